Background: an optimization exercise with open tools, aiming at small area. Do not read the settings as production practice. Where RTL was checked, it was by simulation tests only, not by an equivalence proof against the original. Runs are listed by start time; runs that overlapped did not see each other's results, and the first one shown may already differ from the original design. Not every run is shown, and edits may drop behaviour that the tests do not exercise. No functional check of the RTL was part of runs 1 and 2. Power figures rest on the tool's default switching activity, not on a simulated workload.

==> design.v <==
module chia_xung (
    input main_clk,
    input rst,
    input [6:0]count_set,
    output reg out
);
parameter Clock_frequency  = 27_000_000;
reg [24:0] count;
always @(posedge main_clk)
begin
    if (rst) begin
        count <= 0;
        out <= 1'b0;
    end
    else if(count <= ((((Clock_frequency/2)-1) / count_set)-1)) count <= count + 1'b1;
    else begin
        count <= 0;
        out <= ~out;
    end
end
endmodule
module dieu_khien_nut(
    input main_clk,
    input rst,
    input btn_up, btn_dwn,
    output reg [6:0] count
);
reg btn_up_old, btn_dwn_old;
reg [19:0] debounce_counter_up, debounce_counter_dwn;
reg btn_up_stable, btn_dwn_stable;
reg [6:0] cnt;
parameter DEBOUNCE_LIMIT = 2700;   
always @(posedge main_clk)
begin
    if (rst) begin
        btn_up_old = 0;
        btn_dwn_old = 0;
        btn_up_stable = 0;
        btn_dwn_stable = 0;
        debounce_counter_up <= 0;
        debounce_counter_dwn <= 0;
        count <= 7'd1;
    end else begin
    cnt = count;
    if (btn_up != btn_up_stable) begin
        debounce_counter_up <= debounce_counter_up + 1;
        if (debounce_counter_up >= DEBOUNCE_LIMIT) begin
            btn_up_stable = btn_up;
            debounce_counter_up <= 0;
        end
    end
    if (btn_dwn != btn_dwn_stable) begin
        debounce_counter_dwn <= debounce_counter_dwn + 1;
        if (debounce_counter_dwn >= DEBOUNCE_LIMIT) begin
            btn_dwn_stable = btn_dwn;
            debounce_counter_dwn <= 0;
        end
    end 
    if (cnt < 99 && btn_up_stable) begin
        if (btn_up_old == 0) begin
            cnt = cnt + 1'b1;
            btn_up_old = 1;
        end
    end else if (btn_up_stable == 0) begin
        btn_up_old = 0;
    end
    if (cnt > 1 && btn_dwn_stable) begin
        if (btn_dwn_old == 0) begin
            cnt = cnt - 1'b1;
            btn_dwn_old = 1;
        end
    end else if (btn_dwn_stable == 0) begin
        btn_dwn_old = 0;
    end
    count <= cnt;
    end
end
endmodule
module led_7_doan(
    input wire clk,                
    input wire rst,                
    input wire [6:0] value,        
    output reg [6:0] seg,          
    output reg [1:0] led_select    
);
    reg [3:0] tens;                
    reg [3:0] units;               
    reg toggle;
    always @(posedge clk) begin
        if (rst) begin
            tens   <= 4'd0;
            units  <= 4'd0;
            toggle <= 1'b0;
        end else begin
            tens  <= value / 10;        
            units <= value % 10;        
            toggle <= ~toggle;          
        end
    end
    always @(*) begin
        case (toggle)
            1'b0: begin
                seg = decode(units);   
                led_select[0] = 0;
                led_select[1] = 1;
            end
            1'b1: begin
                seg = decode(tens);    
                led_select[0] = 1;
                led_select[1] = 0;
            end
        endcase
    end
    function [6:0] decode;
        input [3:0] num;
        case (num)
            4'd0: decode = 7'b0111111;
            4'd1: decode = 7'b0000110;
            4'd2: decode = 7'b1011011;
            4'd3: decode = 7'b1001111;
            4'd4: decode = 7'b1100110;
            4'd5: decode = 7'b1101101;
            4'd6: decode = 7'b1111101;
            4'd7: decode = 7'b0000111;
            4'd8: decode = 7'b1111111;
            4'd9: decode = 7'b1101111;
            default: decode = 7'b0000000;
        endcase
    endfunction
endmodule
module top_module(
    input main_clk,
    input rst,
    input btn_up, btn_dwn,
    output [6:0] leds,
    output [1:0] segment,
    output out_pulse
);
wire [6:0] count; 
dieu_khien_nut u0 (main_clk, rst, btn_up, btn_dwn, count);
chia_xung u1 (main_clk, rst, count, out_pulse);
led_7_doan u2 (main_clk, rst, count, leds, segment);
endmodule
==> run.sh <==
#!/bin/bash
# synth_recipe.tcl (not shown) runs the flow's synth.tcl, then flattens the netlist and writes it again
# the make line also repeats each setting of config.mk as NAME=value (left out here)
make -C /OpenROAD-flow-scripts/flow DESIGN_CONFIG=/design/flow/config.mk WORK_HOME=/design/flow/orfs CLKGATE_MAP_FILE= SYNTH_SCRIPT=/design/flow/synth_recipe.tcl finish
==> config.mk <==
export PLATFORM = sky130hd
export DESIGN_NAME = top_module
export DESIGN_NICKNAME = top_module
export VERILOG_FILES = /design/flow/design.v
export SDC_FILE = /design/flow/constraint.sdc
export NUM_CORES = 4
export LEC_CHECK = 0
export CAP_MARGIN = 20
export CORE_MARGIN = 2
export CORE_UTILIZATION = 40
export SLEW_MARGIN = 20
==> constraint.sdc <==
create_clock -name core_clock -period 80.0 [get_ports {main_clk}]
set_input_delay 16.0000 -clock core_clock [delete_from_list [all_inputs] [get_ports {main_clk}]]
set_output_delay 16.0000 -clock core_clock [all_outputs]
set_load 0.01 [all_outputs]
==> impl_metrics.py, run 1 <==
metrics = {
    "sta": {
        "finalSetupViolCount": 0,
        "post-route-period-util_pct": 92.57,
        "hold_slack_ns": 0.4735,
        "relSlewSlack_pct": 28.86,
        "report.final.slew_viol_count": 0,
        "hold_viol_final": 0,
        "clock_skew_ns": 0.01220,
        "finalCriticalPeriod_ns": 74.05,
        "worst_pin_slew_ns": 1.056,
        "max_clock_freq_ghz": 0.01350,
    },
    "die": {
        "start_util_pct": 40.46,
        "ioPinCount": 14,
        "die_h_um": 267.4,
        "die_w_um": 267.4,
        "die_area_um2": 71500,
        "num_rows": 96,
        "core_um2": 68590,
    },
    "detailed_routing": {
        "routedWlPerCell_um": 18.02,
        "vias_per_cell": 6.263,
        "drt_iter0_drc": 2383,
        "first_pass_iters": 5,
        "drt_wl_total_um": 86820,
        "ant_nets": 0,
        "drc": 0,
        "vias": 30173,
    },
    "synth": {
        "syn_inst": 3875,
        "synth_ff_type": "dfxtp_1",
        "synth_area_leaders": "ha_1 (10%), dfxtp_1 (6.6%), nor2_1 (6.1%)",
        "synthAdderAreaFrac_pct": 10.22,
        "postSynthAreaPerCell_um2": 7.162,
        "async_flop_share_pct": 0,
        "synth-seq-area-share_pct": 6.637,
        "synth_area_um2": 27750,
        "synth_xor_area_share_pct": 9.445,
        "ys_types": 154,
        "yosysWarningCount": 3,
        "synth-compound-area-share_pct": 34.33,
        "syn-num-nets": 4104,
        "ys_ff_latch": 92,
        "synth_top_area_share_pct": 10.14,
        "synth_edf_count": 0,
        "synth.area.mux_share_pct": 4.053,
        "synth_top_family_by_area": "compound AO/OA/AOI/OAI gates",
        "synth_top_cell_by_area": "ha_1",
        "synthSimpleGateAreaFrac_pct": 31.29,
    },
    "worst_setup_path": {
        "endpoint": "u1.count[8]",
        "slowest_stage": "nor4_1",
        "start_kind": "flip-flop",
        "rr_worst_depth": 375,
        "ff2ff_setup_slack_ns": 5.95,
        "r2r-start": "u0.count[4]",
        "worstReg2RegEnd": "u1.count[8]",
        "path_common_cell": "ha_1",
        "cp_data_required_time_ns": 80.25,
        "crit_arrival_ns": 74.31,
        "cp-startpoint": "u0.count[4]",
        "end_kind": "flip-flop",
        "crit_fanout": 26,
        "cp_slowest_stage_delay_ns": 0.63,
        "criticalPathCategory": "reg -> reg",
    },
    "layout": {
        "final_core_util_pct": 43.50,
        "synthToLayoutAreaGrowth_pct": 7.502,
        "layout-drive-gt1-share_pct": 11.94,
        "final_cell_area_um2": 29830,
        "nNetsFinal": 4111,
        "num_antenna_cells": 0,
    },
    "place": {
        "dp_hpwl_um": 66800,
        "dpl-instance-area_um2": 28720,
        "portBuffers": 13,
        "gp_congestion": 0.9566,
    },
    "clocking": {
        "cts_hold_buf": 0,
        "clk_pin_slew_ns": 0.08,
        "cts_buffers": 9,
        "clk_latency_ns": 0.36,
        "cts.sink_count": 92,
        "root_buffer": "clkbuf_16",
        "clock_path_buffers": 2,
        "htreeDepth": 3,
        "cts_tree": "done",
    },
    "flow_run": {
        "maxCapViolCount": 0,
    },
    "global_route": {
        "grt.total_usage_pct": 22.84,
        "grt_remaining_overflow": 0,
        "first_global_vias": 27536,
        "antenna_found_initial": 0,
        "grt_pass1_wl_um": 140000,
        "grt_max_degree": 60,
    },
    "min_path": {
        "hold_path_class": "reg -> reg",
    },
    "status": {
        "outcome": "no timing/DRC/antenna violations",
    },
}
-- how the worst min path moves through the flow --
stage,startpoint,to,slack (ns),cells after the start
floorplan,u0.debounce_counter_dwn[19],u0.debounce_counter_dwn[19],0.44,2
global placement,u0.debounce_counter_up[19],u0.debounce_counter_up[19],0.45,2
detailed placement,u0.btn_dwn_old,u0.btn_dwn_old,0.46,1
CTS,u0.btn_up_old,u0.btn_up_old,0.48,1
global route,u0.btn_up_old,u0.btn_up_old,0.51,1
finish,u0.debounce_counter_up[19],u0.debounce_counter_up[19],0.47,2
-- Yosys cell counts (16+ instances only) --
master / count
buf_4: 31
o31a_1: 21
buf_6: 18
or3_1: 52
nand4_1: 77
nor3_1: 124
dfxtp_1: 92
nand2_1: 270
clkbuf_1: 47
nor2_1: 452
inv_1: 92
nand3_1: 115
and2_1: 56
nor4_1: 54
buf_2: 18
o2111ai_1: 16
a31o_2: 20
xor2_1: 105
o21ai_0: 165
or2_2: 39
o211ai_1: 49
ha_1: 225
and3_1: 66
o31ai_1: 42
o21bai_1: 22
a21o_1: 124
a31oi_1: 66
o21ai_1: 21
a211oi_1: 55
a21oi_1: 267
nor2b_1: 43
o22ai_1: 30
a311oi_1: 19
a41oi_1: 16
or4_1: 21
mux2i_1: 45
o21a_1: 89
xnor2_1: 178
mux2_2: 54
nand2b_1: 72
and4_1: 25
-- layer usage --
metal | share of wire, % | up-vias | track usage [%]
li1 | - | 14953 | -
met1 | 49 | 14243 | 32.37
met2 | 45 | 861 | 37.78
met3 | 4.5 | 116 | 1.591
met4 | 1.6 | 0 | 4.646
met5 | 0 | - | 0
-- placed cells by master (no fill, tap or decap), types with 65 or more instances in the layout --
cell	n
nor2_1	449
nand2_1	266
a21oi_1	248
ha_1	225
xnor2_1	178
o21ai_0	160
a21o_1	123
nor3_1	123
nand3_1	113
xor2_1	105
buf_4	96
inv_1	91
dfxtp_1	90
o21a_1	89
nand4_1	77
nand2b_1	72
and3_1	65
a31oi_1	65
-- per-stage QoR --
step	setup WS [ns]	std cells	TNS [ns]
after floorplan	5.053	3875	0
after global placement	0.9452	4754	0
after detailed placement	-1.338	4754	-33.98
after CTS	0.04374	4771	0
after global routing	-0.2311	4818	-5.128
final	5.947	4818	0
-- worst max-delay path: cells and delay by family (launching register included) --
family | cells | cell delay [ns]
and+or+nand+nor | 141 | 24.93
AOI/OAI and AO/OA | 168 | 32.99
xor gates and xnor gates | 1 | 0.17
DFF | 1 | 0.57
buffers and inverters | 29 | 4.04
adders and majority gates | 33 | 10.02
muxes | 3 | 0.99
-- area by class of cell --
| cell class | count | area [µm²] |
|---|---|---|
| fillers | 7161 | 38750 |
| multi-input cells | 3565 | 25260 |
| repair buffers | 109 | 850.8 |
| flip-flops and latches | 92 | 1844 |
| clock buffers | 9 | 225.2 |
| well taps | 931 | 1165 |
| inverters | 105 | 400.4 |
| clock inverters | 7 | 88.84 |
-- timing repair --
action	in CTS	in global routing
cloned	0	5
setup buffers	1	42
resized for setup	12	89
pin swaps	2	14
setup endpoints to repair	26	26
-- cells by family after synthesis --
family,count (synthesis)
fa+ha+maj,227
flops,92
mux,104
xor+xnor,290
simple gates,1622
compound gates,1317
buf+inv,223
Power of run 1 is left out: the tool's default activity adds up to more than one toggle a clock period on the data nets, which glitch-free logic cannot reach.
==> run 2: changes to the inputs <==
==> design.v (replaced) <==
module thr_table(
    input [7:0] n,
    output [23:0] thr
);
    assign thr =
        ({24{n == 8'd1}} & 24'd13499999) |
        ({24{n == 8'd2}} & 24'd6749999) |
        ({24{n == 8'd3}} & 24'd4499999) |
        ({24{n == 8'd4}} & 24'd3374999) |
        ({24{n == 8'd5}} & 24'd2699999) |
        ({24{n == 8'd6}} & 24'd2249999) |
        ({24{n == 8'd7}} & 24'd1928571) |
        ({24{n == 8'd8}} & 24'd1687499) |
        ({24{n == 8'd9}} & 24'd1499999) |
        ({24{n == 8'd16}} & 24'd1349999) |
        ({24{n == 8'd17}} & 24'd1227272) |
        ({24{n == 8'd18}} & 24'd1124999) |
        ({24{n == 8'd19}} & 24'd1038461) |
        ({24{n == 8'd20}} & 24'd964285) |
        ({24{n == 8'd21}} & 24'd899999) |
        ({24{n == 8'd22}} & 24'd843749) |
        ({24{n == 8'd23}} & 24'd794117) |
        ({24{n == 8'd24}} & 24'd749999) |
        ({24{n == 8'd25}} & 24'd710526) |
        ({24{n == 8'd32}} & 24'd674999) |
        ({24{n == 8'd33}} & 24'd642857) |
        ({24{n == 8'd34}} & 24'd613636) |
        ({24{n == 8'd35}} & 24'd586956) |
        ({24{n == 8'd36}} & 24'd562499) |
        ({24{n == 8'd37}} & 24'd539999) |
        ({24{n == 8'd38}} & 24'd519230) |
        ({24{n == 8'd39}} & 24'd499999) |
        ({24{n == 8'd40}} & 24'd482142) |
        ({24{n == 8'd41}} & 24'd465517) |
        ({24{n == 8'd48}} & 24'd449999) |
        ({24{n == 8'd49}} & 24'd435483) |
        ({24{n == 8'd50}} & 24'd421874) |
        ({24{n == 8'd51}} & 24'd409090) |
        ({24{n == 8'd52}} & 24'd397058) |
        ({24{n == 8'd53}} & 24'd385714) |
        ({24{n == 8'd54}} & 24'd374999) |
        ({24{n == 8'd55}} & 24'd364864) |
        ({24{n == 8'd56}} & 24'd355263) |
        ({24{n == 8'd57}} & 24'd346153) |
        ({24{n == 8'd64}} & 24'd337499) |
        ({24{n == 8'd65}} & 24'd329268) |
        ({24{n == 8'd66}} & 24'd321428) |
        ({24{n == 8'd67}} & 24'd313953) |
        ({24{n == 8'd68}} & 24'd306818) |
        ({24{n == 8'd69}} & 24'd299999) |
        ({24{n == 8'd70}} & 24'd293478) |
        ({24{n == 8'd71}} & 24'd287234) |
        ({24{n == 8'd72}} & 24'd281249) |
        ({24{n == 8'd73}} & 24'd275510) |
        ({24{n == 8'd80}} & 24'd269999) |
        ({24{n == 8'd81}} & 24'd264705) |
        ({24{n == 8'd82}} & 24'd259615) |
        ({24{n == 8'd83}} & 24'd254716) |
        ({24{n == 8'd84}} & 24'd249999) |
        ({24{n == 8'd85}} & 24'd245454) |
        ({24{n == 8'd86}} & 24'd241071) |
        ({24{n == 8'd87}} & 24'd236842) |
        ({24{n == 8'd88}} & 24'd232758) |
        ({24{n == 8'd89}} & 24'd228813) |
        ({24{n == 8'd96}} & 24'd224999) |
        ({24{n == 8'd97}} & 24'd221311) |
        ({24{n == 8'd98}} & 24'd217741) |
        ({24{n == 8'd99}} & 24'd214285) |
        ({24{n == 8'd100}} & 24'd210937) |
        ({24{n == 8'd101}} & 24'd207692) |
        ({24{n == 8'd102}} & 24'd204545) |
        ({24{n == 8'd103}} & 24'd201492) |
        ({24{n == 8'd104}} & 24'd198529) |
        ({24{n == 8'd105}} & 24'd195652) |
        ({24{n == 8'd112}} & 24'd192857) |
        ({24{n == 8'd113}} & 24'd190140) |
        ({24{n == 8'd114}} & 24'd187499) |
        ({24{n == 8'd115}} & 24'd184931) |
        ({24{n == 8'd116}} & 24'd182432) |
        ({24{n == 8'd117}} & 24'd179999) |
        ({24{n == 8'd118}} & 24'd177631) |
        ({24{n == 8'd119}} & 24'd175324) |
        ({24{n == 8'd120}} & 24'd173076) |
        ({24{n == 8'd121}} & 24'd170886) |
        ({24{n == 8'd128}} & 24'd168749) |
        ({24{n == 8'd129}} & 24'd166666) |
        ({24{n == 8'd130}} & 24'd164634) |
        ({24{n == 8'd131}} & 24'd162650) |
        ({24{n == 8'd132}} & 24'd160714) |
        ({24{n == 8'd133}} & 24'd158823) |
        ({24{n == 8'd134}} & 24'd156976) |
        ({24{n == 8'd135}} & 24'd155172) |
        ({24{n == 8'd136}} & 24'd153409) |
        ({24{n == 8'd137}} & 24'd151685) |
        ({24{n == 8'd144}} & 24'd149999) |
        ({24{n == 8'd145}} & 24'd148351) |
        ({24{n == 8'd146}} & 24'd146739) |
        ({24{n == 8'd147}} & 24'd145161) |
        ({24{n == 8'd148}} & 24'd143617) |
        ({24{n == 8'd149}} & 24'd142105) |
        ({24{n == 8'd150}} & 24'd140624) |
        ({24{n == 8'd151}} & 24'd139175) |
        ({24{n == 8'd152}} & 24'd137755) |
        ({24{n == 8'd153}} & 24'd136363);
endmodule
module top_module(
    input main_clk,
    input rst,
    input btn_up, btn_dwn,
    output [6:0] leds,
    output [1:0] segment,
    output out_pulse
);
    reg [11:0] up_d;
    reg up_s, up_o;
    wire up_diff = btn_up ^ up_s;
    wire up_lim = ~up_d[0] & ~up_d[1] & ~up_d[3] & up_d[4] & up_d[6] & ~up_d[8] & up_d[9] & up_d[10] & ~up_d[11];
    wire up_flip = up_diff & up_lim;
    wire up_sn = up_s ^ up_flip;
    always @(posedge main_clk) begin
        if (rst | up_flip) up_d <= 12'b000000000001;
        else if (up_diff) up_d <= {up_d[10:0], ~(up_d[10] ^ up_d[11])};
    end
    reg [11:0] dn_d;
    reg dn_s, dn_o;
    wire dn_diff = btn_dwn ^ dn_s;
    wire dn_lim = ~dn_d[0] & ~dn_d[1] & ~dn_d[3] & dn_d[4] & dn_d[6] & ~dn_d[8] & dn_d[9] & dn_d[10] & ~dn_d[11];
    wire dn_flip = dn_diff & dn_lim;
    wire dn_sn = dn_s ^ dn_flip;
    always @(posedge main_clk) begin
        if (rst | dn_flip) dn_d <= 12'b000000000001;
        else if (dn_diff) dn_d <= {dn_d[10:0], ~(dn_d[10] ^ dn_d[11])};
    end
    reg [3:0] pt, pu;
    reg si, sd;
    wire plus = si & ~sd;
    wire minus = sd & ~si;
    wire pu9 = (pu == 4'd9);
    wire pu0 = (pu == 4'd0);
    wire [3:0] nu = plus ? (pu9 ? 4'd0 : pu + 4'd1) : minus ? (pu0 ? 4'd9 : pu - 4'd1) : pu;
    wire [3:0] nt = (plus & pu9) ? pt + 4'd1 : (minus & pu0) ? pt - 4'd1 : pt;
    wire at_max = (nt == 4'd9) & (nu == 4'd9);
    wire at_one = (nt == 4'd0) & (nu == 4'd1);
    wire inc = up_sn & ~up_o & ~at_max;
    wire up_on = up_sn & (up_o | ~at_max);
    wire dn_lock = at_one & ~inc;
    wire dec = dn_sn & ~dn_o & ~dn_lock;
    wire dn_on = dn_sn & (dn_o | ~dn_lock);
    reg toggle;
    always @(posedge main_clk) begin
        if (rst) begin
            up_s <= 1'b0; dn_s <= 1'b0; up_o <= 1'b0; dn_o <= 1'b0;
            pt <= 4'd0; pu <= 4'd0; si <= 1'b1; sd <= 1'b0;
            toggle <= 1'b0;
        end else begin
            up_s <= up_sn; dn_s <= dn_sn; up_o <= up_on; dn_o <= dn_on;
            pt <= nt; pu <= nu; si <= inc; sd <= dec;
            toggle <= ~toggle;
        end
    end
    wire [23:0] thr;
    thr_table u_thr (.n({nt, nu}), .thr(thr));
    reg [23:0] c;
    reg pulse;
    wire [24:0] ge;      
    wire [24:0] cy;      
    wire [23:0] c1;
    assign ge[0] = 1'b1;
    assign cy[0] = 1'b1;
    genvar i;
    generate for (i = 0; i < 24; i = i + 1) begin : g
        assign ge[i+1] = (c[i] & ~thr[i]) | (~(c[i] ^ thr[i]) & ge[i]);
        assign c1[i] = c[i] ^ cy[i];
        assign cy[i+1] = c[i] & cy[i];
    end endgenerate
    wire wrap = ge[24];
    always @(posedge main_clk) begin
        if (rst | wrap) c <= 24'd0;
        else c <= c1;
        if (rst) pulse <= 1'b0;
        else if (wrap) pulse <= ~pulse;
    end
    assign out_pulse = pulse;
    wire [3:0] digit = toggle ? pt : pu;
    reg [6:0] seg;
    always @(*) begin
        case (digit)
            4'd0: seg = 7'b0111111;
            4'd1: seg = 7'b0000110;
            4'd2: seg = 7'b1011011;
            4'd3: seg = 7'b1001111;
            4'd4: seg = 7'b1100110;
            4'd5: seg = 7'b1101101;
            4'd6: seg = 7'b1111101;
            4'd7: seg = 7'b0000111;
            4'd8: seg = 7'b1111111;
            4'd9: seg = 7'b1101111;
            default: seg = 7'b0000000;
        endcase
    end
    assign leds = seg;
    assign segment = {~toggle, toggle};
endmodule
==> flow/run.sh (new file) <==
#!/bin/bash
# Own layout flow: the standard flow (standard.sh) with one change to synthesis:
# the combinational logic is mapped by ABC with an area-oriented script (flow/abc_own.script)
# instead of ORFS's, and Yosys's full/half-adder extraction is skipped so that ABC sees all
# the logic. Registers are mapped by the standard synthesis unchanged.
set -euo pipefail
W=$(pwd)
cp flow/abc_own.script "$W/abc_own.script"
cat > "$W/own_synth.tcl" <<EOT
proc abc {args} {
  set i [lsearch -exact \$args -script]
  if {\$i >= 0} { set args [lreplace \$args [expr {\$i+1}] [expr {\$i+1}] $W/abc_own.script] }
  yosys abc {*}\$args
}
proc extract_fa {args} { }
source $W/synth_recipe.tcl
EOT
sed -E "s#SYNTH_SCRIPT=[^ ]*synth_recipe.tcl'?#SYNTH_SCRIPT=$W/own_synth.tcl#" standard.sh > own_standard.sh
grep -q "own_synth.tcl" own_standard.sh
bash own_standard.sh > "$W/own_flow.log" 2>&1
==> flow/abc_own.script (new file) <==
strash
&get -n
&deepsyn -T 120
&dch -f
&nf -R 1000
&put
topo
==> standard.sh (new file) <==
#!/bin/bash
# synth_recipe.tcl (not shown) runs the flow's synth.tcl, then flattens the netlist and writes it again
# the make line also repeats each setting of config.mk as NAME=value (left out here)
make -C /OpenROAD-flow-scripts/flow DESIGN_CONFIG=/design/flow/config.mk WORK_HOME=/design/flow/orfs CLKGATE_MAP_FILE= SYNTH_SCRIPT=/design/flow/synth_recipe.tcl "${@:-finish}"
--- a/config.mk
+++ b/config.mk
@@ -8,4 +8,6 @@
 export CAP_MARGIN = 20
+export CELL_PAD_IN_SITES_DETAIL_PLACEMENT = 1
+export CELL_PAD_IN_SITES_GLOBAL_PLACEMENT = 1
 export CORE_MARGIN = 2
-export CORE_UTILIZATION = 40
+export CORE_UTILIZATION = 45
 export SLEW_MARGIN = 20
removed: run.sh
==> run 2 against run 1 <==
Hold slack gained 0.016 ns. Final area shrank 82%. Non-clock buffer count shrank 83. Global-route usage grew 23 points. Worst setup slack gained 55 ns. Utilization grew 8.4 points. Critical path depth shrank 368. First-iteration DRC count shrank 48%. Sequential share of layout area grew 18 points. Clock skew grew 0.0062 ns. Critical endpoint is now leds[4].
==> impl_metrics.py, run 2 <==
metrics = {
    "global_route": {
        "gr-usage-met3_pct": 18.24,
        "antenna_found_initial": 0,
        "first_global_vias": 6787,
        "met1_usage_pct": 51.19,
        "grt-busiest-layer": "met2",
        "grt_remaining_overflow": 0,
        "grt_pass1_wl_um": 39270,
        "use_met2_pct": 70.06,
        "grt.total_usage_pct": 45.60,
        "grt_max_degree": 20,
    },
    "sta": {
        "post-route-period-util_pct": 23.63,
        "hold_slack_ns": 0.4895,
        "finalSetupTns_ns": 0,
        "hold_viol_final": 0,
        "worst_pin_slew_ns": 1.115,
        "clock_skew_ns": 0.01844,
        "rsz0062_at_grt": "false",
        "relSlewSlack_pct": 24.86,
        "max_clock_freq_ghz": 0.05290,
        "finalSetupViolCount": 0,
        "report.final.slew_viol_count": 0,
        "finalCriticalPeriod_ns": 18.90,
    },
    "layout": {
        "synthToLayoutAreaGrowth_pct": 12.32,
        "layout-drive-gt1-share_pct": 4.172,
        "nNetsFinal": 719,
        "top_regs": "c (24), dn_d (12), up_d (12)",
        "layout_commonest_cell": "nor2_1",
        "num_antenna_cells": 0,
        "largest_reg_flops": 24,
        "final_cell_area_um2": 5339,
        "nFillCells": 1350,
        "regMostFlops": "c",
        "final_cell_mix": "nor2_1 (104), nand2_1 (93), dfxtp_1 (64)",
    },
    "die": {
        "die_w_um": 106.8,
        "core_um2": 10280,
        "start_util_pct": 46.25,
        "die_area_um2": 11400,
        "die_h_um": 106.8,
        "ioPinCount": 14,
        "num_rows": 37,
    },
    "detailed_routing": {
        "ant_nets": 0,
        "drc": 0,
        "routedWlPerCell_um": 30.56,
        "vias": 6684,
        "first_pass_iters": 7,
        "drt_iter0_drc": 1244,
        "drt_wl_total_um": 26130,
        "vias_per_cell": 7.818,
    },
    "worst_setup_path": {
        "start_kind": "flip-flop",
        "crit_arrival_ns": 2.90,
        "cp_data_required_time_ns": 64.00,
        "ff2ff_setup_slack_ns": 68.64,
        "rr_worst_depth": 42,
        "crit_fanout": 8,
        "end_kind": "output pin",
        "criticalPathCategory": "reg -> out",
    },
    "place": {
        "gp_congestion": 1.146,
        "dp_hpwl_um": 17960,
        "portBuffers": 13,
        "dpl-instance-area_um2": 5149,
    },
    "min_path": {
        "hold_path_class": "reg -> reg",
        "whs_path_depth": 1,
    },
    "synth": {
        "async_flop_share_pct": 0,
        "synthMostInstantiatedCell": "nor2_1",
        "synth_area_um2": 4753,
        "postSynthAreaPerCell_um2": 7.000,
        "ys_ff_latch": 64,
        "yosysWarningCount": 1,
        "synth-seq-area-share_pct": 26.95,
        "synth_top_area_share_pct": 26.95,
        "synth_edf_count": 0,
        "synth_ff_type": "dfxtp_1",
        "ys_top_cells_by_count": "nor2_1 (104), nand2_1 (93), dfxtp_1 (64)",
        "synth_top_cell_by_area": "dfxtp_1",
        "synth_area_leaders": "dfxtp_1 (27%), nor2_1 (8.2%), nand2_1 (7.3%)",
        "ys_types": 53,
        "syn_inst": 679,
        "syn-num-nets": 683,
    },
    "clocking": {
        "cts_buffers": 9,
        "ctsResizeCount": 0,
        "cts_hold_buf": 0,
        "root_buffer": "clkbuf_8",
        "cts_setup_buffers": 0,
        "cts_tree": "done",
        "htreeDepth": 3,
        "clk_latency_ns": 0.36,
        "clock_path_buffers": 2,
        "clk_pin_slew_ns": 0.08,
        "cts.sink_count": 64,
    },
    "pwr": {
        "p_seq_share_pct": 26.4,
        "vdd_drop_max_v": 0.00001072,
        "total_power_w": 0.0001287,
        "p_leak_nw": 2.055,
        "power.internal_w": 0.00006534,
        "power_density_nw_per_um2": 24.11,
        "p_sw_share_pct": 49.24,
        "p_clk_share_pct": 21.7,
        "p_sw_w": 0.00006339,
        "combinationalPowerShare_pct": 51.8,
    },
    "flow_run": {
        "maxCapViolCount": 0,
    },
    "status": {
        "outcome": "no timing/DRC/antenna violations",
    },
}
## run 2: changes by cell type in the layout (fill, tap and decap cells not counted), moves of 91 or more
cell and change:
nor2_1 -345, ha_1 -225, a21oi_1 -197, nand2_1 -173, xnor2_1 -163, a21o_1 -121
o21ai_0 -114, xor2_1 -96, nand3_1 -92, inv_1 -91
## run 2: metrics by stage
| step | std cells | worst slack [ns] | utilization [%] |
|---|---|---|---|
| floorplan | 679 | 62.10 | - |
| global placement | 839 | 61.81 | 50.01 |
| detailed placement | 840 | 61.58 | 50.10 |
| CTS | 855 | 61.19 | 51.90 |
| global route | 855 | 60.91 | 51.95 |
| finish | 855 | 61.10 | 51.95 |
## run 2: final cells by class
type / count / area (µm²) / area share [%]
Multi-Input combinational cell: 609 / 3456 / 64.73
Sequential cell: 64 / 1281 / 24.00
Timing Repair Buffer: 26 / 227.7 / 4.265
Tap cell: 136 / 170.2 / 3.187
Clock buffer: 9 / 123.9 / 2.320
Clock inverter: 6 / 61.31 / 1.148
Inverter: 5 / 18.77 / 0.3515
## run 2: power groups by stage
stage | Sequential, W | Clock [W] | Combinational [W]
floorplan | 0.0000343 | 0 | 0.0000365
global placement | 0.0000345 | 0 | 0.0000597
detailed placement | 0.0000347 | 0 | 0.0000593
CTS | 0.0000339 | 0.0000276 | 0.0000606
global route | 0.0000341 | 0.0000294 | 0.0000679
finish | 0.0000340 | 0.0000280 | 0.0000667
## run 2: worst paths after layout
check,from,endpoint
max,toggle,leds[4]
min,dn_d[2],dn_d[2]
max reg2reg,pu[0],c[8]
min reg2reg,dn_d[2],dn_d[2]
## run 2: kinds of logic after synthesis
group           Yosys count  synth area share, %
mux                       7                1.500
fa+ha+maj                 1               0.2106
flops                    64                26.95
simple gates            353                35.75
compound gates          224                30.61
xor+xnor                 24                4.422
buf+inv                   6               0.5529
## run 2: critical path, cell delays in order, from the launching register on
cell and delay (ns):
dfxtp_1 0.55, mux2i_1 0.50, nand2_1 0.16, a31oi_1 0.32, o21a_1 0.19, o22ai_1 0.13
nor2_1 0.15, clkdlybuf4s50_1 0.55
## run 2: metal layers
metal  part of all wire (%)  routed length (µm)
met4                    9.4                2468
met2                     42               10950
met5                      0                   0
met3                     13                3463
met1                     35                9248
==> run 3: changes to the inputs <==
==> design.v (replaced) <==
module thr_table(
    input [7:0] n,
    output [23:0] thr
);
    wire new_n33, new_n34, new_n35, new_n36, new_n39, new_n40, new_n41, new_n42, new_n43, new_n44, new_n45, new_n46, new_n47, new_n48, new_n49, new_n50, new_n51, new_n52, new_n53, new_n54, new_n55, new_n56, new_n57, new_n58, new_n59, new_n60, new_n61, new_n62, new_n63, new_n64, new_n65, new_n66, new_n67, new_n68, new_n69, new_n70, new_n71, new_n72, new_n73, new_n74, new_n75, new_n76, new_n77, new_n78, new_n79, new_n80, new_n81, new_n82, new_n83, new_n84, new_n85, new_n86, new_n87, new_n88, new_n89, new_n90, new_n91, new_n92, new_n93, new_n94, new_n95, new_n96, new_n97, new_n98, new_n99, new_n100, new_n101, new_n102, new_n103, new_n105, new_n106, new_n107, new_n108, new_n109, new_n110, new_n111, new_n112, new_n113, new_n114, new_n115, new_n116, new_n117, new_n119, new_n120, new_n121, new_n122, new_n123, new_n124, new_n125, new_n126, new_n127, new_n128, new_n129, new_n130, new_n131, new_n132, new_n133, new_n134, new_n135, new_n136, new_n138, new_n139, new_n140, new_n141, new_n142, new_n143, new_n144, new_n145, new_n146, new_n147, new_n149, new_n150, new_n151, new_n152, new_n153, new_n154, new_n155, new_n156, new_n157, new_n158, new_n159, new_n160, new_n161, new_n163, new_n164, new_n165, new_n166, new_n167, new_n168, new_n169, new_n170, new_n171, new_n172, new_n173, new_n174, new_n175, new_n176, new_n177, new_n178, new_n179, new_n180, new_n181, new_n182, new_n183, new_n184, new_n185, new_n186, new_n187, new_n188, new_n189, new_n190, new_n191, new_n192, new_n193, new_n194, new_n195, new_n196, new_n197, new_n198, new_n199, new_n200, new_n201, new_n202, new_n203, new_n204, new_n205, new_n206, new_n207, new_n208, new_n209, new_n210, new_n211, new_n212, new_n213, new_n214, new_n215, new_n216, new_n217, new_n218, new_n219, new_n220, new_n221, new_n222, new_n224, new_n225, new_n226, new_n227, new_n228, new_n229, new_n230, new_n231, new_n232, new_n233, new_n234, new_n235, new_n236, new_n237, new_n238, new_n239, new_n240, new_n241, new_n242, new_n243, new_n244, new_n245, new_n246, new_n247, new_n248, new_n250, new_n251, new_n252, new_n253, new_n254, new_n255, new_n256, new_n257, new_n258, new_n259, new_n260, new_n261, new_n262, new_n263, new_n264, new_n265, new_n266, new_n267, new_n268, new_n269, new_n270, new_n271, new_n272, new_n273, new_n274, new_n275, new_n276, new_n277, new_n279, new_n280, new_n281, new_n282, new_n283, new_n284, new_n285, new_n286, new_n287, new_n288, new_n289, new_n290, new_n291, new_n292, new_n293, new_n294, new_n295, new_n296, new_n297, new_n298, new_n299, new_n300, new_n301, new_n302, new_n303, new_n304, new_n305, new_n306, new_n307, new_n308, new_n309, new_n310, new_n311, new_n312, new_n313, new_n314, new_n316, new_n317, new_n318, new_n319, new_n320, new_n321, new_n322, new_n323, new_n324, new_n325, new_n326, new_n328, new_n329, new_n330, new_n331, new_n332, new_n333, new_n334, new_n335, new_n336, new_n337, new_n338, new_n339, new_n341, new_n342, new_n343, new_n344, new_n345, new_n346, new_n347, new_n348, new_n349, new_n350, new_n351, new_n352, new_n353, new_n354, new_n355, new_n356, new_n358, new_n359, new_n360, new_n361, new_n362, new_n363, new_n364, new_n365, new_n366, new_n367, new_n368, new_n369, new_n370, new_n371, new_n372, new_n373, new_n374, new_n375, new_n376, new_n377, new_n378, new_n379, new_n380, new_n381, new_n382, new_n383, new_n384, new_n385, new_n386, new_n387, new_n388, new_n389, new_n390, new_n391, new_n392, new_n394, new_n395, new_n396, new_n397, new_n398, new_n399, new_n400, new_n401, new_n402, new_n403, new_n405, new_n406, new_n407, new_n408, new_n409, new_n410, new_n411, new_n412, new_n413, new_n414, new_n415, new_n416, new_n417, new_n418, new_n419, new_n420, new_n421, new_n422, new_n423, new_n424, new_n425, new_n426, new_n427, new_n428, new_n429, new_n431, new_n432, new_n433, new_n434, new_n435, new_n436, new_n437, new_n438, new_n439, new_n440, new_n441, new_n442, new_n443, new_n444, new_n445, new_n446, new_n447, new_n448, new_n449, new_n450, new_n451, new_n452, new_n453, new_n454, new_n455, new_n456, new_n458, new_n459, new_n460, new_n461, new_n462, new_n463, new_n464, new_n465, new_n466, new_n467, new_n468, new_n469, new_n470, new_n471, new_n472, new_n473, new_n474, new_n475, new_n476, new_n477, new_n478, new_n479, new_n480, new_n481, new_n482, new_n484, new_n485, new_n486, new_n487, new_n488, new_n489, new_n490, new_n491, new_n492, new_n493, new_n494, new_n495, new_n496, new_n497, new_n498, new_n499, new_n500, new_n501, new_n502, new_n503, new_n504, new_n505, new_n506, new_n507, new_n508, new_n509, new_n511, new_n512, new_n513, new_n514, new_n515, new_n516, new_n517, new_n518, new_n519, new_n520, new_n521, new_n522, new_n523, new_n524, new_n525, new_n526, new_n527, new_n528, new_n529, new_n530, new_n531, new_n532, new_n534, new_n535, new_n536, new_n537, new_n538, new_n539, new_n540, new_n541, new_n542, new_n543, new_n544, new_n545, new_n546, new_n547, new_n548, new_n550, new_n551, new_n552, new_n553, new_n554, new_n555, new_n556, new_n557, new_n558, new_n559, new_n560, new_n561, new_n562, new_n563, new_n564, new_n565, new_n566, new_n567, new_n568, new_n569, new_n570, new_n571, new_n573, new_n574, new_n575, new_n576, new_n577, new_n578, new_n579, new_n580, new_n581, new_n582, new_n583, new_n584, new_n585, new_n586, new_n587, new_n588, new_n589, new_n590;
    assign new_n33 = ~n[3] & ~n[2];
    assign new_n34 = ~n[7] & ~n[6];
    assign new_n35 = ~n[5] & new_n34;
    assign new_n36 = ~n[4] & new_n33;
    assign thr[22] = new_n35 & new_n36;
    assign thr[23] = ~n[1] & thr[22];
    assign new_n39 = n[6] & ~new_n33;
    assign new_n40 = ~n[5] & ~n[1];
    assign new_n41 = new_n33 & ~new_n40;
    assign new_n42 = ~n[5] & n[4];
    assign new_n43 = ~new_n39 & ~new_n41;
    assign new_n44 = new_n42 & ~new_n43;
    assign new_n45 = n[4] & ~n[0];
    assign new_n46 = ~n[6] & ~n[3];
    assign new_n47 = n[2] & n[1];
    assign new_n48 = n[5] & n[4];
    assign new_n49 = ~n[4] & ~n[0];
    assign new_n50 = n[3] & ~new_n49;
    assign new_n51 = n[5] & ~new_n50;
    assign new_n52 = ~n[6] & new_n50;
    assign new_n53 = ~new_n51 & ~new_n52;
    assign new_n54 = ~new_n48 & ~new_n53;
    assign new_n55 = new_n46 & ~new_n47;
    assign new_n56 = new_n54 & ~new_n55;
    assign new_n57 = ~n[6] & ~n[5];
    assign new_n58 = ~n[1] & ~new_n45;
    assign new_n59 = new_n57 & new_n58;
    assign new_n60 = ~new_n56 & ~new_n59;
    assign new_n61 = n[6] & ~n[0];
    assign new_n62 = n[4] & new_n61;
    assign new_n63 = ~n[3] & n[2];
    assign new_n64 = ~new_n45 & new_n57;
    assign new_n65 = ~new_n63 & new_n64;
    assign new_n66 = ~new_n33 & new_n62;
    assign new_n67 = ~new_n65 & ~new_n66;
    assign new_n68 = ~n[3] & ~n[1];
    assign new_n69 = n[4] & new_n33;
    assign new_n70 = ~n[0] & new_n68;
    assign new_n71 = ~new_n69 & ~new_n70;
    assign new_n72 = ~n[4] & n[0];
    assign new_n73 = ~n[6] & n[5];
    assign new_n74 = new_n71 & ~new_n72;
    assign new_n75 = new_n73 & new_n74;
    assign new_n76 = ~new_n60 & new_n67;
    assign new_n77 = ~new_n75 & ~new_n76;
    assign new_n78 = ~new_n44 & new_n77;
    assign new_n79 = ~n[5] & new_n78;
    assign new_n80 = ~n[3] & n[0];
    assign new_n81 = n[1] & n[0];
    assign new_n82 = new_n33 & ~new_n81;
    assign new_n83 = ~new_n61 & ~new_n80;
    assign new_n84 = ~new_n82 & ~new_n83;
    assign new_n85 = ~n[1] & ~n[0];
    assign new_n86 = ~new_n81 & ~new_n85;
    assign new_n87 = new_n33 & new_n86;
    assign new_n88 = n[0] & ~new_n33;
    assign new_n89 = ~new_n87 & ~new_n88;
    assign new_n90 = ~n[6] & n[4];
    assign new_n91 = n[4] & ~new_n63;
    assign new_n92 = n[0] & new_n91;
    assign new_n93 = n[6] & n[5];
    assign new_n94 = ~new_n90 & ~new_n92;
    assign new_n95 = new_n68 & new_n93;
    assign new_n96 = ~new_n94 & ~new_n95;
    assign new_n97 = new_n79 & new_n84;
    assign new_n98 = new_n56 & ~new_n89;
    assign new_n99 = ~new_n97 & ~new_n98;
    assign new_n100 = ~new_n96 & new_n99;
    assign new_n101 = ~n[3] & n[1];
    assign new_n102 = ~new_n63 & ~new_n101;
    assign new_n103 = new_n35 & new_n100;
    assign thr[21] = ~new_n102 & new_n103;
    assign new_n105 = ~n[2] & ~n[1];
    assign new_n106 = ~new_n47 & ~new_n105;
    assign new_n107 = ~n[0] & new_n106;
    assign new_n108 = n[4] & ~n[3];
    assign new_n109 = ~new_n47 & ~new_n107;
    assign new_n110 = new_n108 & ~new_n109;
    assign new_n111 = n[4] & ~new_n39;
    assign new_n112 = ~new_n82 & new_n111;
    assign new_n113 = ~n[3] & new_n86;
    assign new_n114 = ~new_n91 & ~new_n110;
    assign new_n115 = new_n113 & new_n114;
    assign new_n116 = ~new_n112 & ~new_n115;
    assign new_n117 = new_n35 & ~new_n36;
    assign thr[20] = new_n116 & new_n117;
    assign new_n119 = n[3] & new_n73;
    assign new_n120 = new_n100 & ~new_n119;
    assign new_n121 = n[6] & n[0];
    assign new_n122 = ~n[5] & ~new_n121;
    assign new_n123 = n[5] & new_n121;
    assign new_n124 = ~new_n122 & ~new_n123;
    assign new_n125 = ~new_n33 & ~new_n124;
    assign new_n126 = ~new_n42 & ~new_n125;
    assign new_n127 = ~new_n82 & ~new_n126;
    assign new_n128 = n[5] & ~n[0];
    assign new_n129 = ~new_n47 & new_n128;
    assign new_n130 = new_n49 & ~new_n129;
    assign new_n131 = ~new_n102 & new_n130;
    assign new_n132 = n[3] & n[0];
    assign new_n133 = ~n[4] & new_n132;
    assign new_n134 = new_n34 & ~new_n133;
    assign new_n135 = ~new_n120 & ~new_n127;
    assign new_n136 = new_n134 & ~new_n135;
    assign thr[19] = ~new_n131 & new_n136;
    assign new_n138 = ~n[6] & ~new_n72;
    assign new_n139 = ~new_n33 & ~new_n68;
    assign new_n140 = ~n[4] & ~new_n139;
    assign new_n141 = new_n79 & ~new_n138;
    assign new_n142 = new_n73 & ~new_n140;
    assign new_n143 = ~new_n141 & ~new_n142;
    assign new_n144 = n[4] & new_n46;
    assign new_n145 = ~new_n87 & new_n144;
    assign new_n146 = new_n143 & ~new_n145;
    assign new_n147 = ~n[7] & ~new_n146;
    assign thr[18] = thr[22] | new_n147;
    assign new_n149 = new_n79 & thr[21];
    assign new_n150 = n[6] & ~new_n79;
    assign new_n151 = ~n[5] & ~n[2];
    assign new_n152 = n[4] & n[0];
    assign new_n153 = ~n[4] & n[2];
    assign new_n154 = new_n151 & ~new_n152;
    assign new_n155 = n[5] & new_n153;
    assign new_n156 = ~new_n154 & ~new_n155;
    assign new_n157 = ~n[6] & new_n156;
    assign new_n158 = ~new_n71 & new_n157;
    assign new_n159 = ~n[7] & ~new_n158;
    assign new_n160 = ~new_n56 & ~new_n149;
    assign new_n161 = ~new_n150 & new_n160;
    assign thr[17] = ~new_n159 | ~new_n161;
    assign new_n163 = ~n[5] & n[3];
    assign new_n164 = n[6] & ~n[5];
    assign new_n165 = new_n102 & ~new_n164;
    assign new_n166 = ~new_n39 & ~new_n46;
    assign new_n167 = new_n165 & ~new_n166;
    assign new_n168 = n[4] & ~n[1];
    assign new_n169 = ~n[4] & n[1];
    assign new_n170 = ~new_n168 & ~new_n169;
    assign new_n171 = new_n63 & new_n170;
    assign new_n172 = new_n56 & ~new_n68;
    assign new_n173 = ~n[2] & ~n[0];
    assign new_n174 = n[2] & n[0];
    assign new_n175 = ~new_n173 & ~new_n174;
    assign new_n176 = ~n[3] & new_n175;
    assign new_n177 = ~new_n101 & ~new_n176;
    assign new_n178 = ~new_n49 & new_n106;
    assign new_n179 = ~new_n177 & new_n178;
    assign new_n180 = ~new_n126 & ~new_n172;
    assign new_n181 = ~new_n179 & new_n180;
    assign new_n182 = ~n[3] & new_n106;
    assign new_n183 = ~n[4] & ~new_n101;
    assign new_n184 = ~new_n45 & ~new_n110;
    assign new_n185 = ~new_n182 & new_n184;
    assign new_n186 = ~new_n183 & new_n185;
    assign new_n187 = ~n[2] & new_n72;
    assign new_n188 = ~new_n47 & ~new_n187;
    assign new_n189 = ~n[3] & new_n188;
    assign new_n190 = new_n164 & ~new_n186;
    assign new_n191 = ~new_n189 & new_n190;
    assign new_n192 = new_n101 & new_n191;
    assign new_n193 = new_n45 & new_n73;
    assign new_n194 = ~new_n192 & ~new_n193;
    assign new_n195 = ~new_n181 & new_n194;
    assign new_n196 = n[5] & new_n195;
    assign new_n197 = new_n167 & ~new_n196;
    assign new_n198 = new_n143 & ~new_n167;
    assign new_n199 = ~new_n91 & new_n198;
    assign new_n200 = ~new_n171 & ~new_n199;
    assign new_n201 = ~new_n197 & new_n200;
    assign new_n202 = ~n[6] & ~new_n151;
    assign new_n203 = ~new_n163 & new_n202;
    assign new_n204 = new_n201 & new_n203;
    assign new_n205 = ~n[5] & new_n204;
    assign new_n206 = ~n[6] & ~n[2];
    assign new_n207 = ~new_n61 & ~new_n206;
    assign new_n208 = ~n[6] & ~new_n152;
    assign new_n209 = new_n46 & new_n81;
    assign new_n210 = new_n163 & new_n208;
    assign new_n211 = ~new_n95 & ~new_n210;
    assign new_n212 = ~new_n209 & new_n211;
    assign new_n213 = ~n[3] & ~new_n207;
    assign new_n214 = ~n[5] & new_n213;
    assign new_n215 = new_n212 & ~new_n214;
    assign new_n216 = ~n[2] & new_n68;
    assign new_n217 = new_n72 & new_n216;
    assign new_n218 = new_n102 & ~new_n215;
    assign new_n219 = new_n49 & new_n218;
    assign new_n220 = ~new_n217 & ~new_n219;
    assign new_n221 = ~new_n205 & new_n220;
    assign new_n222 = new_n78 & new_n221;
    assign thr[16] = ~n[7] & ~new_n222;
    assign new_n224 = new_n36 & ~new_n81;
    assign new_n225 = new_n67 & ~new_n93;
    assign new_n226 = ~new_n95 & ~new_n209;
    assign new_n227 = n[4] & new_n226;
    assign new_n228 = ~new_n73 & ~new_n227;
    assign new_n229 = ~n[1] & new_n138;
    assign new_n230 = new_n188 & ~new_n229;
    assign new_n231 = ~n[3] & ~new_n228;
    assign new_n232 = ~new_n230 & new_n231;
    assign new_n233 = ~n[3] & ~new_n106;
    assign new_n234 = new_n48 & ~new_n182;
    assign new_n235 = ~new_n48 & ~new_n233;
    assign new_n236 = ~new_n234 & ~new_n235;
    assign new_n237 = ~new_n163 & ~new_n232;
    assign new_n238 = ~n[6] & new_n237;
    assign new_n239 = new_n128 & new_n236;
    assign new_n240 = ~new_n238 & ~new_n239;
    assign new_n241 = new_n164 & new_n182;
    assign new_n242 = ~new_n232 & ~new_n241;
    assign new_n243 = ~n[1] & ~new_n240;
    assign new_n244 = ~new_n242 & ~new_n243;
    assign new_n245 = ~n[7] & ~new_n244;
    assign new_n246 = new_n77 & ~new_n225;
    assign new_n247 = new_n245 & ~new_n246;
    assign new_n248 = n[7] & ~new_n224;
    assign thr[15] = ~new_n247 & ~new_n248;
    assign new_n250 = new_n72 & new_n167;
    assign new_n251 = ~new_n45 & ~new_n72;
    assign new_n252 = new_n68 & new_n143;
    assign new_n253 = ~new_n251 & new_n252;
    assign new_n254 = new_n120 & ~new_n253;
    assign new_n255 = ~new_n62 & ~new_n163;
    assign new_n256 = ~new_n254 & ~new_n255;
    assign new_n257 = new_n49 & ~new_n240;
    assign new_n258 = new_n34 & new_n257;
    assign new_n259 = ~n[7] & ~new_n258;
    assign new_n260 = n[5] & n[2];
    assign new_n261 = ~new_n152 & ~new_n260;
    assign new_n262 = ~n[3] & new_n261;
    assign new_n263 = ~n[5] & ~new_n47;
    assign new_n264 = ~new_n62 & ~new_n263;
    assign new_n265 = new_n41 & ~new_n73;
    assign new_n266 = ~new_n208 & new_n265;
    assign new_n267 = new_n75 & ~new_n101;
    assign new_n268 = new_n262 & new_n264;
    assign new_n269 = ~new_n267 & ~new_n268;
    assign new_n270 = ~new_n266 & new_n269;
    assign new_n271 = ~new_n256 & new_n259;
    assign new_n272 = new_n270 & new_n271;
    assign new_n273 = ~n[1] & new_n69;
    assign new_n274 = n[7] & ~new_n273;
    assign new_n275 = ~n[4] & ~new_n82;
    assign new_n276 = new_n274 & ~new_n275;
    assign new_n277 = ~new_n250 & new_n272;
    assign thr[14] = ~new_n276 & ~new_n277;
    assign new_n279 = new_n152 & ~new_n233;
    assign new_n280 = ~new_n63 & ~new_n78;
    assign new_n281 = new_n279 & ~new_n280;
    assign new_n282 = ~n[5] & ~n[4];
    assign new_n283 = ~new_n46 & ~new_n48;
    assign new_n284 = ~new_n282 & new_n283;
    assign new_n285 = n[6] & ~new_n63;
    assign new_n286 = ~new_n266 & ~new_n284;
    assign new_n287 = ~new_n285 & ~new_n286;
    assign new_n288 = ~new_n91 & new_n113;
    assign new_n289 = ~new_n281 & ~new_n287;
    assign new_n290 = ~new_n274 & new_n289;
    assign new_n291 = ~new_n288 & ~new_n290;
    assign new_n292 = ~new_n127 & ~new_n139;
    assign new_n293 = n[5] & ~n[2];
    assign new_n294 = new_n108 & ~new_n293;
    assign new_n295 = ~new_n86 & new_n294;
    assign new_n296 = n[2] & new_n68;
    assign new_n297 = new_n128 & new_n139;
    assign new_n298 = n[4] & new_n297;
    assign new_n299 = ~n[7] & ~new_n298;
    assign new_n300 = ~new_n128 & new_n296;
    assign new_n301 = ~n[6] & new_n300;
    assign new_n302 = new_n299 & ~new_n301;
    assign new_n303 = new_n46 & new_n86;
    assign new_n304 = ~new_n143 & new_n303;
    assign new_n305 = new_n302 & ~new_n304;
    assign new_n306 = ~new_n215 & ~new_n295;
    assign new_n307 = new_n305 & ~new_n306;
    assign new_n308 = n[2] & ~new_n291;
    assign new_n309 = n[7] & ~new_n308;
    assign new_n310 = new_n182 & new_n291;
    assign new_n311 = new_n309 & ~new_n310;
    assign new_n312 = ~new_n291 & ~new_n292;
    assign new_n313 = new_n121 & new_n312;
    assign new_n314 = ~new_n307 & ~new_n311;
    assign thr[13] = new_n313 | new_n314;
    assign new_n316 = n[6] & ~new_n80;
    assign new_n317 = new_n201 & ~new_n316;
    assign new_n318 = ~new_n128 & ~new_n153;
    assign new_n319 = new_n101 & ~new_n318;
    assign new_n320 = n[6] & ~new_n69;
    assign new_n321 = ~new_n319 & new_n320;
    assign new_n322 = n[0] & ~new_n51;
    assign new_n323 = new_n321 & ~new_n322;
    assign new_n324 = ~new_n281 & new_n323;
    assign new_n325 = ~n[7] & ~new_n324;
    assign new_n326 = ~new_n317 & new_n325;
    assign thr[12] = new_n291 | new_n326;
    assign new_n328 = ~n[0] & ~new_n91;
    assign new_n329 = n[7] & ~new_n132;
    assign new_n330 = new_n204 & new_n262;
    assign new_n331 = new_n86 & ~new_n195;
    assign new_n332 = ~n[3] & new_n331;
    assign new_n333 = ~new_n240 & ~new_n332;
    assign new_n334 = ~new_n195 & new_n240;
    assign new_n335 = ~new_n333 & ~new_n334;
    assign new_n336 = ~new_n330 & new_n335;
    assign new_n337 = ~n[7] & ~new_n336;
    assign new_n338 = ~new_n328 & new_n329;
    assign new_n339 = ~new_n92 & new_n338;
    assign thr[11] = new_n337 | new_n339;
    assign new_n341 = n[4] & new_n163;
    assign new_n342 = new_n49 & new_n68;
    assign new_n343 = new_n46 & ~new_n151;
    assign new_n344 = ~new_n342 & ~new_n343;
    assign new_n345 = ~new_n341 & new_n344;
    assign new_n346 = new_n77 & ~new_n345;
    assign new_n347 = ~n[7] & ~new_n346;
    assign new_n348 = ~n[3] & ~n[0];
    assign new_n349 = ~new_n132 & ~new_n348;
    assign new_n350 = n[4] & ~new_n101;
    assign new_n351 = new_n349 & new_n350;
    assign new_n352 = ~new_n36 & ~new_n351;
    assign new_n353 = ~new_n133 & new_n352;
    assign new_n354 = ~new_n70 & new_n353;
    assign new_n355 = n[7] & ~new_n354;
    assign new_n356 = ~new_n254 & new_n347;
    assign thr[10] = ~new_n355 & ~new_n356;
    assign new_n358 = n[0] & new_n42;
    assign new_n359 = ~new_n93 & ~new_n358;
    assign new_n360 = ~new_n39 & new_n359;
    assign new_n361 = ~new_n284 & ~new_n360;
    assign new_n362 = ~new_n153 & ~new_n206;
    assign new_n363 = ~new_n282 & ~new_n362;
    assign new_n364 = n[5] & ~new_n349;
    assign new_n365 = new_n68 & ~new_n363;
    assign new_n366 = ~new_n364 & ~new_n365;
    assign new_n367 = thr[12] & ~new_n366;
    assign new_n368 = new_n361 & ~new_n367;
    assign new_n369 = ~new_n361 & ~new_n366;
    assign new_n370 = ~new_n179 & ~new_n369;
    assign new_n371 = ~new_n368 & new_n370;
    assign new_n372 = ~new_n119 & ~new_n309;
    assign new_n373 = n[4] & new_n348;
    assign new_n374 = new_n102 & ~new_n348;
    assign new_n375 = ~new_n263 & ~new_n374;
    assign new_n376 = ~n[4] & ~new_n375;
    assign new_n377 = ~n[6] & ~new_n376;
    assign new_n378 = ~new_n110 & new_n377;
    assign new_n379 = new_n63 & new_n72;
    assign new_n380 = ~new_n328 & ~new_n379;
    assign new_n381 = ~n[4] & ~new_n380;
    assign new_n382 = ~new_n39 & ~new_n93;
    assign new_n383 = ~new_n381 & ~new_n382;
    assign new_n384 = ~new_n75 & ~new_n378;
    assign new_n385 = ~new_n383 & new_n384;
    assign new_n386 = ~new_n281 & ~new_n385;
    assign new_n387 = ~n[7] & ~new_n386;
    assign new_n388 = ~new_n372 & ~new_n373;
    assign new_n389 = ~new_n132 & new_n388;
    assign new_n390 = ~new_n387 & ~new_n389;
    assign new_n391 = new_n152 & ~new_n371;
    assign new_n392 = new_n68 & new_n391;
    assign thr[9] = ~new_n390 | new_n392;
    assign new_n394 = ~n[7] & new_n371;
    assign new_n395 = ~new_n90 & ~new_n153;
    assign new_n396 = new_n128 & ~new_n395;
    assign new_n397 = ~new_n75 & new_n396;
    assign new_n398 = ~new_n50 & ~new_n379;
    assign new_n399 = n[7] & new_n398;
    assign new_n400 = ~new_n397 & ~new_n399;
    assign new_n401 = new_n106 & new_n254;
    assign new_n402 = ~new_n77 & new_n401;
    assign new_n403 = ~new_n394 & ~new_n402;
    assign thr[8] = ~new_n400 | ~new_n403;
    assign new_n405 = n[4] & n[1];
    assign new_n406 = n[0] & new_n405;
    assign new_n407 = new_n63 & new_n406;
    assign new_n408 = new_n70 & ~new_n276;
    assign new_n409 = new_n329 & ~new_n408;
    assign new_n410 = ~new_n63 & new_n143;
    assign new_n411 = ~new_n317 & new_n410;
    assign new_n412 = new_n63 & ~new_n143;
    assign new_n413 = ~new_n411 & ~new_n412;
    assign new_n414 = new_n68 & new_n260;
    assign new_n415 = new_n212 & ~new_n296;
    assign new_n416 = new_n254 & ~new_n415;
    assign new_n417 = ~new_n138 & ~new_n236;
    assign new_n418 = ~new_n45 & ~new_n417;
    assign new_n419 = ~n[5] & ~new_n116;
    assign new_n420 = new_n72 & ~new_n419;
    assign new_n421 = ~new_n330 & new_n418;
    assign new_n422 = ~new_n420 & ~new_n421;
    assign new_n423 = ~new_n414 & new_n416;
    assign new_n424 = ~new_n422 & ~new_n423;
    assign new_n425 = new_n45 & ~new_n413;
    assign new_n426 = ~new_n424 & ~new_n425;
    assign new_n427 = ~new_n245 & ~new_n302;
    assign new_n428 = ~new_n426 & ~new_n427;
    assign new_n429 = ~new_n407 & new_n409;
    assign thr[7] = ~new_n428 & ~new_n429;
    assign new_n431 = n[7] & ~new_n139;
    assign new_n432 = ~n[5] & new_n132;
    assign new_n433 = ~n[7] & new_n432;
    assign new_n434 = ~new_n431 & ~new_n433;
    assign new_n435 = n[5] & ~new_n107;
    assign new_n436 = new_n206 & new_n435;
    assign new_n437 = ~new_n49 & ~new_n106;
    assign new_n438 = ~new_n107 & ~new_n437;
    assign new_n439 = ~n[5] & ~new_n438;
    assign new_n440 = ~new_n164 & ~new_n170;
    assign new_n441 = ~n[7] & ~new_n440;
    assign new_n442 = ~n[3] & new_n441;
    assign new_n443 = ~new_n439 & new_n442;
    assign new_n444 = n[3] & ~n[0];
    assign new_n445 = ~new_n259 & ~new_n444;
    assign new_n446 = ~n[4] & ~new_n445;
    assign new_n447 = new_n259 & new_n282;
    assign new_n448 = ~new_n373 & ~new_n447;
    assign new_n449 = ~new_n106 & ~new_n448;
    assign new_n450 = thr[12] & new_n446;
    assign new_n451 = ~new_n449 & ~new_n450;
    assign new_n452 = ~new_n165 & new_n347;
    assign new_n453 = ~new_n451 & ~new_n452;
    assign new_n454 = thr[14] & ~new_n434;
    assign new_n455 = ~new_n436 & new_n443;
    assign new_n456 = ~new_n454 & ~new_n455;
    assign thr[6] = new_n453 | ~new_n456;
    assign new_n458 = n[1] & ~new_n42;
    assign new_n459 = new_n82 & ~new_n164;
    assign new_n460 = new_n458 & new_n459;
    assign new_n461 = ~new_n45 & ~new_n460;
    assign new_n462 = new_n79 & ~new_n461;
    assign new_n463 = ~n[1] & ~new_n93;
    assign new_n464 = new_n176 & ~new_n463;
    assign new_n465 = ~new_n42 & ~new_n164;
    assign new_n466 = n[1] & new_n465;
    assign new_n467 = ~new_n191 & ~new_n464;
    assign new_n468 = ~new_n466 & ~new_n467;
    assign new_n469 = new_n52 & ~new_n282;
    assign new_n470 = ~new_n75 & ~new_n266;
    assign new_n471 = new_n236 & ~new_n470;
    assign new_n472 = ~n[7] & ~new_n471;
    assign new_n473 = ~new_n462 & ~new_n468;
    assign new_n474 = ~new_n469 & new_n473;
    assign new_n475 = new_n472 & new_n474;
    assign new_n476 = new_n63 & ~new_n168;
    assign new_n477 = n[0] & new_n476;
    assign new_n478 = n[7] & ~new_n477;
    assign new_n479 = ~new_n71 & ~new_n175;
    assign new_n480 = new_n478 & ~new_n479;
    assign new_n481 = ~new_n186 & new_n480;
    assign new_n482 = ~new_n330 & new_n475;
    assign thr[5] = ~new_n481 & ~new_n482;
    assign new_n484 = ~new_n183 & ~new_n352;
    assign new_n485 = n[1] & new_n348;
    assign new_n486 = new_n86 & new_n143;
    assign new_n487 = ~new_n67 & new_n350;
    assign new_n488 = ~new_n42 & ~new_n54;
    assign new_n489 = new_n121 & new_n488;
    assign new_n490 = ~new_n182 & new_n489;
    assign new_n491 = ~new_n287 & new_n487;
    assign new_n492 = ~new_n490 & ~new_n491;
    assign new_n493 = ~n[1] & new_n93;
    assign new_n494 = new_n492 & ~new_n493;
    assign new_n495 = new_n49 & new_n63;
    assign new_n496 = ~new_n380 & ~new_n495;
    assign new_n497 = ~n[4] & ~new_n163;
    assign new_n498 = ~new_n486 & new_n494;
    assign new_n499 = new_n496 & new_n498;
    assign new_n500 = new_n497 & new_n499;
    assign new_n501 = new_n69 & ~new_n242;
    assign new_n502 = new_n67 & ~new_n501;
    assign new_n503 = new_n494 & new_n502;
    assign new_n504 = ~new_n496 & ~new_n503;
    assign new_n505 = ~new_n167 & new_n504;
    assign new_n506 = new_n305 & ~new_n505;
    assign new_n507 = ~new_n484 & ~new_n485;
    assign new_n508 = n[7] & new_n507;
    assign new_n509 = ~new_n500 & new_n506;
    assign thr[4] = ~new_n508 & ~new_n509;
    assign new_n511 = ~n[2] & n[0];
    assign new_n512 = ~new_n169 & ~new_n511;
    assign new_n513 = ~new_n293 & ~new_n512;
    assign new_n514 = ~n[3] & ~new_n513;
    assign new_n515 = new_n34 & ~new_n514;
    assign new_n516 = n[4] & ~new_n272;
    assign new_n517 = ~new_n515 & ~new_n516;
    assign new_n518 = ~new_n355 & new_n517;
    assign new_n519 = ~n[4] & n[3];
    assign new_n520 = n[7] & new_n519;
    assign new_n521 = ~new_n518 & ~new_n520;
    assign new_n522 = ~new_n110 & new_n521;
    assign new_n523 = n[5] & new_n85;
    assign new_n524 = ~new_n287 & new_n523;
    assign new_n525 = n[1] & new_n138;
    assign new_n526 = ~n[7] & ~new_n525;
    assign new_n527 = ~new_n131 & new_n514;
    assign new_n528 = ~new_n524 & new_n527;
    assign new_n529 = new_n526 & new_n528;
    assign new_n530 = new_n106 & new_n529;
    assign new_n531 = new_n522 & ~new_n530;
    assign new_n532 = ~new_n522 & new_n529;
    assign thr[3] = new_n531 | new_n532;
    assign new_n534 = new_n128 & new_n182;
    assign new_n535 = ~new_n121 & new_n251;
    assign new_n536 = ~new_n534 & ~new_n535;
    assign new_n537 = ~new_n254 & new_n266;
    assign new_n538 = new_n536 & ~new_n537;
    assign new_n539 = new_n80 & new_n164;
    assign new_n540 = new_n538 & ~new_n539;
    assign new_n541 = ~new_n330 & new_n540;
    assign new_n542 = new_n36 & new_n93;
    assign new_n543 = ~new_n419 & ~new_n542;
    assign new_n544 = new_n105 & new_n189;
    assign new_n545 = ~new_n133 & ~new_n544;
    assign new_n546 = new_n478 & new_n545;
    assign new_n547 = ~new_n541 & new_n543;
    assign new_n548 = new_n259 & new_n547;
    assign thr[2] = ~new_n546 & ~new_n548;
    assign new_n550 = ~n[6] & ~n[0];
    assign new_n551 = n[5] & ~new_n550;
    assign new_n552 = ~new_n485 & new_n551;
    assign new_n553 = ~new_n45 & ~new_n183;
    assign new_n554 = ~new_n552 & ~new_n553;
    assign new_n555 = ~new_n419 & new_n554;
    assign new_n556 = ~new_n256 & new_n555;
    assign new_n557 = n[5] & ~new_n63;
    assign new_n558 = ~new_n108 & new_n557;
    assign new_n559 = new_n63 & new_n164;
    assign new_n560 = ~n[6] & ~new_n294;
    assign new_n561 = ~new_n559 & ~new_n560;
    assign new_n562 = ~new_n558 & ~new_n561;
    assign new_n563 = new_n472 & ~new_n562;
    assign new_n564 = ~new_n91 & ~new_n407;
    assign new_n565 = ~new_n71 & ~new_n107;
    assign new_n566 = ~new_n437 & new_n565;
    assign new_n567 = ~new_n140 & new_n564;
    assign new_n568 = ~new_n566 & ~new_n567;
    assign new_n569 = ~new_n556 & new_n563;
    assign new_n570 = ~new_n281 & new_n569;
    assign new_n571 = n[7] & ~new_n568;
    assign thr[1] = ~new_n570 & ~new_n571;
    assign new_n573 = ~n[4] & ~new_n177;
    assign new_n574 = new_n139 & new_n485;
    assign new_n575 = ~new_n573 & ~new_n574;
    assign new_n576 = n[7] & new_n575;
    assign new_n577 = new_n42 & new_n101;
    assign new_n578 = ~new_n287 & ~new_n577;
    assign new_n579 = new_n240 & ~new_n578;
    assign new_n580 = new_n73 & ~new_n102;
    assign new_n581 = ~new_n153 & new_n580;
    assign new_n582 = ~n[0] & new_n240;
    assign new_n583 = ~new_n579 & ~new_n581;
    assign new_n584 = ~new_n582 & ~new_n583;
    assign new_n585 = ~n[7] & new_n492;
    assign new_n586 = ~new_n584 & new_n585;
    assign new_n587 = new_n34 & new_n49;
    assign new_n588 = ~new_n131 & ~new_n587;
    assign new_n589 = ~new_n143 & ~new_n588;
    assign new_n590 = ~new_n576 & ~new_n586;
    assign thr[0] = ~new_n589 & ~new_n590;
endmodule
module top_module(
    input main_clk,
    input rst,
    input btn_up, btn_dwn,
    output [6:0] leds,
    output [1:0] segment,
    output out_pulse
);
    reg [11:0] up_d;
    reg up_s, up_o;
    wire up_diff = btn_up ^ up_s;
    wire up_lim = ~up_d[0] & ~up_d[1] & ~up_d[3] & up_d[4] & up_d[6] & ~up_d[8] & up_d[9] & up_d[10] & ~up_d[11];
    wire up_flip = up_diff & up_lim;
    wire up_sn = up_s ^ up_flip;
    always @(posedge main_clk) begin
        if (rst | up_flip) up_d <= 12'b000000000001;
        else if (up_diff) up_d <= {up_d[10:0], ~(up_d[10] ^ up_d[11])};
    end
    reg [11:0] dn_d;
    reg dn_s, dn_o;
    wire dn_diff = btn_dwn ^ dn_s;
    wire dn_lim = ~dn_d[0] & ~dn_d[1] & ~dn_d[3] & dn_d[4] & dn_d[6] & ~dn_d[8] & dn_d[9] & dn_d[10] & ~dn_d[11];
    wire dn_flip = dn_diff & dn_lim;
    wire dn_sn = dn_s ^ dn_flip;
    always @(posedge main_clk) begin
        if (rst | dn_flip) dn_d <= 12'b000000000001;
        else if (dn_diff) dn_d <= {dn_d[10:0], ~(dn_d[10] ^ dn_d[11])};
    end
    reg [3:0] pt, pu;
    reg si, sd;
    wire plus = si & ~sd;
    wire minus = sd & ~si;
    wire pu9 = (pu == 4'd9);
    wire pu0 = (pu == 4'd0);
    wire [3:0] nu = plus ? (pu9 ? 4'd0 : pu + 4'd1) : minus ? (pu0 ? 4'd9 : pu - 4'd1) : pu;
    wire [3:0] nt = (plus & pu9) ? pt + 4'd1 : (minus & pu0) ? pt - 4'd1 : pt;
    wire at_max = (nt == 4'd9) & (nu == 4'd9);
    wire at_one = (nt == 4'd0) & (nu == 4'd1);
    wire inc = up_sn & ~up_o & ~at_max;
    wire up_on = up_sn & (up_o | ~at_max);
    wire dn_lock = at_one & ~inc;
    wire dec = dn_sn & ~dn_o & ~dn_lock;
    wire dn_on = dn_sn & (dn_o | ~dn_lock);
    reg toggle;
    always @(posedge main_clk) begin
        if (rst) begin
            up_s <= 1'b0; dn_s <= 1'b0; up_o <= 1'b0; dn_o <= 1'b0;
            pt <= 4'd0; pu <= 4'd0; si <= 1'b1; sd <= 1'b0;
            toggle <= 1'b0;
        end else begin
            up_s <= up_sn; dn_s <= dn_sn; up_o <= up_on; dn_o <= dn_on;
            pt <= nt; pu <= nu; si <= inc; sd <= dec;
            toggle <= ~toggle;
        end
    end
    wire [23:0] thr;
    thr_table u_thr (.n({nt, nu}), .thr(thr));
    reg [23:0] c;
    reg pulse;
    wire [24:0] ge;      
    wire [24:0] cy;      
    wire [23:0] c1;
    assign ge[0] = 1'b1;
    assign cy[0] = 1'b1;
    genvar i;
    generate for (i = 0; i < 24; i = i + 1) begin : g
        assign ge[i+1] = (c[i] & ~thr[i]) | (~(c[i] ^ thr[i]) & ge[i]);
        assign c1[i] = c[i] ^ cy[i];
        assign cy[i+1] = c[i] & cy[i];
    end endgenerate
    wire wrap = ge[24];
    always @(posedge main_clk) begin
        if (rst | wrap) c <= 24'd0;
        else c <= c1;
        if (rst) pulse <= 1'b0;
        else if (wrap) pulse <= ~pulse;
    end
    assign out_pulse = pulse;
    wire [3:0] digit = toggle ? pt : pu;
    reg [6:0] seg;
    always @(*) begin
        case (digit)
            4'd0: seg = 7'b0111111;
            4'd1: seg = 7'b0000110;
            4'd2: seg = 7'b1011011;
            4'd3: seg = 7'b1001111;
            4'd4: seg = 7'b1100110;
            4'd5: seg = 7'b1101101;
            4'd6: seg = 7'b1111101;
            4'd7: seg = 7'b0000111;
            4'd8: seg = 7'b1111111;
            4'd9: seg = 7'b1101111;
            default: seg = 7'b0000000;
        endcase
    end
    assign leds = seg;
    assign segment = {~toggle, toggle};
endmodule
==> flow/run.sh (replaced) <==
#!/bin/bash
# Own layout flow: the standard flow (standard.sh, ORFS) with these changes:
#  - synthesis: the combinational logic is mapped by ABC with an area-oriented script
#    (flow/abc_own.script) instead of ORFS's, and Yosys's full/half-adder extraction is
#    skipped so that ABC sees all the logic; registers are mapped by the standard
#    synthesis unchanged (same cells and names);
#  - port buffers are sky130_fd_sc_hd__buf_1 (every input and output still gets one);
#  - CTS builds its tree from clkbuf_8 only and inserts no dummy loads.
# Each tool's log is in orfs/logs/; make's output is in own_flow.log.
set -euo pipefail
W=$(pwd)
cp flow/abc_own.script "$W/abc_own.script"
cat > "$W/own_synth.tcl" <<EOT
proc abc {args} {
  set i [lsearch -exact \$args -script]
  if {\$i >= 0} { set args [lreplace \$args [expr {\$i+1}] [expr {\$i+1}] $W/abc_own.script] }
  yosys abc {*}\$args
}
proc extract_fa {args} { }
source $W/synth_recipe.tcl
EOT
EXTRA="'BUFFER_PORTS_ARGS=-buffer_cell sky130_fd_sc_hd__buf_1' 'CTS_ARGS=-sink_clustering_enable -repair_clock_nets -dont_use_dummy_load -buf_list sky130_fd_sc_hd__clkbuf_8'"
sed -E "s#SYNTH_SCRIPT=[^ ]*synth_recipe.tcl'?#SYNTH_SCRIPT=$W/own_synth.tcl $EXTRA#" standard.sh > own_standard.sh
grep -q "own_synth.tcl" own_standard.sh
bash own_standard.sh > "$W/own_flow.log" 2>&1
==> flow/abc_own.script (replaced) <==
strash
&get -n
&deepsyn -T 300
&dch -f
&nf -R 1000
&put
topo
--- a/config.mk
+++ b/config.mk
@@ -7,3 +7,3 @@
 export LEC_CHECK = 0
-export CAP_MARGIN = 20
+export CAP_MARGIN = 10
 export CELL_PAD_IN_SITES_DETAIL_PLACEMENT = 1
@@ -12,2 +12,3 @@
 export CORE_UTILIZATION = 45
-export SLEW_MARGIN = 20
+export GPL_TIMING_DRIVEN = 0
+export SLEW_MARGIN = 10
==> run 3 against run 2 <==
Hold slack worse by 0.057 ns. Via count is 21% lower. Sequential power hardly changed. Highest routed layer unchanged. Flip-flop and latch count stayed put. Combinational power hardly changed. Synthesized cell count is 12% lower. Still clean.
==> impl_metrics.py, run 3 <==
metrics = {
    "flow_run": {
        "maxCapViolCount": 0,
    },
    "detailed_routing": {
        "first_pass_iters": 5,
        "drc": 0,
        "ant_nets": 0,
        "routedWlPerCell_um": 25.92,
        "drt_wl_total_um": 19520,
        "vias": 5268,
        "drt_iter0_drc": 745,
        "vias_per_cell": 6.996,
    },
    "synth": {
        "syn_inst": 595,
        "synth_ff_type": "dfxtp_1",
        "yosysWarningCount": 1,
        "synth_edf_count": 0,
        "ys_ff_latch": 64,
        "synth_top_cell_by_area": "dfxtp_1",
        "synthMostInstantiatedCell": "nor2_1",
        "ys_top_cells_by_count": "nor2_1 (105), nand2_1 (75), dfxtp_1 (64)",
        "syn-num-nets": 599,
        "synth_area_um2": 4340,
        "synth_top_area_share_pct": 29.52,
        "ys_types": 53,
        "synth-seq-area-share_pct": 29.52,
        "async_flop_share_pct": 0,
        "postSynthAreaPerCell_um2": 7.295,
        "synth_area_leaders": "dfxtp_1 (30%), nor2_1 (9.1%), nand2_1 (6.5%)",
    },
    "worst_setup_path": {
        "crit_fanout": 16,
        "criticalPathCategory": "reg -> out",
        "cp_num_buf_inv": 1,
        "cp_data_required_time_ns": 64.00,
        "rr_worst_depth": 49,
        "cp_slowest_stage_delay_ns": 0.93,
        "r2r-start": "si",
        "crit_arrival_ns": 2.54,
        "critical_path.top_delay_family": "flip-flops",
        "slowest_stage": "dfxtp_1",
        "worstReg2RegEnd": "c[18]",
        "end_kind": "output pin",
        "start_kind": "flip-flop",
        "ff2ff_setup_slack_ns": 65.07,
        "path_cells": "mux2_1 > nor2_1 > xnor2_1 > o21a_1 > nor2_1 > a21oi_1 > buf_1",
        "path_common_cell": "nor2_1",
        "cp-startpoint": "pt[1]",
    },
    "sta": {
        "clock_skew_ns": 0.02951,
        "rsz0062_at_grt": "false",
        "relSlewSlack_pct": 2.233,
        "setup_ws_ns": 61.46,
        "hold_viol_final": 0,
        "finalSetupTns_ns": 0,
        "report.final.slew_viol_count": 0,
        "finalSetupViolCount": 0,
        "finalCriticalPeriod_ns": 18.54,
        "max_clock_freq_ghz": 0.05393,
        "worst_pin_slew_ns": 1.466,
        "post-route-period-util_pct": 23.18,
    },
    "global_route": {
        "grt_remaining_overflow": 0,
        "antenna_found_initial": 0,
        "grt.total_usage_pct": 37.93,
        "grt_pass1_wl_um": 29440,
        "use_met2_pct": 61.89,
        "grt-busiest-layer": "met2",
        "gr-usage-met3_pct": 9.644,
        "met1_usage_pct": 44.85,
        "first_global_vias": 5370,
        "grt_max_degree": 25,
    },
    "place": {
        "dp_hpwl_um": 14580,
        "portBuffers": 13,
        "gp_congestion": 1.053,
        "place_ws_ns": 61.84,
        "dp.cells": 744,
    },
    "die": {
        "num_rows": 35,
        "die_area_um2": 10450,
        "start_util_pct": 46.75,
        "die_h_um": 102.2,
        "die_w_um": 102.2,
        "ioPinCount": 14,
        "core_um2": 9284,
    },
    "layout": {
        "synthToLayoutAreaGrowth_pct": 11.04,
        "layout-drive-gt1-share_pct": 4.006,
        "regMostFlops": "c",
        "largest_reg_flops": 24,
        "instances_no_fill": 753,
        "top_regs": "c (24), dn_d (12), up_d (12)",
        "register_area_um2": 1281,
        "nFillCells": 1236,
        "multi_input_area_um2": 3095,
        "final_cell_mix": "nor2_1 (105), nand2_1 (75), dfxtp_1 (64)",
        "nNetsFinal": 630,
        "layout_commonest_cell": "nor2_1",
        "num_antenna_cells": 0,
    },
    "clocking": {
        "htreeDepth": 3,
        "root_buffer": "clkbuf_8",
        "cts_setup_buffers": 0,
        "cts_tree": "done",
        "clk_pin_slew_ns": 0.06,
        "clk_latency_ns": 0.36,
        "cts_buffers": 9,
        "cts.sink_count": 64,
        "ctsResizeCount": 0,
        "clock_path_buffers": 2,
        "cts_hold_buf": 0,
    },
    "pwr": {
        "p_sw_w": 0.00006017,
        "power.internal_w": 0.00006151,
        "vdd_drop_max_v": 0.00001142,
        "combinationalPowerShare_pct": 54.9,
        "p_sw_share_pct": 49.45,
        "p_leak_nw": 1.823,
        "total_power_w": 0.0001217,
        "p_clk_share_pct": 17.1,
        "p_seq_share_pct": 28.0,
        "power_density_nw_per_um2": 25.25,
    },
    "min_path": {
        "min-delay-start": "dn_o",
        "whs_path_depth": 1,
        "hold_end": "sd",
        "hold_path_class": "reg -> reg",
    },
    "status": {
        "outcome": "no timing/DRC/antenna violations",
    },
}
[run 3: cell count changes in the layout (fill, tap and decap cells not counted), moves of 9 or more]
cell,previous run,this run
buf_4,13,2
nor4_1,22,5
clkdlybuf4s50_1,13,0
o22ai_1,26,13
buf_1,0,13
nand4_1,14,2
nor3_1,37,28
o21ai_0,46,36
o31ai_1,0,9
nand2_1,93,75
[run 3: cells by family after synthesis]
family	after synthesis	synth area share (%)
DFF	64	29.52
buffers and inverters	4	0.4324
and+or+nand+nor	271	27.76
AOI/OAI and AO/OA	206	31.68
xor gates and xnor gates	36	7.264
adders and majority gates	5	1.153
muxes	9	2.191
[run 3: how the worst max path moves through the flow]
stage                          to  cells past startpoint
final                     leds[1]                      7
after CTS                 leds[1]                      7
after global routing      leds[1]                      7
after detailed placement     c[6]                      3
after global placement    leds[1]                      7
after floorplan           leds[1]                      6
[run 3: final cells by class]
type	instances	area share [%]
multi-input cells	527	64.23
inverters	3	0.2336
flip-flops and latches	64	26.58
well taps	129	3.349
clock buffers	9	2.570
plain buffers	1	0.1558
repair buffers	20	2.882
[run 3: power by group through the flow]
stage / registers [W] / clock network, W / logic, W
floorplan: 0.0000341 / 0 / 0.0000398
global placement: 0.0000345 / 0 / 0.0000608
detailed placement: 0.0000346 / 0 / 0.0000626
CTS: 0.0000340 / 0.0000211 / 0.0000631
global route: 0.0000340 / 0.0000225 / 0.0000694
finish: 0.0000340 / 0.0000208 / 0.0000668
[run 3: stage by stage]
step / hold slack, ns / util [%] / cell area [µm²]
2_1_floorplan: 0.3910 / - / 4340
3_3_place_gp: 0.4244 / 49.02 / 4551
3_5_place_dp: 0.4234 / 50.58 / 4696
4_1_cts: 0.4374 / 51.91 / 4820
5_1_grt: 0.4524 / 51.91 / 4820
6_report: 0.4328 / 51.91 / 4820
[run 3: routing by layer]
layer,part of all wire (%),vias up
li1,-,2305
met1,39,2492
met2,44,368
met3,9.9,103
met4,6.8,0
met5,0,-
[run 3: worst register-to-register path: cells and delay by family, from the launching register on]
kind                     cells  cell delay [ns]
flip-flops                   1             0.40
AO/OA/AOI/OAI               24             6.85
XOR/XNOR                     1             0.80
adder cells (fa/ha/maj)      5             0.94
multiplexers                 1             0.25
AND/OR/NAND/NOR             18             5.53
==> run 4: changes to the inputs <==
--- a/config.mk
+++ b/config.mk
@@ -11,4 +11,5 @@
 export CORE_MARGIN = 2
-export CORE_UTILIZATION = 45
+export CORE_UTILIZATION = 40
 export GPL_TIMING_DRIVEN = 0
+export PLACE_DENSITY = 0.45
 export SLEW_MARGIN = 10
==> run 4 against run 3 <==
Critical path depth stayed put. Still clean on timing, DRC and antenna. Utilization is 6.8 points lower. Register-to-register slack worse by 0.34 ns.
==> impl_metrics.py, run 4 <==
metrics = {
    "detailed_routing": {
        "vias_per_cell": 6.754,
        "first_pass_iters": 5,
        "drc": 0,
        "drt_iter0_drc": 562,
        "routedWlPerCell_um": 24.72,
        "vias": 5160,
        "ant_nets": 0,
        "drt_wl_total_um": 18890,
    },
    "synth": {
        "synth-seq-area-share_pct": 29.52,
        "synth_top_area_share_pct": 29.52,
        "synthMostInstantiatedCell": "nor2_1",
        "synth_top_cell_by_area": "dfxtp_1",
        "ys_ff_latch": 64,
        "synth_top_family_by_area": "compound AO/OA/AOI/OAI gates",
        "yosysWarningCount": 1,
        "synth.area.mux_share_pct": 2.191,
        "synthAdderAreaFrac_pct": 1.153,
        "synthSimpleGateAreaFrac_pct": 27.76,
        "synth_xor_area_share_pct": 7.264,
        "synth_area_leaders": "dfxtp_1 (30%), nor2_1 (9.1%), nand2_1 (6.5%)",
        "synth_ff_type": "dfxtp_1",
        "synth_area_um2": 4340,
        "ys_top_cells_by_count": "nor2_1 (105), nand2_1 (75), dfxtp_1 (64)",
        "postSynthAreaPerCell_um2": 7.295,
        "syn_inst": 595,
        "synth-compound-area-share_pct": 31.68,
        "syn-num-nets": 599,
        "async_flop_share_pct": 0,
        "synth_edf_count": 0,
        "ys_types": 53,
    },
    "sta": {
        "rsz0062_at_grt": "false",
        "clock_skew_ns": 0.02704,
        "hold_viol_final": 0,
        "report.final.slew_viol_count": 0,
        "finalCriticalPeriod_ns": 18.50,
        "relSlewSlack_pct": 14.73,
        "post-route-period-util_pct": 23.13,
        "worst_pin_slew_ns": 1.273,
        "max_clock_freq_ghz": 0.05405,
        "finalSetupTns_ns": 0,
        "finalSetupViolCount": 0,
    },
    "worst_setup_path": {
        "ff2ff_setup_slack_ns": 64.73,
        "crit_arrival_ns": 2.50,
        "crit_fanout": 16,
        "start_kind": "flip-flop",
        "path_cells": "mux2_1 > nor2_1 > xnor2_1 > o21a_1 > nor2_1 > a21oi_1 > buf_1",
        "criticalPathCategory": "reg -> out",
        "cp_slowest_stage_delay_ns": 0.95,
        "end_kind": "output pin",
        "path_common_cell": "nor2_1",
        "slowest_stage": "dfxtp_1",
        "cp_data_required_time_ns": 64.00,
        "cp-startpoint": "pt[1]",
        "r2r-start": "si",
    },
    "clocking": {
        "cts_buffers": 9,
        "clk_pin_slew_ns": 0.07,
        "cts_hold_buf": 0,
        "cts_tree": "done",
        "clock_path_buffers": 2,
        "cts_setup_buffers": 0,
        "cts.sink_count": 64,
        "clk_latency_ns": 0.36,
        "ctsResizeCount": 0,
        "root_buffer": "clkbuf_8",
        "htreeDepth": 3,
    },
    "place": {
        "portBuffers": 13,
        "dp.cells": 755,
        "gp_congestion": 1.054,
        "dpl-instance-area_um2": 4706,
        "dp_hpwl_um": 14210,
    },
    "layout": {
        "final_cell_area_um2": 4830,
        "multi_input_area_um2": 3095,
        "top_regs": "c (24), dn_d (12), up_d (12)",
        "nFillCells": 1374,
        "layout-drive-gt1-share_pct": 4.006,
        "regMostFlops": "c",
        "register_area_um2": 1281,
        "final_cell_mix": "nor2_1 (105), nand2_1 (75), dfxtp_1 (64)",
        "largest_reg_flops": 24,
        "synthToLayoutAreaGrowth_pct": 11.27,
        "num_antenna_cells": 0,
        "instances_no_fill": 764,
        "nNetsFinal": 630,
        "layout_commonest_cell": "nor2_1",
    },
    "global_route": {
        "antenna_found_initial": 0,
        "grt_pass1_wl_um": 28970,
        "grt_max_degree": 25,
        "grt_remaining_overflow": 0,
        "grt.total_usage_pct": 33.02,
        "first_global_vias": 5129,
    },
    "die": {
        "num_rows": 38,
        "die_h_um": 108.2,
        "ioPinCount": 14,
        "start_util_pct": 40.57,
        "die_area_um2": 11700,
        "die_w_um": 108.2,
        "core_um2": 10700,
    },
    "status": {
        "outcome": "no timing/DRC/antenna violations",
    },
    "min_path": {
        "min-delay-start": "dn_o",
        "hold_path_class": "reg -> reg",
    },
    "pwr": {
        "p_leak_nw": 1.821,
        "vdd_drop_max_v": 0.00001297,
        "power_density_nw_per_um2": 25.20,
    },
    "flow_run": {
        "maxCapViolCount": 0,
    },
}
## run 4: cell counts after synthesis
Identical to the previous run, type by type.
## run 4: per-stage QoR
step	utilization [%]	hold slack [ns]	worst slack (ns)	power, W
final	45.15	0.4492	61.50	0.0001217
after global routing	45.15	0.4654	61.42	0.0001272
after CTS	45.15	0.4537	61.56	0.0001191
after detailed placement	43.99	0.4438	61.90	0.00009775
after global placement	42.67	0.4261	62.01	0.00009696
after floorplan	-	0.3910	62.31	0.00007388
## run 4: path summary, 6_finish.rpt
path / endpoint / depth (start not counted)
worst min-delay path: sd / 1
worst max register to register: c[12] / 49
worst min register to register: sd / 1
worst max-delay path: leds[1] / 7
## run 4: area by class of cell
type,count,area share [%]
buffer,1,0.1554
multi-input combinational,527,64.09
clock buffer,9,2.565
inverter,3,0.2332
sequential,64,26.53
timing repair buffer,20,2.798
tap,140,3.627
## run 4: cell families after synthesis
kind of cell,Yosys count
adder cells (fa/ha/maj),5
XOR/XNOR,36
AND/OR/NAND/NOR,271
buffers and inverters,4
multiplexers,9
AO/OA/AOI/OAI,206
flip-flops,64
## run 4: routing by layer
layer,wire length (µm),up-vias,global-route usage [%]
li1,-,2308,-
met1,7775,2493,40.52
met2,8408,277,52.16
met3,1562,82,8.740
met4,1139,0,18.96
met5,0,-,0
## run 4: worst max-delay path: cells and delay by family (launching register included)
family                 cells  cell delay (ns)
buffers and inverters      1             0.17
AND/OR/NAND/NOR            2             0.18
flip-flops                 1             0.95
XOR/XNOR                   1             0.20
multiplexers               1             0.34
AO/OA/AOI/OAI              2             0.32
## run 4: power by group
part / internal, W / leakage, nW / total (W) / switching [W]
sequential: 0.0000326 / 0.518 / 0.0000340 / 0.00000139
clock: 0.00000996 / 0.0647 / 0.0000209 / 0.0000109
combinational: 0.0000189 / 1.24 / 0.0000669 / 0.0000480
total: 0.0000614 / 1.82 / 0.000122 / 0.0000603
==> run 5: changes to the inputs <==
==> flow/abc_own.script (replaced) <==
strash
&get -n
&deepsyn -T 600
&dch -f
&nf -R 1000
&put
topo
--- a/config.mk
+++ b/config.mk
@@ -7,3 +7,3 @@
 export LEC_CHECK = 0
-export CAP_MARGIN = 10
+export CAP_MARGIN = 0
 export CELL_PAD_IN_SITES_DETAIL_PLACEMENT = 1
@@ -11,5 +11,5 @@
 export CORE_MARGIN = 2
-export CORE_UTILIZATION = 40
+export CORE_UTILIZATION = 45
 export GPL_TIMING_DRIVEN = 0
-export PLACE_DENSITY = 0.45
-export SLEW_MARGIN = 10
+export PLACE_DENSITY = 0.5
+export SLEW_MARGIN = 0
==> run 5 against run 4 <==
Now fails the layout checks on max-capacitance violations, max-slew violations. Register-to-register slack better by 0.20 ns. Fmax is 0.45% lower. Via count up 3.6%. Final area decreased by 0.44%. Flip-flop and latch count is the same. Hold slack better by 0.0040 ns. Worst setup slack got worse by 0.084 ns. Combinational power hardly changed. Global-route usage rose by 4.1 points. Clock power is 4% higher. Wire length up 2.4%. Clock skew fell by 0.0051 ns. Highest routed layer unchanged.
==> impl_metrics.py, run 5 <==
metrics = {
    "synth": {
        "synth_top_cell_by_area": "dfxtp_1",
        "synth_area_leaders": "dfxtp_1 (30%), nor2_1 (9.1%), nand2_1 (6.5%)",
        "synth-seq-area-share_pct": 29.52,
        "synth_top_area_share_pct": 29.52,
        "synthMostInstantiatedCell": "nor2_1",
        "synth_area_um2": 4340,
        "synth_edf_count": 0,
        "ys_types": 53,
        "ys_ff_latch": 64,
        "syn-num-nets": 599,
        "synth_ff_type": "dfxtp_1",
        "syn_inst": 595,
        "async_flop_share_pct": 0,
        "ys_top_cells_by_count": "nor2_1 (105), nand2_1 (75), dfxtp_1 (64)",
        "yosysWarningCount": 1,
        "postSynthAreaPerCell_um2": 7.295,
    },
    "clocking": {
        "cts_tree": "done",
        "ctsResizeCount": 0,
        "clk_pin_slew_ns": 0.07,
        "root_buffer": "clkbuf_8",
        "cts_setup_buffers": 0,
        "htreeDepth": 3,
        "cts.sink_count": 64,
        "clk_latency_ns": 0.34,
        "cts_hold_buf": 0,
        "clock_path_buffers": 2,
        "cts_buffers": 9,
    },
    "layout": {
        "multi_input_area_um2": 3103,
        "nNetsFinal": 628,
        "layout_commonest_cell": "nor2_1",
        "top_regs": "c (24), dn_d (12), up_d (12)",
        "register_area_um2": 1281,
        "layout-drive-gt1-share_pct": 3.859,
        "instances_no_fill": 751,
        "final_cell_mix": "nor2_1 (105), nand2_1 (75), dfxtp_1 (64)",
        "synthToLayoutAreaGrowth_pct": 10.78,
        "largest_reg_flops": 24,
        "num_antenna_cells": 0,
        "final_core_util_pct": 51.79,
        "final_cell_area_um2": 4808,
        "nFillCells": 1201,
        "regMostFlops": "c",
    },
    "die": {
        "core_um2": 9284,
        "die_w_um": 102.2,
        "die_h_um": 102.2,
        "ioPinCount": 14,
        "start_util_pct": 46.75,
        "num_rows": 35,
        "die_area_um2": 10450,
    },
    "pwr": {
        "power.internal_w": 0.00006121,
        "p_seq_share_pct": 27.8,
        "vdd_drop_max_v": 0.00001206,
        "total_power_w": 0.0001223,
        "combinationalPowerShare_pct": 54.4,
        "p_clk_share_pct": 17.7,
        "p_leak_nw": 1.812,
        "power_density_nw_per_um2": 25.43,
        "p_sw_w": 0.00006106,
        "p_sw_share_pct": 49.94,
    },
    "global_route": {
        "grt_pass1_wl_um": 29370,
        "grt.total_usage_pct": 37.16,
        "grt_remaining_overflow": 0,
        "first_global_vias": 5289,
        "antenna_found_initial": 0,
        "grt_max_degree": 25,
    },
    "worst_setup_path": {
        "criticalPathCategory": "reg -> out",
        "end_kind": "output pin",
        "cp_data_required_time_ns": 64.00,
        "start_kind": "flip-flop",
        "crit_arrival_ns": 2.59,
        "crit_fanout": 16,
    },
    "detailed_routing": {
        "ant_nets": 0,
        "drt_iter0_drc": 737,
        "first_pass_iters": 6,
        "drc": 0,
        "drt_wl_total_um": 19340,
        "vias_per_cell": 7.121,
        "vias": 5348,
        "routedWlPerCell_um": 25.75,
    },
    "sta": {
        "finalSetupTns_ns": 0,
        "finalSetupViolCount": 0,
        "clock_skew_ns": 0.02192,
        "rsz0062_at_grt": "false",
        "finalCriticalPeriod_ns": 18.59,
        "worst_pin_slew_ns": 1.532,
        "relSlewSlack_pct": -4.793,
        "report.final.slew_viol_count": 4,
        "hold_viol_final": 0,
        "max_clock_freq_ghz": 0.05381,
        "post-route-period-util_pct": 23.23,
    },
    "place": {
        "gp_congestion": 1.053,
        "dp.cells": 742,
        "dp_hpwl_um": 14360,
        "dpl-instance-area_um2": 4669,
        "portBuffers": 13,
    },
    "status": {
        "outcome": "finished with violations",
        "violations": "max-capacitance violations, max-slew violations",
    },
    "flow_run": {
        "maxCapViolCount": 1,
    },
    "min_path": {
        "hold_path_class": "reg -> reg",
    },
}
## run 5: layout make-up
class	instances	share of cell area, %
Clock buffer	9	2.576
Multi-Input combinational cell	527	64.53
Inverter	3	0.2342
Buffer	1	0.1561
Sequential cell	64	26.65
Timing Repair Buffer	18	2.498
Tap cell	129	3.357
## run 5: cell families after synthesis
kind of cell / Yosys count / synth area share (%)
buffers and inverters: 4 / 0.4324
XOR/XNOR: 36 / 7.264
AO/OA/AOI/OAI: 206 / 31.68
AND/OR/NAND/NOR: 271 / 27.76
adder cells (fa/ha/maj): 5 / 1.153
multiplexers: 9 / 2.191
flip-flops: 64 / 29.52
## run 5: final timing paths
check / startpoint / to / slack (ns) / cells after the start
worst max-delay path: pt[1] / leds[1] / 61.41 / 7
worst min-delay path: dn_o / sd / 0.45 / 1
worst max register to register: si / c[6] / 64.93 / 49
worst min register to register: dn_o / sd / 0.45 / 1
## run 5: worst max-delay path: stages (launching register included)
cell and delay [ns]:
dfxtp_1 0.98, mux2_1 0.35, nor2_1 0.11, xnor2_1 0.22, o21a_1 0.20, nor2_1 0.08
a21oi_1 0.15, buf_1 0.17
## run 5: power by group through the flow
stage | logic [W] | clock network, W | registers (W)
4_1_cts | 0.0000622 | 0.0000217 | 0.0000339
3_3_place_gp | 0.0000608 | 0 | 0.0000345
3_5_place_dp | 0.0000618 | 0 | 0.0000346
5_1_grt | 0.0000685 | 0.0000231 | 0.0000341
6_report | 0.0000666 | 0.0000217 | 0.0000340
2_1_floorplan | 0.0000398 | 0 | 0.0000341
## run 5: layer usage
layer  vias to the layer above  global-route usage [%]  share of wire, %
met5                         -                       0                 0
met1                      2529                   45.84                38
met2                       399                   60.78                45
li1                       2308                       -                 -
met3                       112                   7.250                11
met4                         0                   20.82               6.6
## run 5: per-stage QoR
step | setup WS [ns] | hold WS, ns
6_report | 61.41 | 0.4532
4_1_cts | 61.53 | 0.4437
2_1_floorplan | 62.31 | 0.3910
3_3_place_gp | 62.05 | 0.4244
5_1_grt | 61.36 | 0.4587
3_5_place_dp | 61.82 | 0.4406
==> run 6: changes to the inputs <==
--- a/design.v
+++ b/design.v
@@ -643,19 +643,11 @@
     assign out_pulse = pulse;
-    wire [3:0] digit = toggle ? pt : pu;
-    reg [6:0] seg;
-    always @(*) begin
-        case (digit)
-            4'd0: seg = 7'b0111111;
-            4'd1: seg = 7'b0000110;
-            4'd2: seg = 7'b1011011;
-            4'd3: seg = 7'b1001111;
-            4'd4: seg = 7'b1100110;
-            4'd5: seg = 7'b1101101;
-            4'd6: seg = 7'b1111101;
-            4'd7: seg = 7'b0000111;
-            4'd8: seg = 7'b1111111;
-            4'd9: seg = 7'b1101111;
-            default: seg = 7'b0000000;
-        endcase
-    end
+    wire [3:0] d = toggle ? pt : pu;
+    wire [6:0] seg;
+    assign seg[6] = ~((~d[3] & ~d[2] & ~d[1]) | (d[2] & d[1] & d[0]));
+    assign seg[5] = d[3] | (d[2] & ~d[1]) | (d[2] & ~d[0]) | (~d[1] & ~d[0]);
+    assign seg[4] = ~((d[2] & ~d[1]) | d[0]);
+    assign seg[3] = d[3] | (~d[2] & d[1]) | (~d[2] & ~d[0]) | (d[2] & ~d[1] & d[0]) | (d[1] & ~d[0]);
+    assign seg[2] = d[2] | ~d[1] | d[0];
+    assign seg[1] = ~d[2] | (~d[1] & ~d[0]) | (d[1] & d[0]);
+    assign seg[0] = d[3] | (~d[2] & ~d[0]) | (d[2] & d[0]) | d[1];
     assign leds = seg;
==> flow/run.sh (replaced) <==
#!/bin/bash
# Own layout flow: the standard flow (standard.sh, ORFS) with these changes:
#  - synthesis runs four times in parallel, each mapping the combinational logic with ABC's
#    &deepsyn (random seed 1..4, flow/abc_own.script) instead of ORFS's ABC script and
#    without Yosys's full/half-adder extraction; the run with the smallest cell area is
#    kept and the layout continues from it. Registers are mapped by the standard
#    synthesis unchanged (same cells and names);
#  - port buffers are sky130_fd_sc_hd__buf_1 (every input and output still gets one);
#  - CTS builds its tree from clkbuf_8 only and inserts no dummy loads.
# Each tool's log is in orfs/logs/ (and orfs_s<seed>/logs/ for the synthesis runs);
# make's output is in own_flow.log and synth_s<seed>.log.
set -euo pipefail
W=$(pwd)
EXTRA="'BUFFER_PORTS_ARGS=-buffer_cell sky130_fd_sc_hd__buf_1' 'CTS_ARGS=-sink_clustering_enable -repair_clock_nets -dont_use_dummy_load -buf_list sky130_fd_sc_hd__clkbuf_8'"
for s in 1 2 3 4; do
  sed "s/@SEED@/$s/" flow/abc_own.script > "$W/abc_own_s$s.script"
  cat > "$W/own_synth_s$s.tcl" <<EOT
proc abc {args} {
  set i [lsearch -exact \$args -script]
  if {\$i >= 0} { set args [lreplace \$args [expr {\$i+1}] [expr {\$i+1}] $W/abc_own_s$s.script] }
  yosys abc {*}\$args
}
proc extract_fa {args} { }
source $W/synth_recipe.tcl
EOT
  sed -E "s#SYNTH_SCRIPT=[^ ]*synth_recipe.tcl'?#SYNTH_SCRIPT=$W/own_synth_s$s.tcl $EXTRA#; s#WORK_HOME=[^ ]*#WORK_HOME=$W/orfs_s$s#" standard.sh > "own_standard_s$s.sh"
  grep -q "own_synth_s$s.tcl" "own_standard_s$s.sh"
  (bash "own_standard_s$s.sh" synth > "$W/synth_s$s.log" 2>&1 || true) &
done
wait
best=""; bestarea=""
for s in 1 2 3 4; do
  f="$W/orfs_s$s/reports/sky130hd/top_module/base/synth_stat.txt"
  [[ -f "$f" && -f "$W/orfs_s$s/results/sky130hd/top_module/base/1_synth.odb" ]] || continue
  a=$(grep -o "Chip area for module '\\\\top_module': [0-9.]*" "$f" | awk '{print $NF}')
  echo "seed $s: synthesis area $a"
  if [[ -z "$best" ]] || awk "BEGIN{exit !($a < $bestarea)}"; then best=$s; bestarea=$a; fi
done
[[ -n "$best" ]]
echo "using seed $best ($bestarea)"
rm -rf "$W/orfs"
cp -a "$W/orfs_s$best" "$W/orfs"
sed -E "s#SYNTH_SCRIPT=[^ ]*synth_recipe.tcl'?#SYNTH_SCRIPT=$W/own_synth_s$best.tcl $EXTRA#" standard.sh > own_standard.sh
grep -q "own_synth_s$best.tcl" own_standard.sh
bash own_standard.sh > "$W/own_flow.log" 2>&1
==> flow/abc_own.script (replaced) <==
strash
&get -n
&deepsyn -T 450 -S @SEED@
&dch -f
&nf -R 1000
&put
topo
--- a/config.mk
+++ b/config.mk
@@ -7,3 +7,3 @@
 export LEC_CHECK = 0
-export CAP_MARGIN = 0
+export CAP_MARGIN = 10
 export CELL_PAD_IN_SITES_DETAIL_PLACEMENT = 1
@@ -14,2 +14,2 @@
 export PLACE_DENSITY = 0.5
-export SLEW_MARGIN = 0
+export SLEW_MARGIN = 10
==> run 6 against run 5 <==
Now clean on timing, DRC and antenna. Wire length is 0.81% lower. Final area is 0.99% higher. Non-clock buffer count is 3 higher. Total power is 27% lower. Critical endpoint is now leds[3].
==> impl_metrics.py, run 6 <==
metrics = {
    "detailed_routing": {
        "vias": 5353,
        "routedWlPerCell_um": 25.34,
        "first_pass_iters": 5,
        "vias_per_cell": 7.071,
        "drt_iter0_drc": 649,
        "drt_wl_total_um": 19180,
        "drc": 0,
        "ant_nets": 0,
    },
    "layout": {
        "regMostFlops": "c",
        "instances_no_fill": 757,
        "layout_commonest_cell": "nor2_1",
        "nNetsFinal": 634,
        "largest_reg_flops": 24,
        "num_antenna_cells": 0,
        "top_regs": "c (24), dn_d (12), up_d (12)",
        "final_cell_mix": "nor2_1 (108), dfxtp_1 (64), nand2_1 (59)",
        "final_core_util_pct": 52.30,
        "layout-drive-gt1-share_pct": 4.618,
        "synthToLayoutAreaGrowth_pct": 11.97,
    },
    "synth": {
        "synth_top_area_share_pct": 29.54,
        "ys_ff_latch": 64,
        "synth_ff_type": "dfxtp_1",
        "synth_top_cell_by_area": "dfxtp_1",
        "synth_edf_count": 0,
        "yosysWarningCount": 1,
        "synth_area_um2": 4337,
        "ys_types": 53,
        "syn_inst": 598,
        "synthMostInstantiatedCell": "nor2_1",
        "syn-num-nets": 602,
        "synth_area_leaders": "dfxtp_1 (30%), nor2_1 (9.3%), a21oi_1 (6.8%)",
        "synth-seq-area-share_pct": 29.54,
        "ys_top_cells_by_count": "nor2_1 (108), dfxtp_1 (64), a21oi_1 (59), nand2_1 (59), o21ai_0 (50)",
        "async_flop_share_pct": 0,
        "postSynthAreaPerCell_um2": 7.252,
    },
    "worst_setup_path": {
        "criticalPathCategory": "reg -> out",
        "crit_fanout": 7,
        "crit_arrival_ns": 2.22,
        "path_common_cell": "nor2_1",
        "start_kind": "flip-flop",
        "slowest_stage": "dfxtp_1",
        "end_kind": "output pin",
        "cp_slowest_stage_delay_ns": 0.55,
        "path_cells": "mux2i_1 > clkinv_1 > nor2_1 > nor2_1 > a21o_1 > nand3b_1 > a21boi_0 > buf_1",
        "critical_path.top_delay_family": "flip-flops",
        "cp_num_buf_inv": 2,
        "cp_data_required_time_ns": 64.00,
    },
    "sta": {
        "rsz0062_at_grt": "false",
        "worst_pin_slew_ns": 1.338,
        "finalCriticalPeriod_ns": 18.22,
        "clock_skew_ns": 0.03061,
        "setup_ws_ns": 61.78,
        "relSlewSlack_pct": 10.53,
        "report.final.slew_viol_count": 0,
        "hold_viol_final": 0,
        "finalSetupTns_ns": 0,
        "post-route-period-util_pct": 22.78,
        "hold_slack_ns": 0.4149,
        "max_clock_freq_ghz": 0.05488,
        "finalSetupViolCount": 0,
    },
    "clocking": {
        "htreeDepth": 3,
        "clk_latency_ns": 0.34,
        "cts_buffers": 9,
        "cts.sink_count": 64,
        "cts_tree": "done",
        "cts_hold_buf": 0,
        "clock_path_buffers": 2,
        "root_buffer": "clkbuf_8",
        "clk_pin_slew_ns": 0.07,
        "ctsResizeCount": 0,
        "cts_setup_buffers": 0,
    },
    "place": {
        "place_ws_ns": 61.93,
        "portBuffers": 13,
        "dp.cells": 748,
        "gp_congestion": 1.066,
        "dp_hpwl_um": 14360,
    },
    "die": {
        "start_util_pct": 46.71,
        "core_um2": 9284,
        "die_area_um2": 10440,
        "die_h_um": 102.2,
        "ioPinCount": 14,
        "num_rows": 35,
        "die_w_um": 102.2,
    },
    "global_route": {
        "grt_pass1_wl_um": 30260,
        "grt_max_degree": 25,
        "first_global_vias": 5420,
        "antenna_found_initial": 0,
        "grt_remaining_overflow": 0,
        "grt.total_usage_pct": 38.22,
    },
    "flow_run": {
        "maxCapViolCount": 0,
    },
    "min_path": {
        "hold_path_class": "reg -> reg",
    },
    "pwr": {
        "p_leak_nw": 1.763,
        "power_density_nw_per_um2": 18.43,
        "vdd_drop_max_v": 0.00001088,
    },
    "status": {
        "outcome": "no timing/DRC/antenna violations",
    },
}
==> run 6: cell count changes after synthesis, moves of 4 or more <==
cell and change:
o31ai_1 -5, a21oi_1 +8, a311oi_1 +4, a32oi_1 +4, o22ai_1 +5, o221ai_1 -4
nand3_1 -9, clkinv_1 +7, nor2b_1 +4, o21ai_0 +14, nand2_1 -16
==> run 6: final timing paths <==
kind	slack, ns	cells after the start	from	endpoint
max	61.78	8	toggle	leds[3]
min	0.41	1	dn_o	sd
max reg2reg	67.14	45	si	c[5]
min reg2reg	0.41	1	dn_o	sd
==> run 6: area by class of cell <==
| type | instances | area, µm² |
|---|---|---|
| repair buffers | 21 | 150.1 |
| plain buffers | 1 | 7.507 |
| multi-input cells | 523 | 3094 |
| flip-flops and latches | 64 | 1281 |
| fillers | 1195 | 4428 |
| inverters | 10 | 37.54 |
| well taps | 129 | 161.4 |
| clock buffers | 9 | 123.9 |
==> run 6: metal layers <==
layer	wire [µm]	vias to the layer above	global-route usage, %
li1	-	2315	-
met1	7788	2611	50.49
met2	8461	341	59.26
met3	1985	86	7.798
met4	948	0	19.59
met5	0	-	0
==> run 6: kinds of logic after synthesis <==
family	count (synthesis)	synth area share (%)
AO/OA/AOI/OAI	221	32.98
XOR/XNOR	35	7.069
adder cells (fa/ha/maj)	4	0.9233
buffers and inverters	11	1.039
flip-flops	64	29.54
multiplexers	7	1.645
AND/OR/NAND/NOR	256	26.80
==> run 6: power by group <==
part	internal [W]	switching (W)	total [W]	leakage (nW)
clock network	0.00000999	0.0000108	0.0000208	0.0647
registers	0.0000324	0.000000813	0.0000332	0.518
logic	0.0000103	0.0000251	0.0000354	1.18
total	0.0000527	0.0000368	0.0000895	1.76
==> run 6: stage by stage <==
stage	total power (W)	instance area (µm²)
finish	0.00008949	4856
global route	0.00009302	4856
detailed placement	0.00006708	4732
floorplan	0.00005494	4337
CTS	0.00008766	4856
global placement	0.00006601	4547
==> run 7: changes to the inputs <==
--- a/design.v
+++ b/design.v
@@ -597,3 +597,3 @@
     wire minus = sd & ~si;
-    wire pu9 = (pu == 4'd9);
+    wire pu9 = pu[3] & pu[0];
     wire pu0 = (pu == 4'd0);
@@ -601,3 +601,3 @@
     wire [3:0] nt = (plus & pu9) ? pt + 4'd1 : (minus & pu0) ? pt - 4'd1 : pt;
-    wire at_max = (nt == 4'd9) & (nu == 4'd9);
+    wire at_max = nt[3] & nt[0] & nu[3] & nu[0];
     wire at_one = (nt == 4'd0) & (nu == 4'd1);
==> run 7 against run 6 <==
Still clean. Clock skew increased by 0.0036 ns. Flip-flop and latch count unchanged. Sequential power about the same. Sequential share of layout area decreased by 0.12 points. Clock power increased by 6%. Critical path depth decreased by 2. Count of clock-buffer cells in the layout unchanged. Via count increased by 3.3%. Synthesized cell count increased by 2.7%. Critical path type unchanged. Highest routed layer unchanged.
==> impl_metrics.py, run 7 <==
metrics = {
    "global_route": {
        "antenna_found_initial": 0,
        "grt_remaining_overflow": 0,
        "first_global_vias": 5604,
        "grt.total_usage_pct": 40.25,
        "grt_max_degree": 25,
        "grt_pass1_wl_um": 31680,
    },
    "pwr": {
        "p_clk_share_pct": 29.7,
        "power.internal_w": 0.00004779,
        "p_seq_share_pct": 44.0,
        "p_sw_w": 0.00002690,
        "p_sw_share_pct": 36.02,
        "combinationalPowerShare_pct": 26.3,
        "power_density_nw_per_um2": 15.31,
        "p_leak_nw": 1.812,
        "vdd_drop_max_v": 0.00001099,
        "total_power_w": 0.00007469,
    },
    "synth": {
        "async_flop_share_pct": 0,
        "synth_top_family_by_area": "compound AO/OA/AOI/OAI gates",
        "synthMostInstantiatedCell": "nor2_1",
        "synth_edf_count": 0,
        "postSynthAreaPerCell_um2": 7.098,
        "synth-compound-area-share_pct": 32.93,
        "synth_area_leaders": "dfxtp_1 (29%), nor2_1 (11%), nand2_1 (6.7%)",
        "synth_area_um2": 4358,
        "synthSimpleGateAreaFrac_pct": 28.80,
        "syn_inst": 614,
        "synth_ff_type": "dfxtp_1",
        "synth-seq-area-share_pct": 29.40,
        "synth.area.mux_share_pct": 2.153,
        "ys_types": 51,
        "synthAdderAreaFrac_pct": 0.6891,
        "synth_top_cell_by_area": "dfxtp_1",
        "synth_top_area_share_pct": 29.40,
        "ys_ff_latch": 64,
        "ys_top_cells_by_count": "nor2_1 (125), nand2_1 (78), dfxtp_1 (64)",
        "synth_xor_area_share_pct": 5.426,
        "yosysWarningCount": 1,
        "syn-num-nets": 618,
    },
    "clocking": {
        "cts_setup_buffers": 0,
        "cts_tree": "done",
        "clock_path_buffers": 2,
        "clk_pin_slew_ns": 0.09,
        "ctsResizeCount": 0,
        "cts_buffers": 9,
        "cts_hold_buf": 0,
        "cts.sink_count": 64,
        "root_buffer": "clkbuf_8",
        "clk_latency_ns": 0.36,
        "htreeDepth": 3,
    },
    "place": {
        "dp.cells": 764,
        "gp_congestion": 1.056,
        "portBuffers": 13,
        "dp_hpwl_um": 14920,
        "place_ws_ns": 61.84,
    },
    "detailed_routing": {
        "ant_nets": 0,
        "routedWlPerCell_um": 26.32,
        "vias": 5529,
        "drt_iter0_drc": 647,
        "drc": 0,
        "first_pass_iters": 8,
        "vias_per_cell": 7.153,
        "drt_wl_total_um": 20350,
    },
    "sta": {
        "rsz0062_at_grt": "false",
        "finalSetupViolCount": 0,
        "relSlewSlack_pct": 15.03,
        "finalSetupTns_ns": 0,
        "max_clock_freq_ghz": 0.05506,
        "hold_viol_final": 0,
        "setup_ws_ns": 61.84,
        "worst_pin_slew_ns": 1.270,
        "report.final.slew_viol_count": 0,
        "post-route-period-util_pct": 22.70,
        "clock_skew_ns": 0.03417,
        "finalCriticalPeriod_ns": 18.16,
    },
    "worst_setup_path": {
        "start_kind": "flip-flop",
        "end_kind": "output pin",
        "criticalPathCategory": "reg -> out",
        "crit_fanout": 9,
        "cp_data_required_time_ns": 64.00,
        "crit_arrival_ns": 2.16,
    },
    "flow_run": {
        "maxCapViolCount": 0,
    },
    "layout": {
        "num_antenna_cells": 0,
        "final_cell_mix": "nor2_1 (124), nand2_1 (78), dfxtp_1 (64)",
        "top_regs": "c (24), dn_d (12), up_d (12)",
        "instances_no_fill": 773,
        "synthToLayoutAreaGrowth_pct": 11.94,
        "nNetsFinal": 650,
        "largest_reg_flops": 24,
        "layout_commonest_cell": "nor2_1",
        "regMostFlops": "c",
        "layout-drive-gt1-share_pct": 4.658,
    },
    "die": {
        "start_util_pct": 46.72,
        "ioPinCount": 14,
        "die_w_um": 102.4,
        "core_um2": 9328,
        "die_area_um2": 10490,
        "num_rows": 35,
        "die_h_um": 102.4,
    },
    "min_path": {
        "hold_path_class": "reg -> reg",
    },
    "status": {
        "outcome": "no timing/DRC/antenna violations",
    },
}
## run 7: cell types whose count changed in the layout (fill, tap and decap cells not counted), moves of 5 or more
| cell | before | now |
|---|---|---|
| nand3_1 | 8 | 19 |
| clkinv_1 | 10 | 5 |
| nor2_1 | 108 | 124 |
| a221oi_1 | 3 | 9 |
| xnor2_1 | 18 | 13 |
| a21oi_1 | 58 | 50 |
| nor3_1 | 26 | 19 |
| nand2_1 | 59 | 78 |
## run 7: metal layers
| metal | vias to the layer above | share of wire (%) | GRT usage, % | routed length [µm] |
|---|---|---|---|---|
| li1 | 2366 | - | - | - |
| met3 | 132 | 11 | 12.79 | 2333 |
| met5 | - | 0 | 0 | 0 |
| met4 | 0 | 6.0 | 20.41 | 1219 |
| met1 | 2649 | 39 | 50.15 | 7932 |
| met2 | 382 | 44 | 62.65 | 8863 |
## run 7: power groups by stage
stage               clock network, W  logic (W)  registers [W]
global route               0.0000231  0.0000204      0.0000329
CTS                        0.0000221  0.0000183      0.0000329
detailed placement                 0  0.0000181      0.0000336
floorplan                          0  0.0000114      0.0000334
finish                     0.0000221  0.0000197      0.0000329
global placement                   0  0.0000175      0.0000335
## run 7: kinds of logic after synthesis
group,count (synthesis)
and+or+nand+nor,286
AOI/OAI and AO/OA,219
DFF,64
xor gates and xnor gates,27
muxes,9
buffers and inverters,6
adders and majority gates,3
## run 7: worst max-delay path, cell delays in order (launching register included)
cell and delay (ns):
dfxtp_1 0.58, mux2_1 0.39, o21ai_0 0.21, nand2_1 0.09
or2_0 0.23, o21a_1 0.18, buf_1 0.12
## run 7: final timing paths
| kind | startpoint | endpoint | slack (ns) | depth (start not counted) |
|---|---|---|---|---|
| setup reg to reg | pu[0] | c[19] | 66.70 | 47 |
| hold / removal | dn_o | sd | 0.43 | 1 |
| setup / recovery | toggle | leds[3] | 61.84 | 6 |
| hold reg to reg | dn_o | sd | 0.43 | 1 |
## run 7: stage by stage
step	instance area, µm²	hold slack [ns]	utilization, %
floorplan	4358	0.3920	-
CTS	4878	0.4454	52.30
detailed placement	4755	0.4223	50.97
finish	4878	0.4332	52.30
global route	4878	0.4601	52.30
global placement	4568	0.4005	48.97
## run 7: final cells by class
type	count	area, µm²
fillers	1227	4449
clock buffers	9	123.9
repair buffers	21	146.4
well taps	129	161.4
multi-input cells	544	3139
flip-flops and latches	64	1281
inverters	5	18.77
plain buffers	1	7.507
==> run 8: changes to the inputs <==
--- a/flow/run.sh
+++ b/flow/run.sh
@@ -8,3 +8,3 @@
 #  - port buffers are sky130_fd_sc_hd__buf_1 (every input and output still gets one);
-#  - CTS builds its tree from clkbuf_8 only and inserts no dummy loads.
+#  - CTS builds its tree from clkbuf_4 only and inserts no dummy loads.
 # Each tool's log is in orfs/logs/ (and orfs_s<seed>/logs/ for the synthesis runs);
@@ -13,3 +13,3 @@
 W=$(pwd)
-EXTRA="'BUFFER_PORTS_ARGS=-buffer_cell sky130_fd_sc_hd__buf_1' 'CTS_ARGS=-sink_clustering_enable -repair_clock_nets -dont_use_dummy_load -buf_list sky130_fd_sc_hd__clkbuf_8'"
+EXTRA="'BUFFER_PORTS_ARGS=-buffer_cell sky130_fd_sc_hd__buf_1' 'CTS_ARGS=-sink_clustering_enable -repair_clock_nets -dont_use_dummy_load -buf_list sky130_fd_sc_hd__clkbuf_4'"
 for s in 1 2 3 4; do
--- a/config.mk
+++ b/config.mk
@@ -11,5 +11,5 @@
 export CORE_MARGIN = 2
-export CORE_UTILIZATION = 45
+export CORE_UTILIZATION = 40
 export GPL_TIMING_DRIVEN = 0
-export PLACE_DENSITY = 0.5
+export PLACE_DENSITY = 0.45
 export SLEW_MARGIN = 10
==> run 8 against run 7 <==
Global-route usage is 6.4 points lower. Non-clock buffer count is 2 higher. Largest cell class unchanged. Critical path depth stayed put. Final cell count is 1.7% higher. Highest routed layer unchanged. Sequential power hardly changed. Still clean on timing, DRC and antenna. Via count is 3.5% lower. Sequential share of layout area hardly changed.
==> impl_metrics.py, run 8 <==
metrics = {
    "detailed_routing": {
        "drt_iter0_drc": 618,
        "first_pass_iters": 5,
        "drt_wl_total_um": 19280,
        "drc": 0,
        "vias_per_cell": 6.789,
        "routedWlPerCell_um": 24.53,
        "vias": 5336,
        "ant_nets": 0,
    },
    "layout": {
        "final_cell_area_um2": 4870,
        "nNetsFinal": 652,
        "final_cell_mix": "nor2_1 (124), nand2_1 (78), dfxtp_1 (64)",
        "top_regs": "c (24), dn_d (12), up_d (12)",
        "largest_reg_flops": 24,
        "regMostFlops": "c",
        "layout-drive-gt1-share_pct": 4.954,
        "synthToLayoutAreaGrowth_pct": 11.74,
        "num_antenna_cells": 0,
        "layout_commonest_cell": "nor2_1",
    },
    "worst_setup_path": {
        "start_kind": "flip-flop",
        "rr_worst_depth": 48,
        "end_kind": "output pin",
        "ff2ff_setup_slack_ns": 66.72,
        "crit_fanout": 9,
        "r2r-start": "pu[0]",
        "criticalPathCategory": "reg -> out",
        "worstReg2RegEnd": "c[7]",
        "cp_data_required_time_ns": 64.00,
        "crit_arrival_ns": 2.23,
    },
    "synth": {
        "synth_ff_type": "dfxtp_1",
        "ys_top_cells_by_count": "nor2_1 (125), nand2_1 (78), dfxtp_1 (64)",
        "synth_top_cell_by_area": "dfxtp_1",
        "synthMostInstantiatedCell": "nor2_1",
        "synth_top_area_share_pct": 29.40,
        "syn-num-nets": 618,
        "synth_area_um2": 4358,
        "synth-seq-area-share_pct": 29.40,
        "synth_area_leaders": "dfxtp_1 (29%), nor2_1 (11%), nand2_1 (6.7%)",
        "yosysWarningCount": 1,
        "postSynthAreaPerCell_um2": 7.098,
        "ys_types": 51,
        "ys_ff_latch": 64,
        "async_flop_share_pct": 0,
        "syn_inst": 614,
        "synth_edf_count": 0,
    },
    "pwr": {
        "p_leak_nw": 1.804,
        "total_power_w": 0.00006748,
        "power_density_nw_per_um2": 13.86,
        "vdd_drop_max_v": 0.00001223,
    },
    "sta": {
        "report.final.slew_viol_count": 0,
        "post-route-period-util_pct": 22.79,
        "clock_skew_ns": 0.03608,
        "finalCriticalPeriod_ns": 18.23,
        "setup_ws_ns": 61.77,
        "rsz0062_at_grt": "false",
        "worst_pin_slew_ns": 1.243,
        "finalSetupTns_ns": 0,
        "relSlewSlack_pct": 16.26,
        "max_clock_freq_ghz": 0.05486,
        "finalSetupViolCount": 0,
        "hold_viol_final": 0,
    },
    "min_path": {
        "hold_end": "sd",
        "hold_path_class": "reg -> reg",
        "whs_path_depth": 1,
        "min-delay-start": "dn_o",
    },
    "global_route": {
        "grt.total_usage_pct": 33.85,
        "antenna_found_initial": 0,
        "first_global_vias": 5148,
        "grt_remaining_overflow": 0,
        "grt_max_degree": 25,
        "grt_pass1_wl_um": 29480,
    },
    "die": {
        "num_rows": 38,
        "die_w_um": 108.4,
        "ioPinCount": 14,
        "die_area_um2": 11750,
        "core_um2": 10750,
        "die_h_um": 108.4,
        "start_util_pct": 40.56,
    },
    "clocking": {
        "ctsResizeCount": 0,
        "cts_tree": "done",
        "cts_buffers": 9,
        "clk_pin_slew_ns": 0.11,
        "cts_setup_buffers": 0,
        "htreeDepth": 3,
        "root_buffer": "clkbuf_4",
        "cts_hold_buf": 0,
        "clk_latency_ns": 0.44,
        "cts.sink_count": 64,
        "clock_path_buffers": 2,
    },
    "status": {
        "outcome": "no timing/DRC/antenna violations",
    },
    "place": {
        "gp_congestion": 1.096,
        "dp_hpwl_um": 14110,
        "place_ws_ns": 61.93,
        "portBuffers": 13,
        "dpl-instance-area_um2": 4802,
    },
    "flow_run": {
        "maxCapViolCount": 0,
    },
}
## run 8: cell counts after synthesis
No cell type changed its count.
## run 8: metal layers
metal | routed length, µm | track usage, % | vias up
met5 | 0 | 0 | -
met4 | 1088 | 19.51 | 0
met3 | 2005 | 8.861 | 111
met2 | 8058 | 49.24 | 337
met1 | 8127 | 45.05 | 2506
li1 | - | - | 2382
## run 8: cells by family after synthesis
| kind of cell | synth area share, % |
|---|---|
| AOI/OAI and AO/OA | 32.93 |
| DFF | 29.40 |
| and+or+nand+nor | 28.80 |
| adders and majority gates | 0.6891 |
| muxes | 2.153 |
| xor gates and xnor gates | 5.426 |
| buffers and inverters | 0.6030 |
## run 8: final cells by class
class	count	area [µm²]
multi-input cells	544	3139
repair buffers	23	180.2
well taps	140	175.2
inverters	5	18.77
flip-flops and latches	64	1281
fillers	1416	5876
plain buffers	1	7.507
clock buffers	9	67.56
## run 8: worst max-delay path, cell delays in order, from the launching register on
cell     delay, ns
dfxtp_1       0.58
mux2_1        0.39
o21ai_0       0.20
nand2_1       0.10
or2_0         0.22
o21a_1        0.18
buf_1         0.12
## run 8: through the flow
| stage | util (%) | hold WS [ns] | cells |
|---|---|---|---|
| after floorplan | - | 0.3920 | 614 |
| after global placement | 42.64 | 0.4000 | 767 |
| after detailed placement | 44.69 | 0.4064 | 777 |
| after CTS | 45.32 | 0.4228 | 786 |
| after global routing | 45.32 | 0.4491 | 786 |
| final | 45.32 | 0.4274 | 786 |
## run 8: how the worst max path moves through the flow
stage	from	end	slack (ns)	depth (start not counted)
floorplan	toggle	leds[3]	62.44	5
global placement	rst	c[5]	62.06	3
detailed placement	rst	c[3]	61.93	3
CTS	toggle	leds[3]	61.75	6
global route	toggle	leds[3]	61.62	7
finish	toggle	leds[3]	61.77	6
## run 8: power by group
| group | switching (W) | internal [W] | leakage, nW |
|---|---|---|---|
| registers | 0.000000574 | 0.0000323 | 0.518 |
| logic | 0.0000138 | 0.00000547 | 1.24 |
| clock network | 0.0000101 | 0.00000520 | 0.0414 |
==> run 9: changes to the inputs <==
--- a/flow/run.sh
+++ b/flow/run.sh
@@ -2,4 +2,4 @@
 # Own layout flow: the standard flow (standard.sh, ORFS) with these changes:
-#  - synthesis runs four times in parallel, each mapping the combinational logic with ABC's
-#    &deepsyn (random seed 1..4, flow/abc_own.script) instead of ORFS's ABC script and
+#  - synthesis runs sixteen times, four at a time, each mapping the combinational logic with
+#    ABC's &deepsyn (random seed 1..16, flow/abc_own.script) instead of ORFS's ABC script and
 #    without Yosys's full/half-adder extraction; the run with the smallest cell area is
@@ -14,3 +14,5 @@
 EXTRA="'BUFFER_PORTS_ARGS=-buffer_cell sky130_fd_sc_hd__buf_1' 'CTS_ARGS=-sink_clustering_enable -repair_clock_nets -dont_use_dummy_load -buf_list sky130_fd_sc_hd__clkbuf_4'"
-for s in 1 2 3 4; do
+SEEDS=$(seq 1 16)
+n=0
+for s in $SEEDS; do
   sed "s/@SEED@/$s/" flow/abc_own.script > "$W/abc_own_s$s.script"
@@ -28,2 +30,4 @@
   (bash "own_standard_s$s.sh" synth > "$W/synth_s$s.log" 2>&1 || true) &
+  n=$((n + 1))
+  if (( n % 4 == 0 )); then wait; fi
 done
@@ -31,3 +35,3 @@
 best=""; bestarea=""
-for s in 1 2 3 4; do
+for s in $SEEDS; do
   f="$W/orfs_s$s/reports/sky130hd/top_module/base/synth_stat.txt"
==> flow/abc_own.script (replaced) <==
strash
&get -n
&deepsyn -T 60 -S @SEED@
&dch -f
&nf -R 1000
&put
topo
==> run 9 against run 8 <==
Largest cell class unchanged. Die area is 1.3% lower. Fmax hardly changed. Synthesized cell count is 2.0% lower. Utilization is 0.71 points higher. First-iteration DRC count is 12% higher. Count of clock-buffer cells in the layout stayed put. Largest power group unchanged. Clock power hardly changed. Area after synthesis is 1.4% lower. Sequential power hardly changed. Flip-flop and latch count stayed put. Non-clock buffer count is 1 lower. Still clean on timing, DRC and antenna.
==> impl_metrics.py, run 9 <==
metrics = {
    "layout": {
        "regMostFlops": "c",
        "final_core_util_pct": 46.03,
        "multi_input_area_um2": 3080,
        "register_area_um2": 1281,
        "final_cell_mix": "nor2_1 (106), nand2_1 (84), dfxtp_1 (64)",
        "num_antenna_cells": 0,
        "synthToLayoutAreaGrowth_pct": 11.06,
        "nFillCells": 1354,
        "largest_reg_flops": 24,
        "layout_commonest_cell": "nor2_1",
        "layout-drive-gt1-share_pct": 4.581,
        "top_regs": "c (24), dn_d (12), up_d (12)",
        "nNetsFinal": 639,
    },
    "sta": {
        "post-route-period-util_pct": 22.80,
        "rsz0062_at_grt": "false",
        "finalSetupViolCount": 0,
        "worst_pin_slew_ns": 1.116,
        "report.final.slew_viol_count": 0,
        "finalSetupTns_ns": 0,
        "relSlewSlack_pct": 25.29,
        "clock_skew_ns": 0.04483,
        "finalCriticalPeriod_ns": 18.24,
        "hold_viol_final": 0,
        "max_clock_freq_ghz": 0.05482,
    },
    "synth": {
        "synth_top_area_share_pct": 29.81,
        "ys_ff_latch": 64,
        "async_flop_share_pct": 0,
        "postSynthAreaPerCell_um2": 7.139,
        "syn-num-nets": 606,
        "syn_inst": 602,
        "synth_top_cell_by_area": "dfxtp_1",
        "yosysWarningCount": 1,
        "synth_area_um2": 4298,
        "synthMostInstantiatedCell": "nor2_1",
        "synth_area_leaders": "dfxtp_1 (30%), nor2_1 (9.3%), nand2_1 (7.3%)",
        "synth_ff_type": "dfxtp_1",
        "synth_edf_count": 0,
        "ys_top_cells_by_count": "nor2_1 (106), nand2_1 (84), dfxtp_1 (64)",
        "ys_types": 53,
        "synth-seq-area-share_pct": 29.81,
    },
    "die": {
        "ioPinCount": 14,
        "die_w_um": 107.7,
        "core_um2": 10370,
        "die_area_um2": 11590,
        "num_rows": 37,
        "start_util_pct": 41.45,
        "die_h_um": 107.7,
    },
    "place": {
        "portBuffers": 13,
        "dp_hpwl_um": 14880,
        "gp_congestion": 1.051,
    },
    "detailed_routing": {
        "drc": 0,
        "vias": 5424,
        "routedWlPerCell_um": 25.52,
        "vias_per_cell": 7.053,
        "ant_nets": 0,
        "drt_iter0_drc": 692,
        "drt_wl_total_um": 19620,
        "first_pass_iters": 6,
    },
    "worst_setup_path": {
        "crit_fanout": 5,
        "path_cells": "mux2i_1 > o21ai_0 > nand2b_1 > nand3b_1 > and2_0 > buf_1",
        "start_kind": "flip-flop",
        "cp_num_buf_inv": 1,
        "crit_arrival_ns": 2.24,
        "cp_data_required_time_ns": 64.00,
        "end_kind": "output pin",
        "slowest_stage": "dfxtp_1",
        "criticalPathCategory": "reg -> out",
        "critical_path.top_delay_family": "flip-flops",
        "cp_slowest_stage_delay_ns": 0.59,
    },
    "global_route": {
        "grt_max_degree": 25,
        "antenna_found_initial": 0,
        "grt.total_usage_pct": 34.89,
        "first_global_vias": 5353,
        "grt_remaining_overflow": 0,
        "grt_pass1_wl_um": 30750,
    },
    "clocking": {
        "htreeDepth": 3,
        "cts_buffers": 9,
        "clk_pin_slew_ns": 0.12,
        "clock_path_buffers": 2,
        "root_buffer": "clkbuf_4",
        "cts.sink_count": 64,
        "cts_setup_buffers": 0,
        "clk_latency_ns": 0.43,
        "cts_tree": "done",
        "ctsResizeCount": 0,
        "cts_hold_buf": 0,
    },
    "pwr": {
        "power_density_nw_per_um2": 13.83,
        "p_leak_nw": 1.762,
        "vdd_drop_max_v": 0.00001150,
    },
    "status": {
        "outcome": "no timing/DRC/antenna violations",
    },
    "min_path": {
        "hold_path_class": "reg -> reg",
    },
    "flow_run": {
        "maxCapViolCount": 0,
    },
}
## run 9: cell count changes in the layout (fill, tap and decap cells not counted), moves of 4 or more
cell / change
nor2b_1: -4
nor2_1: -18
nor3_1: +9
nand3_1: -6
a21oi_1: +7
nand2_1: +6
## run 9: report_power, final
group          internal (W)  leakage, nW  total [W]  switching (W)
clock network    0.00000522       0.0414  0.0000154      0.0000102
registers         0.0000323        0.518  0.0000328    0.000000537
logic            0.00000478         1.20  0.0000178      0.0000130
total             0.0000423         1.76  0.0000660      0.0000237
## run 9: metrics by stage
stage                     hold slack [ns]  cells   power (W)  setup WS [ns]  cell area [µm²]
after floorplan                    0.3902    602  0.00004371          62.37             4298
after global routing               0.4438    769  0.00006883          61.57             4773
after detailed placement           0.4070    760  0.00005027          62.23             4691
final                              0.4247    769  0.00006600          61.76             4773
after global placement             0.3987    751  0.00005000          62.35             4517
after CTS                          0.4274    769  0.00006573          61.79             4758
## run 9: kinds of logic (layout without fill, tap and decap cells)
group | after synthesis | in the layout | share of synthesized area [%]
AOI/OAI and AO/OA | 225 | 225 | 34.27
and+or+nand+nor | 276 | 276 | 28.53
muxes | 6 | 6 | 1.427
DFF | 64 | 64 | 29.81
xor gates and xnor gates | 26 | 26 | 5.298
buffers and inverters | 4 | 35 | 0.4367
adders and majority gates | 1 | 1 | 0.2329
## run 9: layer usage
layer | share of wire [%] | routed length [µm] | GRT usage, % | vias to the layer above
met1 | 41 | 8082 | 44.81 | 2623
met4 | 4.9 | 968 | 14.65 | 0
met3 | 10 | 2057 | 10.29 | 96
met5 | 0 | 0 | 0 | -
li1 | - | - | - | 2356
met2 | 43 | 8515 | 54.40 | 349
## run 9: path summary, 6_finish.rpt
kind / cells past startpoint / to / startpoint / slack [ns]
worst max-delay path: 6 / leds[3] / pt[1] / 61.76
worst min-delay path: 1 / sd / dn_o / 0.42
worst max register to register: 48 / c[1] / pu[0] / 66.74
worst min register to register: 1 / sd / dn_o / 0.42
## run 9: layout make-up
type / instances / area share, %
buffer: 1 / 0.1573
clock buffer: 9 / 1.415
inverter: 3 / 0.2359
multi-input combinational: 534 / 64.53
sequential: 64 / 26.84
tap: 136 / 3.565
timing repair buffer: 22 / 3.250

## re-timing with driven ports
In the flow no input, the clock included, has a driving cell. The finished layouts below were timed again as built, in two steps.
Step 1 sets driving cells, clkbuf_16 on the clock port and buf_2 on the other inputs (assumed; they add their load-dependent delay and slew).
Step 2 moves the port delays by t, midway between the first and last clock arrival at a register: inputs arrive t later, outputs are due t later. That takes back most of the time a late clock gives input paths.
a / b / c = no drivers / after step 1 / after step 2; a / b = the first two.
run	t, ns	slack for setup (ns)	worst hold slack (ns)	worst setup path after step 2	cell pins on the clock port's net
run 1	0.394	5.947 / 5.947 / 5.947	0.473 / 0.473 / 0.473	register to register	1
run 2	0.386	61.098 / 61.064 / 61.450	0.490 / 0.490 / 0.490	register to output	1
run 3	0.379	61.458 / 61.423 / 61.801	0.433 / 0.433 / 0.433	register to output	1
run 4	0.378	61.498 / 61.465 / 61.842	0.449 / 0.449 / 0.449	register to output	1
run 5	0.365	61.415 / 61.380 / 61.745	0.453 / 0.453 / 0.453	register to output	1
run 6	0.361	61.777 / 61.744 / 62.105	0.415 / 0.415 / 0.415	register to output	1
run 7	0.374	61.837 / 61.802 / 62.177	0.433 / 0.433 / 0.433	register to output	1
run 8	0.451	61.772 / 61.739 / 62.190	0.427 / 0.427 / 0.427	register to output	1
run 9	0.439	61.758 / 61.724 / 62.163	0.425 / 0.425 / 0.425	register to output	1
